What follows belongs to an exercise in optimizing a design on an open flow for small area and a short achievable clock period; a production flow would make more cautious choices. The RTL was checked by simulation tests, not by an equivalence proof against the original design. The runs stand in the order in which they began. Some may have run side by side, so a run need not build on the results above it, and the first need not be the original design. The series may have gaps, and a smaller design here may also do less where the tests do not look. Power and IR drop assume default switching activity.

--- config.mk ---
export PLATFORM = sky130hd
export DESIGN_NAME = PPCPU
export DESIGN_NICKNAME = PPCPU
export VERILOG_FILES = /design/flow/design.v
export SDC_FILE = /design/flow/constraint.sdc
export NUM_CORES = 4
export LEC_CHECK = 0
export CAP_MARGIN = 20
export CORE_MARGIN = 2
export CORE_UTILIZATION = 40
export SETUP_SLACK_MARGIN = 0.3
export SLEW_MARGIN = 20
--- constraint.sdc ---
create_clock -name core_clock -period 7.0 [get_ports {Clock}]
set_input_delay 1.4000 -clock core_clock [delete_from_list [all_inputs] [get_ports {Clock}]]
set_output_delay 1.4000 -clock core_clock [all_outputs]
set_load 0.01 [all_outputs]
--- design.v ---
`timescale 1ns / 1ps
module PPCPU(Clock, Resetn, PC, IF_Inst, MEM_Alu,
             DM_Write, DM_WData, DM_RData);
input Clock, Resetn;
input [31:0] IF_Inst;
output [31:0] PC;
output [31:0] MEM_Alu;
output DM_Write;
output [31:0] DM_WData;
input [31:0] DM_RData;
integer i;
reg [31:2] pc;               
reg [31:0] ir;               
reg [31:28] id_pc4;          
reg [31:1] rs_oh, rt_oh;     
reg [31:0] ea, eb;           
reg [15:0] eimm;             
reg        eimm_s;           
reg        e_fa, e_fb, e_fimm;    
reg        e_add, e_sub, e_and, e_or, e_xor, e_srl, e_sll;
reg [4:0]  exe_rn;
reg        exe_wreg, exe_m2reg, exe_wmem, exe_is_jump, exe_is_beq, exe_is_bne;
reg [31:0] mem_alu, mem_b;
reg [16:0] mem_off;          
reg [4:0]  mem_rn;
reg        mem_wreg, mem_m2reg, mem_wmem, mem_branch;
reg        wb_branch;
reg [32*32-1:32] rf;         
reg [31:1] vld;              
assign PC = {pc, 2'b00};
assign MEM_Alu = mem_alu;
assign DM_Write = mem_wmem;
assign DM_WData = mem_b;
wire [31:0] mem_wd = mem_m2reg ? DM_RData : mem_alu;    
wire [31:1] rf_we;
genvar g;
generate for (g = 1; g < 32; g = g + 1) begin : wdec
    assign rf_we[g] = mem_wreg & (mem_rn == g);
end endgenerate
always @(posedge Clock)
    for (i = 1; i < 32; i = i + 1)
        if (rf_we[i]) rf[i*32 +: 32] <= mem_wd;
always @(posedge Clock or negedge Resetn)
    if (!Resetn) vld <= 0;
    else vld <= vld | rf_we;
wire [5:0] op = ir[31:26];
wire [5:0] func = ir[25:20];
wire [4:0] rs = ir[9:5];
wire [4:0] rt = ir[4:0];
wire [4:0] rd = ir[14:10];
wire op0 = op == 6'd0, op1 = op == 6'd1, op2 = op == 6'd2;
wire i_add  = op0 & (func[2:0] == 3'b001);
wire i_and  = op1 & (func[2:0] == 3'b001);
wire i_or   = op1 & (func[2:0] == 3'b010);
wire i_xor  = op1 & (func[2:0] == 3'b100);
wire i_srl  = op2 & (func[2:0] == 3'b010);
wire i_sll  = op2 & (func[2:0] == 3'b011);
wire i_addi = op == 6'd5;
wire i_andi = op == 6'd9;
wire i_ori  = op == 6'd10;
wire i_xori = op == 6'd12;
wire i_lw   = op == 6'd13;
wire i_sw   = op == 6'd14;
wire i_beq  = op == 6'd15;
wire i_bne  = op == 6'd16;
wire i_j    = op == 6'd18;
wire rs1_is_reg = i_add|i_and|i_or|i_xor|i_addi|i_andi|i_ori|i_xori|i_lw|i_sw|i_beq|i_bne;
wire rs2_is_reg = i_add|i_and|i_or|i_xor|i_srl|i_sll|i_sw|i_beq|i_bne;
wire shift  = i_sll|i_srl;
wire aluimm = i_addi|i_andi|i_ori|i_xori|i_lw|i_sw;
wire regrt  = i_addi|i_andi|i_ori|i_xori|i_lw;
wire sext   = i_addi|i_lw|i_sw|i_beq|i_bne;
wire a_exe = rs1_is_reg & exe_wreg & (exe_rn == rs);
wire b_exe = rs2_is_reg & exe_wreg & (exe_rn == rt);
wire a_mem = rs1_is_reg & mem_wreg & (mem_rn == rs);
wire b_mem = rs2_is_reg & mem_wreg & (mem_rn == rt);
wire stall = (exe_m2reg & (a_exe | b_exe)) | exe_is_bne | exe_is_beq;
wire discard = exe_is_jump | mem_branch | wb_branch | stall;
wire f1 = func == 6'd1, f2 = func == 6'd2, f3 = func == 6'd3, f4 = func == 6'd4;
wire d_add = op0 | i_addi | i_lw | i_sw;
wire d_and = (op1 & f1) | i_andi;
wire d_or  = (op1 & f2) | i_ori;
wire d_xor = (op1 & f4) | i_xori;
wire d_srl = op2 & f2;
wire d_sll = op2 & f3;
wire d_sub = i_beq | i_bne;
wire [31:1] rsv = rs_oh & vld;
wire [31:1] rtv = rt_oh & vld;
wire [31:1] rsi = rs_oh & ~vld;
wire [31:1] rti = rt_oh & ~vld;
reg [31:0] qa, qb;
always @* begin
    qa = 0;
    qb = 0;
    for (i = 1; i < 32; i = i + 1) begin
        qa = qa | ({32{rsv[i]}} & rf[i*32 +: 32]);
        qb = qb | ({32{rtv[i]}} & rf[i*32 +: 32]);
    end
    for (i = 1; i < 9; i = i + 1) begin
        qa[3:0] = qa[3:0] | ({4{rsi[i]}} & i[3:0]);
        qb[3:0] = qb[3:0] | ({4{rti[i]}} & i[3:0]);
    end
end
wire id_wreg = (i_add|i_and|i_or|i_xor|i_sll|i_srl|i_addi|i_andi|i_ori|i_xori|i_lw) & ~discard;
wire [4:0] id_rn = regrt ? rt : rd;
wire [31:2] pc4 = pc + 30'd1;
wire [31:2] bpc = pc + {{13{mem_off[16]}}, mem_off};
wire [31:2] jpc = {id_pc4, ir[25:0]};
wire [31:2] npc = mem_branch ? bpc : (i_j & ~wb_branch) ? jpc : pc4;
function [31:1] onehot(input [4:0] n);
    integer k;
    for (k = 1; k < 32; k = k + 1) onehot[k] = n == k;
endfunction
always @(posedge Clock or negedge Resetn)
    if (!Resetn) begin
        pc <= 0;
        ir <= 0;
        rs_oh <= 0;
        rt_oh <= 0;
    end else if (!stall) begin
        pc <= npc;
        ir <= IF_Inst;
        rs_oh <= onehot(IF_Inst[9:5]);
        rt_oh <= onehot(IF_Inst[4:0]);
    end
always @(posedge Clock)
    if (!stall) id_pc4 <= pc4[31:28];
always @(posedge Clock) begin
    ea <= shift ? {27'b0, ir[19:15]} : (a_mem & ~a_exe) ? mem_wd : qa;
    eb <= (b_mem & ~b_exe & ~aluimm) ? mem_wd : qb;
    eimm <= ir[25:10];
    eimm_s <= sext & ir[25];
    e_fa <= ~shift & a_exe;
    e_fb <= ~aluimm & b_exe;
    e_fimm <= aluimm;
end
always @(posedge Clock or negedge Resetn)
    if (!Resetn) begin
        {e_add, e_sub, e_and, e_or, e_xor, e_srl, e_sll} <= 0;
        exe_rn <= 0;
        {exe_wreg, exe_m2reg, exe_wmem, exe_is_jump, exe_is_beq, exe_is_bne} <= 0;
    end else begin
        {e_add, e_sub, e_and, e_or, e_xor, e_srl, e_sll} <= {d_add, d_sub, d_and, d_or, d_xor, d_srl, d_sll};
        exe_rn <= id_rn;
        exe_wreg <= id_wreg;
        exe_m2reg <= i_lw;
        exe_wmem <= i_sw & ~discard;
        exe_is_jump <= i_j;
        exe_is_beq <= i_beq & ~discard;
        exe_is_bne <= i_bne & ~discard;
    end
wire [31:0] eimm32 = {{16{eimm_s}}, eimm};
wire [31:0] alua = e_fa ? mem_alu : ea;
wire [31:0] alub = e_fb ? mem_alu : e_fimm ? eimm32 : eb;
wire [32:0] sum2 = {alua, 1'b1} + {alub ^ {32{e_sub}}, e_sub};
wire [31:0] sum = sum2[32:1];
wire [31:0] ealu = ({32{e_add | e_sub}} & sum)
                 | ({32{e_and}} & (alua & alub))
                 | ({32{e_or}}  & (alua | alub))
                 | ({32{e_xor}} & (alua ^ alub))
                 | ({32{e_srl}} & (alub >> ea[4:0]))
                 | ({32{e_sll}} & (alub << ea[4:0]));
wire eq = alua == alub;
wire branch = (exe_is_beq & eq) | (exe_is_bne & ~eq);
always @(posedge Clock or negedge Resetn)
    if (!Resetn) begin
        mem_alu <= 0;
        mem_rn <= 0;
        {mem_wreg, mem_m2reg, mem_wmem, mem_branch} <= 0;
        wb_branch <= 0;
    end else begin
        mem_alu <= ealu;
        mem_rn <= exe_rn;
        {mem_wreg, mem_m2reg, mem_wmem, mem_branch} <= {exe_wreg, exe_m2reg, exe_wmem, branch};
        wb_branch <= mem_branch;
    end
always @(posedge Clock) begin
    mem_b <= eb;
    mem_off <= {eimm_s, eimm} - 17'd1;
end
endmodule
--- run.sh ---
#!/bin/bash
# synth_recipe.tcl (not shown) runs the flow's synth.tcl, then flattens the netlist and writes it again
# the make line also repeats each setting of config.mk as NAME=value (left out here)
make -C /OpenROAD-flow-scripts/flow DESIGN_CONFIG=/design/flow/config.mk WORK_HOME=/design/flow/orfs CLKGATE_MAP_FILE= SYNTH_SCRIPT=/design/flow/synth_recipe.tcl finish
==> results of run 1 <==
[cells by family (layout without fill, tap and decap cells)]
| kind of cell | Yosys count | in the layout |
|---|---|---|
| AOI/OAI and AO/OA | 1614 | 1614 |
| DFF | 1344 | 1344 |
| and+or+nand+nor | 1166 | 1166 |
| buffers and inverters | 553 | 691 |
| muxes | 232 | 232 |
| adders and majority gates | 127 | 127 |
| xor gates and xnor gates | 125 | 125 |
| other | 1 | 11 |
[worst max-delay path, delay by kind of cell (launching register included)]
family,cells,cell delay [ps]
muxes,2,1150
buffers and inverters,1,380
and+or+nand+nor,6,1860
AOI/OAI and AO/OA,1,260
xor gates and xnor gates,1,150
DFF,1,710
adders and majority gates,1,430
[report_power, final]
part / switching (mW) / leakage (nW) / internal [mW]
clock network: 3.43 / 2.30 / 4.40
logic: 1.82 / 10.7 / 1.16
registers: 0.389 / 13.5 / 8.83
[registers in the layout (all words and copies together) (netlist names), 5 cells and up]
| name | cells |
|---|---|
| mem_b | 32 |
| mem_rn | 5 |
| rt_oh | 31 |
| rf | 992 |
| ir | 32 |
| vld | 31 |
| pc | 30 |
| ea | 32 |
| eb | 32 |
| exe_rn | 5 |
| rs_oh | 31 |
| mem_off | 17 |
| eimm | 16 |
| mem_alu | 32 |
[final cells by class]
cell class / instances / area (um2)
clock buffers: 169 / 3700
inverters: 127 / 478
flip-flops and latches: 1344 / 38000
clock inverters: 88 / 1060
fillers: 14200 / 85800
diodes: 9 / 22.5
well taps: 2072 / 2590
repair buffers: 307 / 2740
multi-input cells: 3266 / 24200
[worst min path at each step]
stage | endpoint | from | slack (ps) | cells past startpoint
2_1_floorplan | mem_b[10] | eb[10] | 320 | 0
5_1_grt | mem_wmem | exe_wmem | 360 | 0
6_report | mem_wmem | exe_wmem | 350 | 0
4_1_cts | mem_wmem | exe_wmem | 350 | 0
3_5_place_dp | mem_wmem | exe_wmem | 330 | 0
3_3_place_gp | mem_b[6] | eb[6] | 330 | 0
[through the flow]
stage	power [mW]	utilization [%]	area [um2]	std cells
after detailed placement	12.3	42.8	67900	7115
final	20.0	45.9	72700	7382
after global placement	12.3	42.8	67900	7115
after CTS	20.0	45.8	72700	7372
after floorplan	11.0	-	63900	5163
after global routing	20.6	45.9	72700	7375
[metal layers]
layer | global-route usage (%) | part of all wire (%) | vias up | wire length [um]
met5 | 0.208 | 0.033 | - | 99
met4 | 23.3 | 8.5 | 10 | 25300
met3 | 13.0 | 15 | 1594 | 45200
met2 | 51.7 | 42 | 5291 | 124000
met1 | 43.5 | 34 | 26000 | 102000
li1 | - | - | 20600 | -
[cell usage after synthesis, types with 101 or more instances]
cell type	number	area (um2)
a22oi_1	290	2180
a221oi_1	319	2790
nand2_1	375	1410
nand4_1	137	857
dfxtp_1	133	2660
ha_1	126	1580
a22o_1	311	2720
o21ai_0	134	671
inv_1	120	450
a21oi_1	178	891
edfxtp_1	996	29900
mux2i_1	102	1020
clkbuf_1	339	1270
dfrtp_1	215	5380
nand3_1	101	505
nor2_1	201	754
==> results.json, run 1 <==
{
  "status": "complete, no violations",
  "preCtsSetupSlack_ps": 2170,
  "netlist_instances": 5162,
  "setup_slack_ps": 2000,
  "synth_compound_area_share_pct": 19.3,
  "max-clock-path-buffers": 3,
  "slowest_stage": "mux2i_1",
  "die_w_um": 404,
  "antenna_found_initial": 10,
  "synth_seq_cells": 1344,
  "postSynthAreaPerCell_um2": 12.4,
  "crit_start": "e_fimm",
  "drive_above_1_share_pct": 12.2,
  "max_freq_ghz": 0.200,
  "post_cts_buffers": 0,
  "ctsHtreeMaxLevel": 4,
  "avgRoutedWirePerCell_um": 40.2,
  "crit_fanout": 21,
  "synth_xor_area_share_pct": 1.71,
  "initial_core_util_pct": 40.3,
  "dp_hpwl_mm": 170,
  "crit_type": "reg2reg",
  "rsz0062_at_grt": "no",
  "overflow": 0,
  "p_leak_nw": 26.5,
  "cts_resized": 0,
  "synth_fa_ha_area_share_pct": 2.50,
  "critical_path.most_common_cell": "nand2_1",
  "drt_wl_total_mm": 296,
  "synth_cell_types": 94,
  "drv_slew": 0,
  "cts_buffers": 140,
  "fin_worst_hold_slack_ps": 347,
  "hp-class": "reg2reg",
  "place_congestion": 0.952,
  "cts.sinks": 1344,
  "cp-end-kind": "flop",
  "cap_violations": 0,
  "layout.cells.most_common": "edfxtp_1",
  "clkTransAtPathRegs_ps": 60,
  "async_flop_share_pct": 16.0,
  "setup_violations": 0,
  "routed_via_density": 7.25,
  "syn-cell-area_mm2": 0.0639,
  "yosys_warnings": 1,
  "ios": 163,
  "arrival_ps": 5760,
  "die-area_mm2": 0.163,
  "num_vias": 53500,
  "syn_to_final_growth_pct": 13.9,
  "irDropWorstVdd_v": 0.000266,
  "track_usage_pct": 35.3,
  "port-buffer-count": 160,
  "insertion_delay_ps": 840,
  "synth_top_family_by_area": "compound AO/OA/AOI/OAI gates",
  "powerDensity_mw_per_mm2": 275,
  "route.detailed.drc": 0,
  "cts_tree": "built",
  "grt_start_max_net_pins": 109,
  "synthMuxAreaShare_pct": 4.77,
  "clock_skew_ps": 38.4,
  "die-height_um": 404,
  "ant_nets": 0,
  "rows": 146,
  "final.setup.tns_ps": 0,
  "finalHoldViolations": 0,
  "synth_edf_count": 996,
  "cts_hold_buf": 0,
  "crit_path_max_incr_delay_ps": 780,
  "synthFlopType": "edfxtp_1",
  "grt_first_pass_wirelength_mm": 402,
  "drt_pass1_iterations": 10,
  "synth_seq_area_share_pct": 59.4,
  "drt-initial-drc-count": 10800,
  "reg2reg_to": "mem_alu[30]",
  "crit_end": "mem_alu[30]",
  "cts-root-buf": "clkbuf_16",
  "required_ps": 7760,
  "r2r-start": "e_fimm",
  "rr_worst_depth": 12,
  "worst-slew-pin-transition_ps": 1220,
  "nets": 5379,
  "first_global_vias": 50200,
  "core_area_mm2": 0.159,
  "synth-simple-area-share_pct": 8.93,
  "min_period_over_period_pct": 71.5,
  "critPathLaunchType": "flop",
  "reg2reg_setup_slack_ps": 2000,
  "slew_headroom_pct": 17.7,
  "min_period_ps": 5000,
  "path_cells": "buf_4, mux2_2, mux2i_1, xnor2_1, ha_1, nand2_1, nor2_1, nand2_1, nor4_1, o31ai_1, or4_1, nand3_1",
  "final_cell_mix": "edfxtp_1 (996), nand2_1 (375), a221oi_1 (319), a22o_1 (311), a22oi_1 (290)"
}
==> run 2, diff against run 1 <==
--- a/design.v
+++ b/design.v
@@ -12,7 +12,6 @@
 reg [31:2] pc;               
 reg [31:0] ir;               
 reg [31:28] id_pc4;          
-reg [31:1] rs_oh, rt_oh;     
 reg [31:0] ea, eb;           
 reg [15:0] eimm;             
 reg        eimm_s;           
@@ -84,6 +83,11 @@
 wire d_srl = op2 & f2;
 wire d_sll = op2 & f3;
 wire d_sub = i_beq | i_bne;
+function [31:1] onehot(input [4:0] n);
+    integer k;
+    for (k = 1; k < 32; k = k + 1) onehot[k] = n == k;
+endfunction
+wire [31:1] rs_oh = onehot(rs), rt_oh = onehot(rt);
 wire [31:1] rsv = rs_oh & vld;
 wire [31:1] rtv = rt_oh & vld;
 wire [31:1] rsi = rs_oh & ~vld;
@@ -103,28 +107,19 @@
 end
 wire id_wreg = (i_add|i_and|i_or|i_xor|i_sll|i_srl|i_addi|i_andi|i_ori|i_xori|i_lw) & ~discard;
 wire [4:0] id_rn = regrt ? rt : rd;
-wire [31:2] pc4 = pc + 30'd1;
-wire [31:2] bpc = pc + {{13{mem_off[16]}}, mem_off};
+wire [31:2] pcadd = pc + (mem_branch ? {{13{mem_off[16]}}, mem_off} : 30'd1);
 wire [31:2] jpc = {id_pc4, ir[25:0]};
-wire [31:2] npc = mem_branch ? bpc : (i_j & ~wb_branch) ? jpc : pc4;
-function [31:1] onehot(input [4:0] n);
-    integer k;
-    for (k = 1; k < 32; k = k + 1) onehot[k] = n == k;
-endfunction
+wire [31:2] npc = (i_j & ~wb_branch & ~mem_branch) ? jpc : pcadd;
 always @(posedge Clock or negedge Resetn)
     if (!Resetn) begin
         pc <= 0;
         ir <= 0;
-        rs_oh <= 0;
-        rt_oh <= 0;
     end else if (!stall) begin
         pc <= npc;
         ir <= IF_Inst;
-        rs_oh <= onehot(IF_Inst[9:5]);
-        rt_oh <= onehot(IF_Inst[4:0]);
     end
 always @(posedge Clock)
-    if (!stall) id_pc4 <= pc4[31:28];
+    if (!stall) id_pc4 <= pcadd[31:28];    
 always @(posedge Clock) begin
     ea <= shift ? {27'b0, ir[19:15]} : (a_mem & ~a_exe) ? mem_wd : qa;
     eb <= (b_mem & ~b_exe & ~aluimm) ? mem_wd : qb;
@@ -152,14 +147,18 @@
 wire [31:0] eimm32 = {{16{eimm_s}}, eimm};
 wire [31:0] alua = e_fa ? mem_alu : ea;
 wire [31:0] alub = e_fb ? mem_alu : e_fimm ? eimm32 : eb;
+reg [31:0] sh_in, shl;
+always @* for (i = 0; i < 32; i = i + 1) sh_in[i] = e_sll ? alub[31-i] : alub[i];
+wire [31:0] shr = sh_in >> ea[4:0];
+always @* for (i = 0; i < 32; i = i + 1) shl[i] = shr[31-i];
 wire [32:0] sum2 = {alua, 1'b1} + {alub ^ {32{e_sub}}, e_sub};
 wire [31:0] sum = sum2[32:1];
 wire [31:0] ealu = ({32{e_add | e_sub}} & sum)
                  | ({32{e_and}} & (alua & alub))
                  | ({32{e_or}}  & (alua | alub))
                  | ({32{e_xor}} & (alua ^ alub))
-                 | ({32{e_srl}} & (alub >> ea[4:0]))
-                 | ({32{e_sll}} & (alub << ea[4:0]));
+                 | ({32{e_srl}} & shr)
+                 | ({32{e_sll}} & shl);
 wire eq = alua == alub;
 wire branch = (exe_is_beq & eq) | (exe_is_bne & ~eq);
 always @(posedge Clock or negedge Resetn)
--- a/config.mk
+++ b/config.mk
@@ -5,8 +5,9 @@
 export SDC_FILE = /design/flow/constraint.sdc
 export NUM_CORES = 4
 export LEC_CHECK = 0
+export ABC_CLOCK_PERIOD_IN_PS = 3000
 export CAP_MARGIN = 20
 export CORE_MARGIN = 2
 export CORE_UTILIZATION = 40
-export SETUP_SLACK_MARGIN = 0.3
+export SETUP_SLACK_MARGIN = 3.5
 export SLEW_MARGIN = 20
==> results.json, run 2 <==
{
  "postSynthAreaPerCell_um2": 12.8,
  "cts_tree": "built",
  "irDropWorstVdd_v": 0.000210,
  "core_area_mm2": 0.149,
  "cts_hold_buf": 0,
  "place_congestion": 0.993,
  "powerDensity_mw_per_mm2": 259,
  "track_usage_pct": 35.2,
  "synth_common_cells": "edfxtp_1 (996), a22oi_1 (405), clkbuf_1 (309)",
  "drt-initial-drc-count": 10700,
  "crit_fanout": 17,
  "max_freq_ghz": 0.259,
  "synth_top_cell_area_share_pct": 49.8,
  "arrival_ps": 4540,
  "cp_top_family": "simple AND/OR/NAND/NOR gates",
  "setup_violations": 0,
  "clkTransAtPathRegs_ps": 60,
  "netlist_instances": 4686,
  "rows": 142,
  "num_vias": 50200,
  "cts-root-buf": "clkbuf_16",
  "slowest_stage": "nor2b_2",
  "cts.sinks": 1282,
  "final_cell_mix": "edfxtp_1 (996), a22oi_1 (404), a221oi_1 (209), a22o_1 (201), buf_4 (194)",
  "finalHoldViolations": 0,
  "reg2reg_setup_slack_ps": 3140,
  "max-clock-path-buffers": 3,
  "drv_slew": 0,
  "synth_cell_types": 82,
  "first_global_vias": 47100,
  "drt_pass1_iterations": 11,
  "seq_area_mm2": 0.0364,
  "die-height_um": 391,
  "insertion_delay_ps": 830,
  "fillers": 13100,
  "synth_most_common_cell": "edfxtp_1",
  "die_w_um": 391,
  "antenna_found_initial": 9,
  "ctsHtreeMaxLevel": 4,
  "setup_slack_ps": 3140,
  "fin_util_pct": 47.4,
  "cap_violations": 0,
  "p_leak_nw": 25.6,
  "r2r-start": "ir[9]",
  "synthFlopType": "edfxtp_1",
  "fin_worst_hold_slack_ps": 349,
  "grt_first_pass_wirelength_mm": 376,
  "crit_type": "reg2reg",
  "clock_skew_ps": 33.6,
  "min_from": "exe_wmem",
  "top_register": "rf",
  "nets": 5038,
  "cp-end-kind": "flop",
  "status": "complete, no violations",
  "route.detailed.drc": 0,
  "routed_via_density": 7.19,
  "largest_register_ffs": 992,
  "synth_seq_area_share_pct": 60.6,
  "path_buf_inv": 1,
  "path_cells": "nor2b_2, and2_1, and3_4, buf_4, a22o_1, a221oi_1, and4_1, nand4_1, o22ai_1, o21ai_0",
  "async_flop_share_pct": 11.9,
  "preCtsSetupSlack_ps": 2260,
  "required_ps": 7690,
  "synth_largest_area_cell": "edfxtp_1",
  "drt_wl_total_mm": 281,
  "min_period_over_period_pct": 55.1,
  "worst-slew-pin-transition_ps": 1170,
  "crit_path_max_incr_delay_ps": 630,
  "rsz0062_at_grt": "yes",
  "die-area_mm2": 0.153,
  "yosys_warnings": 1,
  "layout.cells.most_common": "edfxtp_1",
  "ios": 163,
  "drive_above_1_share_pct": 17.7,
  "syn-cell-area_mm2": 0.0600,
  "multi_input_area_mm2": 0.0232,
  "cts_buffers": 136,
  "initial_core_util_pct": 40.2,
  "grt_start_max_net_pins": 84,
  "overflow": 0,
  "syn_to_final_growth_pct": 17.9,
  "dp_hpwl_mm": 157,
  "final.setup.tns_ps": 0,
  "yosys-top-cells-area": "edfxtp_1 (50%), dfrtp_1 (6.4%), a22oi_1 (5.1%), dfxtp_1 (4.4%), a221oi_1 (3.1%)",
  "synth_edf_count": 996,
  "min_period_ps": 3860,
  "hp-class": "reg2reg",
  "avgRoutedWirePerCell_um": 40.3,
  "crit_start": "ir[9]",
  "synth_seq_cells": 1282,
  "critPathLaunchType": "flop",
  "slew_headroom_pct": 21.7,
  "port-buffer-count": 160,
  "ant_nets": 0
}
[run 2: cell count changes after synthesis, sizes merged, moves of 60 or more]
| cell | before | now |
|---|---|---|
| a221oi | 319 | 211 |
| a22o | 311 | 201 |
| nand3 | 101 | 165 |
| nand2 | 376 | 176 |
| a22oi | 290 | 405 |
| dfrtp | 215 | 153 |
| o31ai | 66 | 6 |
[run 2: power breakdown]
group / switching [mW] / internal [mW] / leakage (nW) / total [mW]
Sequential: 0.253 / 8.39 / 11.9 / 8.65
Clock: 3.21 / 4.36 / 2.26 / 7.57
Combinational: 1.24 / 0.852 / 11.4 / 2.09
[run 2: kinds of logic after synthesis]
family / after synthesis / synth area share [%]
AOI/OAI and AO/OA: 1412 / 18.1
DFF: 1282 / 60.6
adders and majority gates: 126 / 2.64
xor gates and xnor gates: 114 / 1.66
buffers and inverters: 471 / 3.03
muxes: 294 / 5.75
other: 1 / 0.00625
and+or+nand+nor: 986 / 8.22
[run 2: cell type report]
cell class | instances | area share (%)
Tap cell | 2016 | 3.56
Multi-Input combinational cell | 2937 | 32.8
Antenna cell | 11 | 0.0389
Clock inverter | 71 | 1.21
Timing Repair Buffer | 389 | 5.09
Sequential cell | 1282 | 51.5
Inverter | 100 | 0.548
Clock buffer | 174 | 5.32
[run 2: path summary, 6_finish.rpt]
path / end / depth (start not counted)
worst max-delay path: ea[3] / 10
worst min-delay path: mem_wmem / 0
worst max register to register: ea[3] / 10
worst min register to register: mem_wmem / 0
max in group asynchronous: mem_alu[25] / 2
min in group asynchronous: ir[8] / 1
[run 2: through the flow]
step	total power, mW	std cells	area, um2
CTS	18.2	6903	69800
global placement	10.6	6609	64100
floorplan	9.75	4687	60100
global route	18.8	6970	70800
finish	18.3	6980	70800
detailed placement	10.6	6609	64100
[run 2: worst reg2reg max path, stage by stage (launching register included)]
cell	delay [ps]
dfrtp_2	540
nor2b_2	640
and2_1	290
and3_4	590
buf_4	530
a22o_1	250
a221oi_1	50
and4_1	280
nand4_1	110
o22ai_1	120
o21ai_0	330
[run 2: timing repair]
action | 4_1_cts | 5_1_grt
endpoints found under the setup margin | 135 | 123
setup buffers | 46 | 62
pin swaps | 37 | 57
cloned | 3 | 4
resized for setup | 149 | 115
[run 2: layer usage]
metal	wire [um]	up-vias	global-route usage, %
li1	-	19300	-
met1	94800	24500	42.3
met2	119000	4970	52.4
met3	41600	1435	12.8
met4	25100	14	24.8
met5	198	-	0
==> run 3, diff against run 2 <==
--- a/design.v
+++ b/design.v
@@ -11,16 +11,15 @@
 integer i;
 reg [31:2] pc;               
 reg [31:0] ir;               
+reg        id_j, id_r1, id_r2;    
 reg [31:28] id_pc4;          
 reg [31:0] ea, eb;           
-reg [15:0] eimm;             
-reg        eimm_s;           
-reg        e_fa, e_fb, e_fimm;    
+reg [31:0] es;               
+reg        e_fa, e_fb;       
 reg        e_add, e_sub, e_and, e_or, e_xor, e_srl, e_sll;
 reg [4:0]  exe_rn;
 reg        exe_wreg, exe_m2reg, exe_wmem, exe_is_jump, exe_is_beq, exe_is_bne;
 reg [31:0] mem_alu, mem_b;
-reg [16:0] mem_off;          
 reg [4:0]  mem_rn;
 reg        mem_wreg, mem_m2reg, mem_wmem, mem_branch;
 reg        wb_branch;
@@ -63,8 +62,8 @@
 wire i_beq  = op == 6'd15;
 wire i_bne  = op == 6'd16;
 wire i_j    = op == 6'd18;
-wire rs1_is_reg = i_add|i_and|i_or|i_xor|i_addi|i_andi|i_ori|i_xori|i_lw|i_sw|i_beq|i_bne;
-wire rs2_is_reg = i_add|i_and|i_or|i_xor|i_srl|i_sll|i_sw|i_beq|i_bne;
+wire rs1_is_reg = id_r1;
+wire rs2_is_reg = id_r2;
 wire shift  = i_sll|i_srl;
 wire aluimm = i_addi|i_andi|i_ori|i_xori|i_lw|i_sw;
 wire regrt  = i_addi|i_andi|i_ori|i_xori|i_lw;
@@ -107,27 +106,48 @@
 end
 wire id_wreg = (i_add|i_and|i_or|i_xor|i_sll|i_srl|i_addi|i_andi|i_ori|i_xori|i_lw) & ~discard;
 wire [4:0] id_rn = regrt ? rt : rd;
-wire [31:2] pcadd = pc + (mem_branch ? {{13{mem_off[16]}}, mem_off} : 30'd1);
+wire [31:0] imm = {{16{sext & ir[25]}}, ir[25:10]};
+function [2:0] if_flags(input [31:0] w);    
+    reg o0, o1, o2, add, a, o, x, rl, ll, addi, andi, ori, xori, lw, sw, beq, bne;
+    begin
+        o0 = w[31:26] == 6'd0; o1 = w[31:26] == 6'd1; o2 = w[31:26] == 6'd2;
+        add = o0 & (w[22:20] == 3'b001);
+        a   = o1 & (w[22:20] == 3'b001);
+        o   = o1 & (w[22:20] == 3'b010);
+        x   = o1 & (w[22:20] == 3'b100);
+        rl  = o2 & (w[22:20] == 3'b010);
+        ll  = o2 & (w[22:20] == 3'b011);
+        addi = w[31:26] == 6'd5;  andi = w[31:26] == 6'd9;  ori = w[31:26] == 6'd10;
+        xori = w[31:26] == 6'd12; lw = w[31:26] == 6'd13;   sw = w[31:26] == 6'd14;
+        beq = w[31:26] == 6'd15;  bne = w[31:26] == 6'd16;
+        if_flags = {w[31:26] == 6'd18,
+                    add|a|o|x|addi|andi|ori|xori|lw|sw|beq|bne,
+                    add|a|o|x|rl|ll|sw|beq|bne};
+    end
+endfunction
+wire [31:2] pc4 = pc + 30'd1;
+wire [31:2] bpc = pc + {{13{mem_b[16]}}, mem_b[16:0]};
+wire [31:2] pcadd = mem_branch ? bpc : pc4;
 wire [31:2] jpc = {id_pc4, ir[25:0]};
-wire [31:2] npc = (i_j & ~wb_branch & ~mem_branch) ? jpc : pcadd;
+wire [31:2] npc = (id_j & ~wb_branch & ~mem_branch) ? jpc : pcadd;
 always @(posedge Clock or negedge Resetn)
     if (!Resetn) begin
         pc <= 0;
         ir <= 0;
+        {id_j, id_r1, id_r2} <= 0;
     end else if (!stall) begin
         pc <= npc;
         ir <= IF_Inst;
+        {id_j, id_r1, id_r2} <= if_flags(IF_Inst);
     end
 always @(posedge Clock)
     if (!stall) id_pc4 <= pcadd[31:28];    
 always @(posedge Clock) begin
-    ea <= shift ? {27'b0, ir[19:15]} : (a_mem & ~a_exe) ? mem_wd : qa;
-    eb <= (b_mem & ~b_exe & ~aluimm) ? mem_wd : qb;
-    eimm <= ir[25:10];
-    eimm_s <= sext & ir[25];
+    ea <= shift ? {27'b0, ir[19:15]} : a_exe ? 32'b0 : a_mem ? mem_wd : qa;
+    eb <= aluimm ? imm : b_exe ? 32'b0 : b_mem ? mem_wd : qb;
+    es <= (i_beq | i_bne) ? {15'b0, {ir[25], ir[25:10]} - 17'd1} : qb;
     e_fa <= ~shift & a_exe;
     e_fb <= ~aluimm & b_exe;
-    e_fimm <= aluimm;
 end
 always @(posedge Clock or negedge Resetn)
     if (!Resetn) begin
@@ -144,9 +164,8 @@
         exe_is_beq <= i_beq & ~discard;
         exe_is_bne <= i_bne & ~discard;
     end
-wire [31:0] eimm32 = {{16{eimm_s}}, eimm};
-wire [31:0] alua = e_fa ? mem_alu : ea;
-wire [31:0] alub = e_fb ? mem_alu : e_fimm ? eimm32 : eb;
+wire [31:0] alua = ({32{e_fa}} & mem_alu) | ea;
+wire [31:0] alub = ({32{e_fb}} & mem_alu) | eb;
 reg [31:0] sh_in, shl;
 always @* for (i = 0; i < 32; i = i + 1) sh_in[i] = e_sll ? alub[31-i] : alub[i];
 wire [31:0] shr = sh_in >> ea[4:0];
@@ -174,7 +193,6 @@
         wb_branch <= mem_branch;
     end
 always @(posedge Clock) begin
-    mem_b <= eb;
-    mem_off <= {eimm_s, eimm} - 17'd1;
+    mem_b <= es;
 end
 endmodule
==> flow/run.sh (new file) <==
#!/bin/bash
# Layout: the standard flow (standard.sh, standard synthesis unchanged), with
# one change: the input and output ports are buffered with buf_2 cells instead of
# the buffer that buffer_ports picks by default (a slow delay cell).
set -e
PORT_BUF="-buffer_cell sky130_fd_sc_hd__buf_2"
export BUFFER_PORTS_ARGS="$PORT_BUF"
if [ -w config.mk ]; then
    echo "export BUFFER_PORTS_ARGS = $PORT_BUF" >> config.mk
fi
bash standard.sh > standard_sh.log 2>&1
==> standard.sh (new file) <==
#!/bin/bash
# synth_recipe.tcl (not shown) runs the flow's synth.tcl, then flattens the netlist and writes it again
# the make line also repeats each setting of config.mk as NAME=value (left out here)
make -C /OpenROAD-flow-scripts/flow DESIGN_CONFIG=/design/flow/config.mk WORK_HOME=/design/flow/orfs CLKGATE_MAP_FILE= SYNTH_SCRIPT=/design/flow/synth_recipe.tcl "${@:-finish}"
==> config.mk (replaced) <==
export PLATFORM = sky130hd
export DESIGN_NAME = PPCPU
export DESIGN_NICKNAME = PPCPU
export VERILOG_FILES = /design/flow/design.v
export SDC_FILE = /design/flow/constraint.sdc
export NUM_CORES = 4
export LEC_CHECK = 0
export CAP_MARGIN = 20
export CORE_MARGIN = 2
export CORE_UTILIZATION = 55
export SETUP_SLACK_MARGIN = 4.3
export SLEW_MARGIN = 20
export TNS_END_PERCENT = 0
export BUFFER_PORTS_ARGS = -buffer_cell sky130_fd_sc_hd__buf_2
removed: run.sh
==> results.json, run 3 <==
{
  "status": "complete, no violations",
  "synth_most_common_cell": "edfxtp_1",
  "cts-root-buf": "clkbuf_16",
  "nets": 5303,
  "cts.sinks": 1282,
  "max_freq_ghz": 0.295,
  "switchingPower_mw": 5.21,
  "synth_top_cell_area_share_pct": 49.4,
  "initial_core_util_pct": 55.5,
  "arrival_ps": 4000,
  "place_congestion": 1.01,
  "power.internal_mw": 13.7,
  "grt_start_max_net_pins": 85,
  "antenna_found_initial": 16,
  "ios": 163,
  "cts_hold_buf": 0,
  "p_leak_nw": 26.0,
  "async_flop_share_pct": 12.2,
  "drt-initial-drc-count": 12000,
  "synthFlopType": "edfxtp_1",
  "critPathLaunchType": "flop",
  "postSynthAreaPerCell_um2": 12.3,
  "grt_first_pass_wirelength_mm": 395,
  "drt_wl_total_mm": 293,
  "max-clock-path-buffers": 3,
  "sequentialPowerShare_pct": 46.9,
  "die-height_um": 336,
  "clock_skew_ps": 28.1,
  "synth_seq_cells": 1282,
  "pwr-share-comb_pct": 13.4,
  "insertion_delay_ps": 800,
  "die_w_um": 336,
  "clkTransAtPathRegs_ps": 60,
  "cap_violations": 0,
  "irDropWorstVdd_v": 0.000260,
  "crit_type": "reg2reg",
  "slew_headroom_pct": 19.8,
  "required_ps": 7600,
  "drv_slew": 0,
  "fin_cells": 6648,
  "track_usage_pct": 50.9,
  "crit_fanout": 20,
  "setup_violations": 0,
  "route.detailed.drc": 0,
  "preCtsSetupSlack_ps": 2970,
  "dp_hpwl_mm": 167,
  "first_global_vias": 49400,
  "yosys-top-cells-area": "edfxtp_1 (49%), dfrtp_1 (6.5%), a22oi_1 (6.3%), dfxtp_1 (4.3%), a221oi_1 (3.9%)",
  "finalHoldViolations": 0,
  "syn_to_final_growth_pct": 16.3,
  "cp-end-kind": "flop",
  "hp-class": "reg2reg",
  "synth_common_cells": "edfxtp_1 (996), a22oi_1 (505), nand2_1 (343)",
  "min_period_over_period_pct": 48.5,
  "die-area_mm2": 0.113,
  "rows": 121,
  "fillers": 8292,
  "routed_via_density": 8.08,
  "switching_share_pct": 27.6,
  "layout.cells.most_common": "edfxtp_1",
  "num_vias": 53700,
  "yosys_warnings": 1,
  "final.setup.tns_ps": 0,
  "rsz0062_at_grt": "yes",
  "setup_slack_ps": 3610,
  "synth_largest_area_cell": "edfxtp_1",
  "cts_buffers": 136,
  "top_register": "rf",
  "synth_cell_types": 81,
  "core_area_mm2": 0.109,
  "min_period_ps": 3390,
  "final_cell_mix": "edfxtp_1 (996), a22oi_1 (504), nand2_1 (341), a221oi_1 (258), buf_4 (220)",
  "worst-slew-pin-transition_ps": 1200,
  "ant_nets": 0,
  "powerDensity_mw_per_mm2": 269,
  "synth_edf_count": 996,
  "syn-cell-area_mm2": 0.0605,
  "largest_register_ffs": 992,
  "dpl.cell_count": 6270,
  "ctsHtreeMaxLevel": 4,
  "synth_seq_area_share_pct": 60.2,
  "netlist_instances": 4930,
  "overflow": 0,
  "cts_tree": "built",
  "pwr-share-clk_pct": 39.8,
  "avgRoutedWirePerCell_um": 44.1,
  "drt_pass1_iterations": 13,
  "port-buffer-count": 160,
  "drive_above_1_share_pct": 20.4
}
==> run 3: cell types whose count changed after synthesis, moves of 40 or more <==
cell      previous run  this run
nand2_1            176       343
mux2_2             112        52
buf_2                6        77
nor2_1             205       141
a22oi_1            405       505
a21oi_1            129       193
clkbuf_1           309       261
a222oi_1           124        37
mux2i_1            119        79
a221oi_1           211       268
==> run 3: logic make-up after synthesis <==
| kind of cell | synth area share, % |
|---|---|
| flip-flops | 60.2 |
| buffers and inverters | 3.46 |
| adder cells (fa/ha/maj) | 2.62 |
| other | 0.00620 |
| multiplexers | 3.02 |
| AND/OR/NAND/NOR | 8.98 |
| AO/OA/AOI/OAI | 20.1 |
| XOR/XNOR | 1.62 |
==> run 3: power by group through the flow <==
stage / registers (mW) / clock network [mW] / logic (mW)
CTS: 8.83 / 7.49 / 2.39
finish: 8.86 / 7.52 / 2.52
floorplan: 8.82 / 0 / 1.39
global placement: 8.97 / 0 / 2.20
global route: 8.86 / 7.78 / 2.67
detailed placement: 8.97 / 0 / 2.20
==> run 3: worst paths after layout <==
path	from	end	slack, ps	cells after the start
min	es[11]	mem_b[11]	320	0
min reg2reg	es[11]	mem_b[11]	320	0
max	ir[7]	ea[18]	3610	8
max reg2reg	ir[7]	ea[18]	3610	8
max in group asynchronous	Resetn	ir[0]	5110	2
min in group asynchronous	Resetn	pc[21]	560	1
==> run 3: worst max-delay path, stage by stage (launching register included) <==
cell      delay [ps]
dfrtp_2          530
inv_1            140
nor2_4           460
and3_4           620
buf_6            430
a22oi_1          180
nand4_1          130
nor3_1            80
a221oi_1         570
==> run 3: per-layer routing <==
metal  track usage (%)  wire (um)  vias up
met5              3.83        764        -
met4              36.3      28200       36
met3              24.4      50500     1839
met2              71.5     119000     5910
met1              61.0      94800    25900
li1                  -          -    20100
==> run 3: stage by stage <==
stage	total power, mW	cell area, um2	hold slack, ps	utilization [%]
6_report	18.9	70400	324	64.6
5_1_grt	19.3	70400	324	64.5
4_1_cts	18.7	70000	321	64.2
3_5_place_dp	11.2	63200	312	58.0
3_3_place_gp	11.2	63200	311	57.9
2_1_floorplan	10.2	60700	310	-
==> run 3: layout make-up <==
cell class	count	area (um2)	area share (%)
inverters	120	474	0.674
diodes	12	30.0	0.0427
repair buffers	429	3300	4.70
clock inverters	75	860	1.22
multi-input cells	3141	23700	33.7
well taps	1414	1770	2.51
clock buffers	174	3730	5.30
repair inverters	1	5.00	0.00711
flip-flops and latches	1282	36500	51.8
==> run 3: repair_timing <==
action	in CTS	in global routing
pin swaps	62	33
setup buffers	97	14
endpoints found under the setup margin	412	428
endpoints found under the hold margin	0	0
resized for setup	295	51
gates cloned	6	0
==> run 4, diff against run 3 <==
--- a/design.v
+++ b/design.v
@@ -13,6 +13,7 @@
 reg [31:0] ir;               
 reg        id_j, id_r1, id_r2;    
 reg [31:28] id_pc4;          
+reg [31:1] rs_oh, rt_oh;     
 reg [31:0] ea, eb;           
 reg [31:0] es;               
 reg        e_fa, e_fb;       
@@ -82,28 +83,18 @@
 wire d_srl = op2 & f2;
 wire d_sll = op2 & f3;
 wire d_sub = i_beq | i_bne;
-function [31:1] onehot(input [4:0] n);
-    integer k;
-    for (k = 1; k < 32; k = k + 1) onehot[k] = n == k;
-endfunction
-wire [31:1] rs_oh = onehot(rs), rt_oh = onehot(rt);
-wire [31:1] rsv = rs_oh & vld;
-wire [31:1] rtv = rt_oh & vld;
-wire [31:1] rsi = rs_oh & ~vld;
-wire [31:1] rti = rt_oh & ~vld;
-reg [31:0] qa, qb;
+wire va = |(rs_oh & vld), vb = |(rt_oh & vld);
+reg [31:0] ra, rb;
 always @* begin
-    qa = 0;
-    qb = 0;
+    ra = 0;
+    rb = 0;
     for (i = 1; i < 32; i = i + 1) begin
-        qa = qa | ({32{rsv[i]}} & rf[i*32 +: 32]);
-        qb = qb | ({32{rtv[i]}} & rf[i*32 +: 32]);
-    end
-    for (i = 1; i < 9; i = i + 1) begin
-        qa[3:0] = qa[3:0] | ({4{rsi[i]}} & i[3:0]);
-        qb[3:0] = qb[3:0] | ({4{rti[i]}} & i[3:0]);
+        ra = ra | ({32{rs_oh[i]}} & rf[i*32 +: 32]);
+        rb = rb | ({32{rt_oh[i]}} & rf[i*32 +: 32]);
     end
 end
+wire [31:0] qa = va ? ra : {28'b0, (rs <= 5'd8) ? rs[3:0] : 4'd0};
+wire [31:0] qb = vb ? rb : {28'b0, (rt <= 5'd8) ? rt[3:0] : 4'd0};
 wire id_wreg = (i_add|i_and|i_or|i_xor|i_sll|i_srl|i_addi|i_andi|i_ori|i_xori|i_lw) & ~discard;
 wire [4:0] id_rn = regrt ? rt : rd;
 wire [31:0] imm = {{16{sext & ir[25]}}, ir[25:10]};
@@ -140,8 +131,16 @@
         ir <= IF_Inst;
         {id_j, id_r1, id_r2} <= if_flags(IF_Inst);
     end
+function [31:1] onehot(input [4:0] n);
+    integer k;
+    for (k = 1; k < 32; k = k + 1) onehot[k] = n == k;
+endfunction
 always @(posedge Clock)
-    if (!stall) id_pc4 <= pcadd[31:28];    
+    if (!stall) begin
+        id_pc4 <= pcadd[31:28];    
+        rs_oh <= onehot(IF_Inst[9:5]);
+        rt_oh <= onehot(IF_Inst[4:0]);
+    end
 always @(posedge Clock) begin
     ea <= shift ? {27'b0, ir[19:15]} : a_exe ? 32'b0 : a_mem ? mem_wd : qa;
     eb <= aluimm ? imm : b_exe ? 32'b0 : b_mem ? mem_wd : qb;
==> results.json, run 4 <==
{
  "status": "complete, no violations",
  "synth_common_cells": "edfxtp_1 (1,058), a221oi_1 (391), a22o_1 (363)",
  "postSynthAreaPerCell_um2": 12.7,
  "min_period_over_period_pct": 48.0,
  "die-area_mm2": 0.116,
  "pwr-share-clk_pct": 33.8,
  "route.detailed.drc": 0,
  "irDropWorstVdd_v": 0.000321,
  "worst-slew-pin-transition_ps": 1370,
  "nets": 5257,
  "netlist_instances": 4892,
  "critPathLaunchType": "flop",
  "path_depth": 8,
  "port-buffer-count": 160,
  "ctsHtreeMaxLevel": 4,
  "overflow": 0,
  "async_flop_share_pct": 11.6,
  "layout.cells.most_common": "edfxtp_1",
  "switching_share_pct": 32.1,
  "slew_headroom_pct": 7.98,
  "power.internal_mw": 15.2,
  "whs_path_depth": 0,
  "drv_slew": 0,
  "syn_to_final_growth_pct": 15.2,
  "syn-cell-area_mm2": 0.0623,
  "p_leak_nw": 26.6,
  "fin_worst_hold_slack_ps": 316,
  "grt_first_pass_wirelength_mm": 396,
  "clkTransAtPathRegs_ps": 60,
  "crit_fanout": 25,
  "synth_seq_area_share_pct": 61.4,
  "largest_register_ffs": 992,
  "grt_start_max_net_pins": 85,
  "path_buf_inv": 1,
  "pwr-share-comb_pct": 22.8,
  "routed_via_density": 8.02,
  "first_global_vias": 49700,
  "synth_cell_types": 80,
  "cts_buffers": 142,
  "finalHoldViolations": 0,
  "drive_above_1_share_pct": 18.3,
  "cp_top_family": "compound AO/OA/AOI/OAI gates",
  "drt_pass1_iterations": 10,
  "core_area_mm2": 0.112,
  "synthFlopType": "edfxtp_1",
  "cts_tree": "built",
  "max_freq_ghz": 0.297,
  "synth_largest_area_cell": "edfxtp_1",
  "ios": 163,
  "initial_core_util_pct": 55.4,
  "sequentialPowerShare_pct": 43.4,
  "synth_seq_cells": 1344,
  "final_cell_mix": "edfxtp_1 (1,058), a221oi_1 (370), a22o_1 (363), nand2_1 (243), nor2_1 (208)",
  "synth_edf_count": 1058,
  "die_w_um": 341,
  "cp-end-kind": "flop",
  "path_cells": "buf_4, a22o_1, a221oi_1, nand4_1, o21ai_1, nor2_1, a21oi_1, o21ai_0",
  "top_register": "rf",
  "synth_most_common_cell": "edfxtp_1",
  "drt_wl_total_mm": 293,
  "final.setup.tns_ps": 0,
  "num_vias": 53600,
  "rows": 123,
  "cap_violations": 0,
  "die-height_um": 341,
  "fin_util_pct": 63.8,
  "cts.sinks": 1344,
  "arrival_ps": 3990,
  "avgRoutedWirePerCell_um": 43.8,
  "cts-root-buf": "clkbuf_16",
  "slowest_stage": "edfxtp_1",
  "powerDensity_mw_per_mm2": 311,
  "ant_nets": 0,
  "required_ps": 7620,
  "switchingPower_mw": 7.18,
  "setup_violations": 0,
  "insertion_delay_ps": 780,
  "synth_top_cell_area_share_pct": 51.0,
  "yosys_warnings": 1,
  "hp-class": "reg2reg",
  "finalPower_mw": 22.4,
  "crit_type": "reg2reg",
  "yosys-top-cells-area": "edfxtp_1 (51%), dfrtp_1 (6.3%), a221oi_1 (5.5%), a22o_1 (5.1%), dfxtp_1 (4.2%)",
  "crit_path_max_incr_delay_ps": 810,
  "cts_hold_buf": 0,
  "rsz0062_at_grt": "yes",
  "place_congestion": 1.00,
  "rr_worst_depth": 8,
  "clock_skew_ps": 50.0,
  "dp_hpwl_mm": 160,
  "track_usage_pct": 49.3,
  "min_period_ps": 3360,
  "max-clock-path-buffers": 3,
  "antenna_found_initial": 20,
  "drt-initial-drc-count": 12100
}
==> run 4: cell count changes after synthesis, moves of 46 or more <==
cell	change
a221oi_1	+123
a222oi_1	+60
nand3_1	-74
and3_1	-70
edfxtp_1	+62
clkbuf_1	+46
buf_2	-62
nor2_1	+105
a22o_1	+180
nand2_1	-100
a22oi_1	-306
==> run 4: worst reg2reg max path: stages (launching register included) <==
cell and delay [ps]:
edfxtp_1 810, buf_4 560, a22o_1 350, a221oi_1 290, nand4_1 120, o21ai_1 780
nor2_1 90, a21oi_1 140, o21ai_0 80
==> run 4: worst paths after layout <==
| check | from | to | slack, ps |
|---|---|---|---|
| min in group asynchronous | Resetn | mem_alu[29] | 630 |
| max in group asynchronous | Resetn | vld[6] | 5000 |
| hold reg to reg | es[15] | mem_b[15] | 320 |
| setup reg to reg | rt_oh[19] | eb[25] | 3640 |
| hold / removal | es[15] | mem_b[15] | 320 |
| setup / recovery | rt_oh[19] | eb[25] | 3640 |
==> run 4: area by class of cell <==
cell class	instances	area (um2)
clock inverter	73	758
inverter	134	532
clock buffer	183	3840
antenna	8	20.0
timing repair inverter	1	8.76
multi-input combinational	3046	23400
tap	1500	1880
fill	8662	40700
timing repair buffer	396	3030
sequential	1344	38300
==> run 4: power by group through the flow <==
stage | combinational [mW] | sequential (mW) | clock [mW]
final | 5.10 | 9.72 | 7.55
after global routing | 5.32 | 9.73 | 7.86
after CTS | 4.74 | 9.68 | 7.53
after detailed placement | 4.43 | 9.83 | 0
after global placement | 4.41 | 9.83 | 0
after floorplan | 2.74 | 9.60 | 0
==> run 4: kinds of logic (layout without fill, tap and decap cells) <==
logic type	count (synthesis)	in the layout	synth area share (%)
xor gates and xnor gates	114	114	1.60
AOI/OAI and AO/OA	1646	1646	20.4
other	1	10	0.00602
DFF	1344	1344	61.4
buffers and inverters	503	787	3.11
adders and majority gates	126	126	2.54
muxes	152	152	3.13
and+or+nand+nor	1006	1006	7.82
==> run 4: routing by layer <==
metal	share of wire, %	up-vias	GRT usage [%]
met4	9.1	20	33.5
met2	40	5841	68.9
met1	33	25800	60.8
met3	18	1752	22.6
met5	0.14	-	1.84
li1	-	20200	-
==> run 4: repair_timing <==
item                                    4_1_cts  5_1_grt
pin swaps                                    33       25
endpoints found under the setup margin      395      376
buffers inserted                             69        9
gates cloned                                  6        1
gates resized for setup                     192       63
==> run 4: per-stage QoR <==
| stage | setup slack (ps) | cell area (um2) | std cells |
|---|---|---|---|
| floorplan | 3850 | 62600 | 4893 |
| global placement | 2680 | 65100 | 6332 |
| detailed placement | 2570 | 65200 | 6334 |
| CTS | 3890 | 71400 | 6665 |
| global route | 3750 | 71800 | 6679 |
| finish | 3640 | 71800 | 6685 |
==> run 5, diff against run 4 <==
--- a/design.v
+++ b/design.v
@@ -16,11 +16,13 @@
 reg [31:1] rs_oh, rt_oh;     
 reg [31:0] ea, eb;           
 reg [31:0] es;               
-reg        e_fa, e_fb;       
+reg        e_fa;             
+reg        e_fbp, e_fbn, e_fbr, e_fbs;    
 reg        e_add, e_sub, e_and, e_or, e_xor, e_srl, e_sll;
 reg [4:0]  exe_rn;
 reg        exe_wreg, exe_m2reg, exe_wmem, exe_is_jump, exe_is_beq, exe_is_bne;
 reg [31:0] mem_alu, mem_b;
+reg [31:0] mem_alu_n;        
 reg [4:0]  mem_rn;
 reg        mem_wreg, mem_m2reg, mem_wmem, mem_branch;
 reg        wb_branch;
@@ -30,12 +32,12 @@
 assign MEM_Alu = mem_alu;
 assign DM_Write = mem_wmem;
 assign DM_WData = mem_b;
+function [31:1] onehot(input [4:0] n);
+    integer k;
+    for (k = 1; k < 32; k = k + 1) onehot[k] = n == k;
+endfunction
 wire [31:0] mem_wd = mem_m2reg ? DM_RData : mem_alu;    
-wire [31:1] rf_we;
-genvar g;
-generate for (g = 1; g < 32; g = g + 1) begin : wdec
-    assign rf_we[g] = mem_wreg & (mem_rn == g);
-end endgenerate
+reg [31:1] rf_we;
 always @(posedge Clock)
     for (i = 1; i < 32; i = i + 1)
         if (rf_we[i]) rf[i*32 +: 32] <= mem_wd;
@@ -98,6 +100,11 @@
 wire id_wreg = (i_add|i_and|i_or|i_xor|i_sll|i_srl|i_addi|i_andi|i_ori|i_xori|i_lw) & ~discard;
 wire [4:0] id_rn = regrt ? rt : rd;
 wire [31:0] imm = {{16{sext & ir[25]}}, ir[25:10]};
+wire [31:0] opb_id = aluimm ? imm : b_mem ? mem_wd : qb;
+function [31:0] rev32(input [31:0] x);
+    integer k;
+    for (k = 0; k < 32; k = k + 1) rev32[k] = x[31-k];
+endfunction
 function [2:0] if_flags(input [31:0] w);    
     reg o0, o1, o2, add, a, o, x, rl, ll, addi, andi, ori, xori, lw, sw, beq, bne;
     begin
@@ -131,10 +138,6 @@
         ir <= IF_Inst;
         {id_j, id_r1, id_r2} <= if_flags(IF_Inst);
     end
-function [31:1] onehot(input [4:0] n);
-    integer k;
-    for (k = 1; k < 32; k = k + 1) onehot[k] = n == k;
-endfunction
 always @(posedge Clock)
     if (!stall) begin
         id_pc4 <= pcadd[31:28];    
@@ -143,10 +146,13 @@
     end
 always @(posedge Clock) begin
     ea <= shift ? {27'b0, ir[19:15]} : a_exe ? 32'b0 : a_mem ? mem_wd : qa;
-    eb <= aluimm ? imm : b_exe ? 32'b0 : b_mem ? mem_wd : qb;
+    eb <= (~aluimm & b_exe) ? 32'b0 : d_sub ? ~opb_id : d_sll ? rev32(opb_id) : opb_id;
     es <= (i_beq | i_bne) ? {15'b0, {ir[25], ir[25:10]} - 17'd1} : qb;
     e_fa <= ~shift & a_exe;
-    e_fb <= ~aluimm & b_exe;
+    e_fbp <= ~aluimm & b_exe & ~d_sub;
+    e_fbn <= ~aluimm & b_exe & d_sub;
+    e_fbr <= ~aluimm & b_exe & d_sll;
+    e_fbs <= ~aluimm & b_exe & ~d_sll;
 end
 always @(posedge Clock or negedge Resetn)
     if (!Resetn) begin
@@ -164,12 +170,12 @@
         exe_is_bne <= i_bne & ~discard;
     end
 wire [31:0] alua = ({32{e_fa}} & mem_alu) | ea;
-wire [31:0] alub = ({32{e_fb}} & mem_alu) | eb;
-reg [31:0] sh_in, shl;
-always @* for (i = 0; i < 32; i = i + 1) sh_in[i] = e_sll ? alub[31-i] : alub[i];
+wire [31:0] alub = ({32{e_fbp}} & mem_alu) | ({32{e_fbn}} & mem_alu_n) | eb;
+wire [31:0] sh_in = ({32{e_fbs}} & mem_alu) | ({32{e_fbr}} & rev32(mem_alu)) | eb;
+reg [31:0] shl;
 wire [31:0] shr = sh_in >> ea[4:0];
 always @* for (i = 0; i < 32; i = i + 1) shl[i] = shr[31-i];
-wire [32:0] sum2 = {alua, 1'b1} + {alub ^ {32{e_sub}}, e_sub};
+wire [32:0] sum2 = {alua, 1'b1} + {alub, e_sub};
 wire [31:0] sum = sum2[32:1];
 wire [31:0] ealu = ({32{e_add | e_sub}} & sum)
                  | ({32{e_and}} & (alua & alub))
@@ -177,21 +183,24 @@
                  | ({32{e_xor}} & (alua ^ alub))
                  | ({32{e_srl}} & shr)
                  | ({32{e_sll}} & shl);
-wire eq = alua == alub;
+wire eq = &(alua ^ alub);    
 wire branch = (exe_is_beq & eq) | (exe_is_bne & ~eq);
 always @(posedge Clock or negedge Resetn)
     if (!Resetn) begin
         mem_alu <= 0;
         mem_rn <= 0;
+        rf_we <= 0;
         {mem_wreg, mem_m2reg, mem_wmem, mem_branch} <= 0;
         wb_branch <= 0;
     end else begin
         mem_alu <= ealu;
         mem_rn <= exe_rn;
+        rf_we <= exe_wreg ? onehot(exe_rn) : 31'b0;
         {mem_wreg, mem_m2reg, mem_wmem, mem_branch} <= {exe_wreg, exe_m2reg, exe_wmem, branch};
         wb_branch <= mem_branch;
     end
 always @(posedge Clock) begin
+    mem_alu_n <= ~ealu;
     mem_b <= es;
 end
 endmodule
==> results.json, run 5 <==
{
  "largest_register_ffs": 992,
  "synth-simple-area-share_pct": 9.74,
  "setup_slack_ps": 3360,
  "ant_nets": 0,
  "path_buf_inv": 1,
  "slew_headroom_pct": 9.37,
  "syn-cell-area_mm2": 0.0640,
  "rsz0062_at_grt": "yes",
  "antenna_found_initial": 28,
  "netlist_instances": 5139,
  "place_congestion": 0.980,
  "critPathLaunchType": "flop",
  "die-height_um": 345,
  "crit_path_max_incr_delay_ps": 1000,
  "synth_seq_area_share_pct": 62.1,
  "cts_tree": "built",
  "clkTransAtPathRegs_ps": 60,
  "placed_cell_area_mm2": 0.0665,
  "cp-end-kind": "flop",
  "yosys_warnings": 1,
  "hp-class": "reg2reg",
  "worst-slew-pin-transition_ps": 1360,
  "synth_seq_cells": 1410,
  "nets": 5410,
  "cap_violations": 0,
  "fillers": 8980,
  "drive_above_1_share_pct": 15.0,
  "final.setup.tns_ps": 0,
  "critical_path.most_common_cell": "nor3_1",
  "insertion_delay_ps": 810,
  "min_period_over_period_pct": 52.0,
  "max_freq_ghz": 0.275,
  "reg2reg_setup_slack_ps": 3360,
  "layout.cells.most_common": "edfxtp_1",
  "yosys-top-cells-area": "edfxtp_1 (50%), dfrtp_1 (7.3%), dfxtp_1 (5.2%), a22oi_1 (4.3%), a221oi_1 (4.2%)",
  "first_global_vias": 50200,
  "clock_skew_ps": 33.4,
  "port-buffer-count": 160,
  "drt-initial-drc-count": 11400,
  "synth_edf_count": 1058,
  "fin_util_pct": 62.4,
  "core_area_mm2": 0.116,
  "cp_top_family": "simple AND/OR/NAND/NOR gates",
  "required_ps": 7680,
  "cts-root-buf": "clkbuf_16",
  "path_cells": "buf_4, a22o_1, a221oi_1, nand4_1, nor3_1, nor3_1, a21oi_1, nor2_1",
  "grt_start_max_net_pins": 160,
  "synth_most_common_cell": "edfxtp_1",
  "synth_fa_ha_area_share_pct": 1.90,
  "slowest_stage": "nor3_1",
  "max-clock-path-buffers": 3,
  "arrival_ps": 4320,
  "finalHoldViolations": 0,
  "die_w_um": 345,
  "preCtsSetupSlack_ps": 2830,
  "crit_type": "reg2reg",
  "ctsHtreeMaxLevel": 4,
  "cts.sinks": 1410,
  "synth_common_cells": "edfxtp_1 (1,058), a22oi_1 (367), nor2_1 (327)",
  "drt_pass1_iterations": 11,
  "cts_buffers": 145,
  "setup_violations": 0,
  "p_leak_nw": 26.4,
  "num_vias": 54700,
  "ios": 163,
  "grt_first_pass_wirelength_mm": 397,
  "top_register": "rf",
  "synthFlopType": "edfxtp_1",
  "irDropWorstVdd_v": 0.000336,
  "synth_cell_types": 84,
  "crit_start": "rs_oh[27]",
  "final_area_mm2": 0.0722,
  "routed_via_density": 7.92,
  "powerDensity_mw_per_mm2": 317,
  "cts_hold_buf": 0,
  "drt_wl_total_mm": 293,
  "min_from": "es[2]",
  "multi_input_area_mm2": 0.0227,
  "async_flop_share_pct": 13.3,
  "synth_largest_area_cell": "edfxtp_1",
  "synth_compound_area_share_pct": 20.0,
  "die-area_mm2": 0.119,
  "postSynthAreaPerCell_um2": 12.5,
  "r2r-start": "rs_oh[27]",
  "synth_xor_area_share_pct": 0.917,
  "fin_cells": 6904,
  "track_usage_pct": 47.8,
  "rows": 125,
  "avgRoutedWirePerCell_um": 42.4,
  "dp_hpwl_mm": 163,
  "status": "complete, no violations",
  "initial_core_util_pct": 55.3,
  "final_cell_mix": "edfxtp_1 (1,058), a22oi_1 (367), nor2_1 (325), a221oi_1 (304), nand2_1 (297)",
  "drv_slew": 0,
  "synthMuxAreaShare_pct": 2.27,
  "route.detailed.drc": 0,
  "dpl.cell_count": 6581,
  "syn_to_final_growth_pct": 12.8,
  "min_period_ps": 3640,
  "synth_top_cell_area_share_pct": 49.7,
  "crit_fanout": 22,
  "overflow": 0,
  "seq_area_mm2": 0.0398,
  "synth_top_family_by_area": "compound AO/OA/AOI/OAI gates"
}
[run 5: cell count changes after synthesis, moves of 55 or more]
cell	previous run	this run
a22oi_1	199	367
a221oi_1	391	305
a22o_1	363	280
nor2_1	246	327
nand3_1	81	152
nand2_1	243	298
[run 5: worst paths after layout]
check	endpoint	cells after the start
setup reg to reg	ea[15]	8
setup / recovery	ea[15]	8
min in group asynchronous	mem_alu[14]	1
max in group asynchronous	rf_we[7]	2
hold reg to reg	mem_b[2]	0
hold / removal	mem_b[2]	0
[run 5: final cells by class]
cell class / instances / area share (%)
antenna: 11 / 0.0381
tap: 1524 / 2.64
clock buffer: 188 / 5.45
clock inverter: 80 / 1.44
multi-input combinational: 3229 / 31.4
inverter: 112 / 0.600
sequential: 1410 / 55.2
timing repair buffer: 350 / 3.28
[run 5: per-stage QoR]
stage          hold WS, ps  total power, mW
5_1_grt                329             23.4
2_1_floorplan          310             12.8
3_5_place_dp           312             14.6
4_1_cts                321             22.6
6_report               313             22.9
3_3_place_gp           312             14.5
[run 5: cell families after synthesis]
logic type,count (synthesis)
AO/OA/AOI/OAI,1654
flip-flops,1410
AND/OR/NAND/NOR,1291
buffers and inverters,501
multiplexers,119
adder cells (fa/ha/maj),96
XOR/XNOR,67
other,1
[run 5: metal layers]
metal	track usage (%)	up-vias	part of all wire [%]
met5	0.280	-	0.090
met4	29.7	24	8.2
met3	20.6	1673	17
met2	69.2	5885	42
met1	58.9	26300	33
li1	-	20800	-
[run 5: power breakdown]
group          internal (mW)  leakage, nW  total, mW  switching (mW)
logic                   1.56         10.1       4.63            3.07
registers               9.60         13.8       10.1           0.532
clock network           4.57         2.40       8.11            3.54
total                   15.7         26.4       22.9            7.14
[run 5: repair_timing]
action / CTS / global route
endpoints found under the setup margin: 381 / 381
gates cloned: 0 / 0
gates resized for setup: 38 / 49
pin swaps: 12 / 15
buffers inserted: 27 / 16
endpoints found under the hold margin: 0 / 0
==> run 6, diff against run 5 <==
--- a/design.v
+++ b/design.v
@@ -16,13 +16,11 @@
 reg [31:1] rs_oh, rt_oh;     
 reg [31:0] ea, eb;           
 reg [31:0] es;               
-reg        e_fa;             
-reg        e_fbp, e_fbn, e_fbr, e_fbs;    
+reg        e_fa, e_fb;       
 reg        e_add, e_sub, e_and, e_or, e_xor, e_srl, e_sll;
 reg [4:0]  exe_rn;
 reg        exe_wreg, exe_m2reg, exe_wmem, exe_is_jump, exe_is_beq, exe_is_bne;
 reg [31:0] mem_alu, mem_b;
-reg [31:0] mem_alu_n;        
 reg [4:0]  mem_rn;
 reg        mem_wreg, mem_m2reg, mem_wmem, mem_branch;
 reg        wb_branch;
@@ -32,12 +30,12 @@
 assign MEM_Alu = mem_alu;
 assign DM_Write = mem_wmem;
 assign DM_WData = mem_b;
-function [31:1] onehot(input [4:0] n);
-    integer k;
-    for (k = 1; k < 32; k = k + 1) onehot[k] = n == k;
-endfunction
 wire [31:0] mem_wd = mem_m2reg ? DM_RData : mem_alu;    
-reg [31:1] rf_we;
+wire [31:1] rf_we;
+genvar g;
+generate for (g = 1; g < 32; g = g + 1) begin : wdec
+    assign rf_we[g] = mem_wreg & (mem_rn == g);
+end endgenerate
 always @(posedge Clock)
     for (i = 1; i < 32; i = i + 1)
         if (rf_we[i]) rf[i*32 +: 32] <= mem_wd;
@@ -100,11 +98,6 @@
 wire id_wreg = (i_add|i_and|i_or|i_xor|i_sll|i_srl|i_addi|i_andi|i_ori|i_xori|i_lw) & ~discard;
 wire [4:0] id_rn = regrt ? rt : rd;
 wire [31:0] imm = {{16{sext & ir[25]}}, ir[25:10]};
-wire [31:0] opb_id = aluimm ? imm : b_mem ? mem_wd : qb;
-function [31:0] rev32(input [31:0] x);
-    integer k;
-    for (k = 0; k < 32; k = k + 1) rev32[k] = x[31-k];
-endfunction
 function [2:0] if_flags(input [31:0] w);    
     reg o0, o1, o2, add, a, o, x, rl, ll, addi, andi, ori, xori, lw, sw, beq, bne;
     begin
@@ -138,21 +131,22 @@
         ir <= IF_Inst;
         {id_j, id_r1, id_r2} <= if_flags(IF_Inst);
     end
+function [31:1] onehot(input [4:0] n);
+    integer k;
+    for (k = 1; k < 32; k = k + 1) onehot[k] = n == k;
+endfunction
 always @(posedge Clock)
-    if (!stall) begin
-        id_pc4 <= pcadd[31:28];    
-        rs_oh <= onehot(IF_Inst[9:5]);
-        rt_oh <= onehot(IF_Inst[4:0]);
-    end
+    if (!stall) id_pc4 <= pcadd[31:28];    
+always @(posedge Clock) begin
+    rs_oh <= onehot(stall ? ir[9:5] : IF_Inst[9:5]);
+    rt_oh <= onehot(stall ? ir[4:0] : IF_Inst[4:0]);
+end
 always @(posedge Clock) begin
     ea <= shift ? {27'b0, ir[19:15]} : a_exe ? 32'b0 : a_mem ? mem_wd : qa;
-    eb <= (~aluimm & b_exe) ? 32'b0 : d_sub ? ~opb_id : d_sll ? rev32(opb_id) : opb_id;
+    eb <= aluimm ? imm : b_exe ? 32'b0 : b_mem ? mem_wd : qb;
     es <= (i_beq | i_bne) ? {15'b0, {ir[25], ir[25:10]} - 17'd1} : qb;
     e_fa <= ~shift & a_exe;
-    e_fbp <= ~aluimm & b_exe & ~d_sub;
-    e_fbn <= ~aluimm & b_exe & d_sub;
-    e_fbr <= ~aluimm & b_exe & d_sll;
-    e_fbs <= ~aluimm & b_exe & ~d_sll;
+    e_fb <= ~aluimm & b_exe;
 end
 always @(posedge Clock or negedge Resetn)
     if (!Resetn) begin
@@ -170,12 +164,12 @@
         exe_is_bne <= i_bne & ~discard;
     end
 wire [31:0] alua = ({32{e_fa}} & mem_alu) | ea;
-wire [31:0] alub = ({32{e_fbp}} & mem_alu) | ({32{e_fbn}} & mem_alu_n) | eb;
-wire [31:0] sh_in = ({32{e_fbs}} & mem_alu) | ({32{e_fbr}} & rev32(mem_alu)) | eb;
-reg [31:0] shl;
+wire [31:0] alub = ({32{e_fb}} & mem_alu) | eb;
+reg [31:0] sh_in, shl;
+always @* for (i = 0; i < 32; i = i + 1) sh_in[i] = e_sll ? alub[31-i] : alub[i];
 wire [31:0] shr = sh_in >> ea[4:0];
 always @* for (i = 0; i < 32; i = i + 1) shl[i] = shr[31-i];
-wire [32:0] sum2 = {alua, 1'b1} + {alub, e_sub};
+wire [32:0] sum2 = {alua, 1'b1} + {alub ^ {32{e_sub}}, e_sub};
 wire [31:0] sum = sum2[32:1];
 wire [31:0] ealu = ({32{e_add | e_sub}} & sum)
                  | ({32{e_and}} & (alua & alub))
@@ -183,24 +177,21 @@
                  | ({32{e_xor}} & (alua ^ alub))
                  | ({32{e_srl}} & shr)
                  | ({32{e_sll}} & shl);
-wire eq = &(alua ^ alub);    
+wire eq = alua == alub;
 wire branch = (exe_is_beq & eq) | (exe_is_bne & ~eq);
 always @(posedge Clock or negedge Resetn)
     if (!Resetn) begin
         mem_alu <= 0;
         mem_rn <= 0;
-        rf_we <= 0;
         {mem_wreg, mem_m2reg, mem_wmem, mem_branch} <= 0;
         wb_branch <= 0;
     end else begin
         mem_alu <= ealu;
         mem_rn <= exe_rn;
-        rf_we <= exe_wreg ? onehot(exe_rn) : 31'b0;
         {mem_wreg, mem_m2reg, mem_wmem, mem_branch} <= {exe_wreg, exe_m2reg, exe_wmem, branch};
         wb_branch <= mem_branch;
     end
 always @(posedge Clock) begin
-    mem_alu_n <= ~ealu;
     mem_b <= es;
 end
 endmodule
==> results.json, run 6 <==
{
  "path_buf_inv": 1,
  "largest_register_ffs": 992,
  "track_usage_pct": 49.0,
  "cts-root-buf": "clkbuf_16",
  "cts_hold_buf": 0,
  "clock_skew_ps": 31.9,
  "routed_via_density": 7.99,
  "setup_violations": 0,
  "finalPower_mw": 19.3,
  "switching_share_pct": 28.0,
  "max_freq_ghz": 0.290,
  "p_leak_nw": 25.6,
  "top_register": "rf",
  "critPathLaunchType": "flop",
  "max-clock-path-buffers": 3,
  "yosys-top-cells-area": "edfxtp_1 (49%), dfrtp_1 (6.3%), dfxtp_1 (6.2%), a221oi_1 (5.5%), a22o_1 (5.1%)",
  "cp-end-kind": "flop",
  "finalHoldViolations": 0,
  "cts_buffers": 138,
  "clkTransAtPathRegs_ps": 60,
  "nets": 5215,
  "synthFlopType": "edfxtp_1",
  "rsz0062_at_grt": "yes",
  "synth_largest_area_cell": "edfxtp_1",
  "die-height_um": 339,
  "slew_headroom_pct": 7.08,
  "antenna_found_initial": 19,
  "dp_hpwl_mm": 169,
  "cts_tree": "built",
  "ant_nets": 0,
  "path_cells": "buf_4, a22o_1, a221oi_1, nand4_1, nor3_1, nand2_1, o21ai_1, nor2_1, a21oi_1, o21ai_0",
  "powerDensity_mw_per_mm2": 276,
  "pwr-share-comb_pct": 14.1,
  "drv_slew": 0,
  "min_period_ps": 3450,
  "layout.cells.most_common": "edfxtp_1",
  "syn-cell-area_mm2": 0.0616,
  "final.setup.tns_ps": 0,
  "synth_top_cell_area_share_pct": 48.6,
  "power.internal_mw": 13.9,
  "setup_slack_ps": 3550,
  "core_area_mm2": 0.111,
  "crit_path_max_incr_delay_ps": 840,
  "hp-class": "reg2reg",
  "preCtsSetupSlack_ps": 2460,
  "crit_type": "reg2reg",
  "async_flop_share_pct": 11.6,
  "drive_above_1_share_pct": 18.0,
  "cp_top_family": "simple AND/OR/NAND/NOR gates",
  "pwr-share-clk_pct": 37.9,
  "overflow": 0,
  "irDropWorstVdd_v": 0.000277,
  "avgRoutedWirePerCell_um": 43.6,
  "yosys_warnings": 1,
  "status": "complete, no violations",
  "sequentialPowerShare_pct": 47.9,
  "synth_seq_cells": 1344,
  "postSynthAreaPerCell_um2": 12.6,
  "min_period_over_period_pct": 49.3,
  "initial_core_util_pct": 55.6,
  "synth_common_cells": "edfxtp_1 (996), a221oi_1 (390), a22o_1 (361)",
  "drt_wl_total_mm": 289,
  "syn_to_final_growth_pct": 13.7,
  "synth_edf_count": 996,
  "drt-initial-drc-count": 11300,
  "synth_most_common_cell": "edfxtp_1",
  "num_vias": 53000,
  "route.detailed.drc": 0,
  "worst-slew-pin-transition_ps": 1390,
  "rows": 122,
  "cap_violations": 0,
  "required_ps": 7610,
  "fin_cells": 6630,
  "drt_pass1_iterations": 10,
  "insertion_delay_ps": 790,
  "crit_fanout": 20,
  "port-buffer-count": 160,
  "switchingPower_mw": 5.40,
  "arrival_ps": 4060,
  "grt_first_pass_wirelength_mm": 391,
  "die_w_um": 339,
  "die-area_mm2": 0.115,
  "synth_seq_area_share_pct": 61.2,
  "ios": 163,
  "place_congestion": 0.995,
  "synth_cell_types": 84,
  "final_cell_mix": "edfxtp_1 (996), a221oi_1 (381), a22o_1 (361), nand2_1 (234), nor2_1 (233)",
  "netlist_instances": 4903,
  "ctsHtreeMaxLevel": 4,
  "slowest_stage": "nor3_1",
  "first_global_vias": 48800,
  "cts.sinks": 1344,
  "grt_start_max_net_pins": 65,
  "dpl.cell_count": 6327
}
==> run 6: area by class of cell <==
type	instances	area, um2
Antenna cell	14	35.0
Clock buffer	190	3880
Clock inverter	55	518
Fill cell	8677	40800
Inverter	105	414
Multi-Input combinational cell	3079	23100
Sequential cell	1344	37800
Tap cell	1488	1860
Timing Repair Buffer	355	2430
==> run 6: cells by family (layout without fill, tap and decap cells) <==
kind of cell | Yosys count | count (layout) | synth area share, %
AO/OA/AOI/OAI | 1673 | 1673 | 20.8
flip-flops | 1344 | 1344 | 61.2
AND/OR/NAND/NOR | 1006 | 1006 | 7.87
buffers and inverters | 481 | 705 | 3.06
multiplexers | 157 | 157 | 2.93
adder cells (fa/ha/maj) | 126 | 126 | 2.57
XOR/XNOR | 115 | 115 | 1.64
other | 1 | 16 | 0.00609
==> run 6: power by group through the flow <==
| stage | logic (mW) | clock network [mW] | registers, mW |
|---|---|---|---|
| floorplan | 1.56 | 0 | 9.19 |
| global placement | 2.44 | 0 | 9.37 |
| detailed placement | 2.45 | 0 | 9.37 |
| CTS | 2.56 | 7.29 | 9.22 |
| global route | 2.87 | 7.62 | 9.25 |
| finish | 2.73 | 7.32 | 9.25 |
==> run 6: worst paths after layout <==
kind                       startpoint         end  slack, ps  cells past startpoint
hold reg to reg                es[21]   mem_b[21]        320                      0
setup reg to reg            rt_oh[28]       eb[3]       3550                     10
max in group asynchronous      Resetn  mem_alu[1]       5120                      2
min in group asynchronous      Resetn      pc[29]        540                      1
hold / removal                 es[21]   mem_b[21]        320                      0
setup / recovery            rt_oh[28]       eb[3]       3550                     10
==> run 6: stage by stage <==
step	area (um2)	utilization (%)	hold WS [ps]
floorplan	61700	-	310
global placement	64300	58.0	310
detailed placement	64300	58.0	312
CTS	69600	62.8	318
global route	70000	63.1	318
finish	70000	63.2	321
==> run 6: worst register-to-register path, cell delays in order, from the launching register on <==
cell	delay, ps
dfxtp_2	640
buf_4	480
a22o_1	310
a221oi_1	240
nand4_1	150
nor3_1	840
nand2_1	120
o21ai_1	170
nor2_1	80
a21oi_1	130
o21ai_0	120
==> run 6: routing by layer <==
| layer | wire [um] | global-route usage, % | part of all wire (%) | up-vias |
|---|---|---|---|---|
| li1 | - | - | - | 20000 |
| met1 | 95700 | 60.8 | 33 | 25500 |
| met2 | 117000 | 68.9 | 41 | 5757 |
| met3 | 49900 | 21.9 | 17 | 1727 |
| met4 | 26300 | 32.5 | 9.1 | 20 |
| met5 | 163 | 0 | 0.056 | - |
==> run 6: timing repair <==
action / 4_1_cts / 5_1_grt
gates resized for setup: 148 / 51
setup buffers: 27 / 15
pin swaps: 18 / 24
endpoints found under the setup margin: 727 / 916
==> run 7, diff against run 6 <==
--- a/design.v
+++ b/design.v
@@ -138,8 +138,8 @@
 always @(posedge Clock)
     if (!stall) id_pc4 <= pcadd[31:28];    
 always @(posedge Clock) begin
-    rs_oh <= onehot(stall ? ir[9:5] : IF_Inst[9:5]);
-    rt_oh <= onehot(stall ? ir[4:0] : IF_Inst[4:0]);
+    rs_oh <= stall ? onehot(ir[9:5]) : onehot(IF_Inst[9:5]);
+    rt_oh <= stall ? onehot(ir[4:0]) : onehot(IF_Inst[4:0]);
 end
 always @(posedge Clock) begin
     ea <= shift ? {27'b0, ir[19:15]} : a_exe ? 32'b0 : a_mem ? mem_wd : qa;
==> results.json, run 7 <==
{
  "track_usage_pct": 49.1,
  "synthFlopType": "edfxtp_1",
  "min_period_over_period_pct": 50.6,
  "syn-cell-area_mm2": 0.0617,
  "routed_via_density": 7.96,
  "cts.sinks": 1344,
  "ant_nets": 0,
  "setup_violations": 0,
  "rows": 122,
  "clkTransAtPathRegs_ps": 60,
  "switching_share_pct": 28.1,
  "synth_edf_count": 996,
  "drive_above_1_share_pct": 17.8,
  "drt_pass1_iterations": 11,
  "grt_first_pass_wirelength_mm": 394,
  "ctsHtreeMaxLevel": 4,
  "layout.cells.most_common": "edfxtp_1",
  "r2r-start": "rt_oh[3]",
  "port-buffer-count": 160,
  "dpl.cell_count": 6345,
  "max_freq_ghz": 0.282,
  "nets": 5249,
  "synth_top_cell_area_share_pct": 48.4,
  "max-clock-path-buffers": 3,
  "pwr-share-comb_pct": 13.9,
  "synth_most_common_cell": "edfxtp_1",
  "synth_common_cells": "edfxtp_1 (996), a221oi_1 (394), a22o_1 (368)",
  "synth_seq_area_share_pct": 61.0,
  "fin_worst_hold_slack_ps": 304,
  "status": "complete, no violations",
  "syn_to_final_growth_pct": 14.5,
  "required_ps": 7650,
  "ios": 163,
  "cap_violations": 0,
  "sequentialPowerShare_pct": 46.9,
  "num_vias": 53100,
  "drt-initial-drc-count": 11100,
  "powerDensity_mw_per_mm2": 279,
  "crit_fanout": 20,
  "pwr-share-clk_pct": 39.2,
  "antenna_found_initial": 15,
  "arrival_ps": 4200,
  "overflow": 0,
  "place_congestion": 0.986,
  "die-area_mm2": 0.115,
  "switchingPower_mw": 5.55,
  "core_area_mm2": 0.111,
  "largest_register_ffs": 992,
  "initial_core_util_pct": 55.6,
  "crit_type": "reg2reg",
  "dp_hpwl_mm": 167,
  "cts-root-buf": "clkbuf_16",
  "cts_buffers": 141,
  "avgRoutedWirePerCell_um": 43.5,
  "worst-slew-pin-transition_ps": 1340,
  "irDropWorstVdd_v": 0.000269,
  "insertion_delay_ps": 810,
  "postSynthAreaPerCell_um2": 12.6,
  "die-height_um": 339,
  "clock_skew_ps": 47.8,
  "rsz0062_at_grt": "yes",
  "power.internal_mw": 14.2,
  "synth_largest_area_cell": "edfxtp_1",
  "yosys_warnings": 1,
  "cts_tree": "built",
  "cts_hold_buf": 0,
  "synth_seq_cells": 1344,
  "drt_wl_total_mm": 290,
  "slew_headroom_pct": 9.99,
  "cp-end-kind": "flop",
  "final.setup.tns_ps": 0,
  "p_leak_nw": 26.5,
  "final_cell_mix": "edfxtp_1 (996), a221oi_1 (379), a22o_1 (368), nand2_1 (268), nor2_1 (201)",
  "first_global_vias": 49600,
  "netlist_instances": 4916,
  "fin_cells": 6669,
  "synth_cell_types": 76,
  "grt_start_max_net_pins": 69,
  "finalHoldViolations": 0,
  "yosys-top-cells-area": "edfxtp_1 (48%), dfrtp_1 (6.3%), dfxtp_1 (6.2%), a221oi_1 (5.6%), a22o_1 (5.2%)",
  "min_period_ps": 3540,
  "route.detailed.drc": 0,
  "drv_slew": 0,
  "top_register": "rf",
  "async_flop_share_pct": 11.6,
  "min_from": "es[2]",
  "critPathLaunchType": "flop",
  "die_w_um": 339,
  "hp-class": "reg2reg",
  "crit_start": "rt_oh[3]"
}
## run 7: timing repair
action                                 CTS  global route
setup endpoints to repair              516           543
pin swaps                               27            20
gates cloned                             9             2
setup buffers                           34            10
resized for setup                      122            44
endpoints found under the hold margin    0             0
## run 7: worst max-delay path: stages (launching register included)
cell and delay (ps):
dfxtp_2 900, a22oi_1 270, nand4_1 170, or4_4 520, buf_4 410, o21ai_0 490
nand2_1 160, o21ai_0 80, o21ai_0 370
## run 7: per-stage QoR
stage | utilization [%] | setup WS [ps] | area (um2) | total power, mW
final | 63.7 | 3460 | 70700 | 19.7
after global routing | 63.7 | 3560 | 70700 | 20.2
after CTS | 63.3 | 3740 | 70200 | 19.5
after detailed placement | 58.1 | 2800 | 64500 | 11.9
after global placement | 58.1 | 2830 | 64500 | 11.9
after floorplan | - | 3540 | 61900 | 10.8
## run 7: area by class of cell
| cell class | instances | area (um2) |
|---|---|---|
| clock buffer | 177 | 3810 |
| inverter | 123 | 500 |
| timing repair inverter | 2 | 13.8 |
| sequential | 1344 | 37800 |
| antenna | 8 | 20.0 |
| timing repair buffer | 361 | 2700 |
| tap | 1488 | 1860 |
| multi-input combinational | 3084 | 23100 |
| fill | 8585 | 40300 |
| clock inverter | 82 | 923 |
## run 7: final timing paths
path | end | slack [ps] | cells after the start
setup / recovery | eb[10] | 3460 | 8
hold / removal | mem_b[2] | 300 | 0
hold reg to reg | mem_b[2] | 300 | 0
min in group asynchronous | pc[22] | 550 | 1
setup reg to reg | eb[10] | 3460 | 8
max in group asynchronous | mem_alu[9] | 5150 | 2
## run 7: cell families after synthesis
group,after synthesis,synth area share [%]
AO/OA/AOI/OAI,1652,20.5
XOR/XNOR,112,1.59
adder cells (fa/ha/maj),126,2.57
buffers and inverters,489,3.09
flip-flops,1344,61.0
multiplexers,168,3.25
other,1,0.00607
AND/OR/NAND/NOR,1024,7.99
## run 7: power groups by stage
stage	Combinational (mW)	Clock, mW	Sequential, mW
floorplan	1.55	0	9.21
detailed placement	2.49	0	9.38
CTS	2.60	7.70	9.23
global placement	2.47	0	9.38
global route	2.90	8.04	9.26
finish	2.75	7.73	9.25
## run 7: per-layer routing
metal / up-vias / track usage (%) / part of all wire (%) / routed length [um]
met3: 1708 / 21.0 / 17 / 49100
li1: 20100 / - / - / -
met1: 25600 / 60.4 / 33 / 95400
met4: 12 / 34.7 / 9.5 / 27700
met2: 5671 / 69.4 / 41 / 118000
met5: - / 0 / 0.10 / 293
==> run 8, diff against run 7 <==
--- a/design.v
+++ b/design.v
@@ -30,12 +30,12 @@
 assign MEM_Alu = mem_alu;
 assign DM_Write = mem_wmem;
 assign DM_WData = mem_b;
+function [31:1] onehot(input [4:0] n);
+    integer k;
+    for (k = 1; k < 32; k = k + 1) onehot[k] = n == k;
+endfunction
 wire [31:0] mem_wd = mem_m2reg ? DM_RData : mem_alu;    
-wire [31:1] rf_we;
-genvar g;
-generate for (g = 1; g < 32; g = g + 1) begin : wdec
-    assign rf_we[g] = mem_wreg & (mem_rn == g);
-end endgenerate
+reg [31:1] rf_we;
 always @(posedge Clock)
     for (i = 1; i < 32; i = i + 1)
         if (rf_we[i]) rf[i*32 +: 32] <= mem_wd;
@@ -131,10 +131,6 @@
         ir <= IF_Inst;
         {id_j, id_r1, id_r2} <= if_flags(IF_Inst);
     end
-function [31:1] onehot(input [4:0] n);
-    integer k;
-    for (k = 1; k < 32; k = k + 1) onehot[k] = n == k;
-endfunction
 always @(posedge Clock)
     if (!stall) id_pc4 <= pcadd[31:28];    
 always @(posedge Clock) begin
@@ -183,11 +179,13 @@
     if (!Resetn) begin
         mem_alu <= 0;
         mem_rn <= 0;
+        rf_we <= 0;
         {mem_wreg, mem_m2reg, mem_wmem, mem_branch} <= 0;
         wb_branch <= 0;
     end else begin
         mem_alu <= ealu;
         mem_rn <= exe_rn;
+        rf_we <= exe_wreg ? onehot(exe_rn) : 31'b0;
         {mem_wreg, mem_m2reg, mem_wmem, mem_branch} <= {exe_wreg, exe_m2reg, exe_wmem, branch};
         wb_branch <= mem_branch;
     end
==> results.json, run 8 <==
{
  "status": "complete, no violations",
  "min_period_ps": 3420,
  "clock_skew_ps": 30.0,
  "port-buffer-count": 160,
  "grt_start_max_net_pins": 86,
  "fin_worst_hold_slack_ps": 323,
  "powerDensity_mw_per_mm2": 284,
  "max-clock-path-buffers": 3,
  "route.detailed.drc": 0,
  "critPathLaunchType": "flop",
  "r2r-start": "rt_oh[23]",
  "first_global_vias": 49700,
  "placed_cell_area_mm2": 0.0648,
  "layout.cells.most_common": "edfxtp_1",
  "path_cells": "a22o_1, a221oi_1, nand3_1, or4_2, buf_6, o21ai_0, nor2_1, a21oi_1, o21ai_0",
  "netlist_instances": 4892,
  "synthFlopType": "edfxtp_1",
  "synth_edf_count": 996,
  "avgRoutedWirePerCell_um": 43.8,
  "whs_endpoint": "mem_b[14]",
  "insertion_delay_ps": 790,
  "synth_common_cells": "edfxtp_1 (996), a221oi_1 (385), a22o_1 (360)",
  "top_register": "rf",
  "num_vias": 54000,
  "nets": 5240,
  "dp_hpwl_mm": 164,
  "cts_buffers": 142,
  "drv_slew": 0,
  "cts.sinks": 1375,
  "antenna_found_initial": 16,
  "synth_largest_area_cell": "edfxtp_1",
  "die-height_um": 340,
  "initial_core_util_pct": 55.4,
  "dpl.cell_count": 6338,
  "postSynthAreaPerCell_um2": 12.7,
  "rr_worst_depth": 9,
  "grt_first_pass_wirelength_mm": 395,
  "hp-class": "reg2reg",
  "required_ps": 7630,
  "crit_path_max_incr_delay_ps": 710,
  "fin_cells": 6688,
  "cap_violations": 0,
  "p_leak_nw": 27.1,
  "crit_type": "reg2reg",
  "slowest_stage": "or4_2",
  "drive_above_1_share_pct": 19.5,
  "rsz0062_at_grt": "yes",
  "irDropWorstVdd_v": 0.000319,
  "final.setup.tns_ps": 0,
  "syn-cell-area_mm2": 0.0622,
  "fillers": 8659,
  "synth_seq_cells": 1375,
  "die_w_um": 340,
  "path_buf_inv": 1,
  "min_from": "es[14]",
  "ant_nets": 0,
  "whs_path_depth": 0,
  "min_period_over_period_pct": 48.9,
  "syn_to_final_growth_pct": 15.0,
  "synth_top_cell_area_share_pct": 48.1,
  "rows": 123,
  "setup_violations": 0,
  "yosys-top-cells-area": "edfxtp_1 (48%), dfrtp_1 (7.5%), dfxtp_1 (6.2%), a221oi_1 (5.4%), a22o_1 (5.1%)",
  "finalPower_mw": 20.4,
  "cts-root-buf": "clkbuf_16",
  "max_freq_ghz": 0.292,
  "path_depth": 9,
  "reg2reg_to": "eb[30]",
  "drt_wl_total_mm": 293,
  "final_area_mm2": 0.0716,
  "clkTransAtPathRegs_ps": 70,
  "cts_hold_buf": 0,
  "synth_seq_area_share_pct": 61.8,
  "reg2reg_setup_slack_ps": 3580,
  "die-area_mm2": 0.116,
  "cp-end-kind": "flop",
  "slew_headroom_pct": 18.1,
  "critical_path.most_common_cell": "o21ai_0",
  "place_congestion": 1.02,
  "synth_most_common_cell": "edfxtp_1",
  "arrival_ps": 4050,
  "cts_tree": "built",
  "core_area_mm2": 0.112,
  "largest_register_ffs": 992,
  "overflow": 0,
  "drt-initial-drc-count": 11700,
  "ctsHtreeMaxLevel": 4,
  "synth_cell_types": 81,
  "finalHoldViolations": 0,
  "ios": 163,
  "drt_pass1_iterations": 14,
  "worst-slew-pin-transition_ps": 1220,
  "yosys_warnings": 1,
  "track_usage_pct": 49.1,
  "cp_top_family": "compound AO/OA/AOI/OAI gates",
  "routed_via_density": 8.07,
  "async_flop_share_pct": 13.6,
  "crit_fanout": 32,
  "final_cell_mix": "edfxtp_1 (996), a221oi_1 (377), a22o_1 (360), nor2_1 (264), nand2_1 (231)"
}
-- run 8: cell type report --
cell class              instances  area, um2  area share, %
inverters                     132        533          0.745
repair inverters                1       7.51         0.0105
clock inverters                88       1100           1.54
repair buffers                358       2570           3.59
clock buffers                 176       3910           5.46
well taps                    1500       1880           2.62
diodes                         20       50.0         0.0699
flip-flops and latches       1375      38600           53.9
multi-input cells            3038      22900           32.0
-- run 8: worst max path at each step --
stage                     from           to  slack (ps)
finish               rt_oh[23]       eb[30]        3580
global route        mem_branch       pc[28]        3600
CTS                       e_fb  mem_alu[28]        3670
detailed placement       ea[3]  mem_alu[29]        2560
global placement         ea[3]  mem_alu[29]        2490
floorplan                 e_fb  mem_alu[29]        3780
-- run 8: where the power goes --
group | internal, mW | total (mW) | switching [mW]
logic | 0.977 | 2.73 | 1.75
registers | 9.02 | 9.42 | 0.401
clock network | 4.81 | 8.20 | 3.39
-- run 8: worst register-to-register path: cells and delay by family (launching register included) --
family                 cells  cell delay, ps
AND/OR/NAND/NOR            3             910
flip-flops                 1             600
AO/OA/AOI/OAI              5            1430
buffers and inverters      1             330
-- run 8: cell families after synthesis --
family | count (synthesis) | synth area share [%]
AOI/OAI and AO/OA | 1631 | 20.3
other | 1 | 0.00603
xor gates and xnor gates | 113 | 1.59
DFF | 1375 | 61.8
muxes | 159 | 2.97
adders and majority gates | 126 | 2.55
and+or+nand+nor | 1007 | 7.79
buffers and inverters | 480 | 3.00
-- run 8: timing repair --
item                       CTS  global route
setup buffers               36            24
hold endpoints to repair     0             0
pin swaps                   28            48
resized for setup           91           151
setup endpoints to repair  323           384
cloned                       4             2
-- run 8: metal layers --
metal / vias to the layer above / GRT usage [%] / share of wire (%)
met5: - / 0.817 / 0.089
met4: 16 / 33.2 / 9.1
met3: 1781 / 21.4 / 17
met2: 5933 / 69.0 / 41
met1: 26100 / 61.1 / 33
li1: 20100 / - / -
-- run 8: stage by stage --
| stage | util, % | setup WS [ps] |
|---|---|---|
| floorplan | - | 3780 |
| global placement | 57.7 | 2490 |
| detailed placement | 57.7 | 2560 |
| CTS | 62.8 | 3670 |
| global route | 63.7 | 3600 |
| finish | 63.7 | 3580 |
==> run 9, diff against run 8 <==
--- a/design.v
+++ b/design.v
@@ -30,12 +30,12 @@
 assign MEM_Alu = mem_alu;
 assign DM_Write = mem_wmem;
 assign DM_WData = mem_b;
-function [31:1] onehot(input [4:0] n);
-    integer k;
-    for (k = 1; k < 32; k = k + 1) onehot[k] = n == k;
-endfunction
 wire [31:0] mem_wd = mem_m2reg ? DM_RData : mem_alu;    
-reg [31:1] rf_we;
+wire [31:1] rf_we;
+genvar g;
+generate for (g = 1; g < 32; g = g + 1) begin : wdec
+    assign rf_we[g] = mem_wreg & (mem_rn == g);
+end endgenerate
 always @(posedge Clock)
     for (i = 1; i < 32; i = i + 1)
         if (rf_we[i]) rf[i*32 +: 32] <= mem_wd;
@@ -131,11 +131,15 @@
         ir <= IF_Inst;
         {id_j, id_r1, id_r2} <= if_flags(IF_Inst);
     end
+function [31:1] onehot(input [4:0] n);
+    integer k;
+    for (k = 1; k < 32; k = k + 1) onehot[k] = n == k;
+endfunction
 always @(posedge Clock)
     if (!stall) id_pc4 <= pcadd[31:28];    
 always @(posedge Clock) begin
-    rs_oh <= stall ? onehot(ir[9:5]) : onehot(IF_Inst[9:5]);
-    rt_oh <= stall ? onehot(ir[4:0]) : onehot(IF_Inst[4:0]);
+    rs_oh <= onehot(stall ? ir[9:5] : IF_Inst[9:5]);
+    rt_oh <= onehot(stall ? ir[4:0] : IF_Inst[4:0]);
 end
 always @(posedge Clock) begin
     ea <= shift ? {27'b0, ir[19:15]} : a_exe ? 32'b0 : a_mem ? mem_wd : qa;
@@ -179,13 +183,11 @@
     if (!Resetn) begin
         mem_alu <= 0;
         mem_rn <= 0;
-        rf_we <= 0;
         {mem_wreg, mem_m2reg, mem_wmem, mem_branch} <= 0;
         wb_branch <= 0;
     end else begin
         mem_alu <= ealu;
         mem_rn <= exe_rn;
-        rf_we <= exe_wreg ? onehot(exe_rn) : 31'b0;
         {mem_wreg, mem_m2reg, mem_wmem, mem_branch} <= {exe_wreg, exe_m2reg, exe_wmem, branch};
         wb_branch <= mem_branch;
     end
--- a/config.mk
+++ b/config.mk
@@ -10,5 +10,5 @@
 export CORE_UTILIZATION = 55
 export SETUP_SLACK_MARGIN = 4.3
 export SLEW_MARGIN = 20
-export TNS_END_PERCENT = 0
+export TNS_END_PERCENT = 100
 export BUFFER_PORTS_ARGS = -buffer_cell sky130_fd_sc_hd__buf_2
==> results.json, run 9 <==
{
  "sequentialPowerShare_pct": 44.6,
  "powerDensity_mw_per_mm2": 275,
  "finalPower_mw": 20.8,
  "pwr-share-comb_pct": 17.4,
  "ios": 163,
  "port-buffer-count": 160,
  "avgRoutedWirePerCell_um": 43.3,
  "initial_core_util_pct": 55.6,
  "place_congestion": 1.00,
  "cts.sinks": 1344,
  "critPathLaunchType": "flop",
  "num_vias": 54700,
  "switchingPower_mw": 5.93,
  "slowest_stage": "dfrtp_4",
  "arrival_ps": 3910,
  "synth_xor_area_share_pct": 1.64,
  "dpl.cell_count": 6318,
  "synth-simple-area-share_pct": 7.87,
  "grt_first_pass_wirelength_mm": 400,
  "synth_seq_area_share_pct": 61.2,
  "min_period_ps": 3260,
  "preCtsSetupSlack_ps": 2560,
  "synth_fa_ha_area_share_pct": 2.57,
  "async_flop_share_pct": 11.6,
  "synthFlopType": "edfxtp_1",
  "cts_hold_buf": 0,
  "track_usage_pct": 50.0,
  "dp_hpwl_mm": 169,
  "top_register": "rf",
  "routed_via_density": 7.98,
  "largest_register_ffs": 992,
  "path_cells": "buf_12, buf_16, xnor2_4, ha_4, a211oi_4, nor2_2, o31a_1, a31oi_4, nor2_4, a2111oi_4, o21bai_2, a211oi_2, xor2_1, o21ai_1",
  "setup_violations": 0,
  "overflow": 0,
  "drt_pass1_iterations": 10,
  "setup_slack_ps": 3740,
  "fin_worst_hold_slack_ps": 319,
  "min_period_over_period_pct": 46.5,
  "netlist_instances": 4903,
  "antenna_found_initial": 19,
  "cts_tree": "built",
  "cts_buffers": 142,
  "reg2reg_to": "mem_alu[25]",
  "synth_compound_area_share_pct": 20.8,
  "drv_slew": 0,
  "rr_worst_depth": 14,
  "synth_most_common_cell": "edfxtp_1",
  "final_cell_mix": "edfxtp_1 (996), a22o_1 (361), a221oi_1 (358), buf_4 (297), nor2_1 (219)",
  "drt-initial-drc-count": 11900,
  "clock_skew_ps": 38.2,
  "synth_top_cell_area_share_pct": 48.6,
  "required_ps": 7650,
  "syn-cell-area_mm2": 0.0616,
  "fin_cells": 6860,
  "cts-root-buf": "clkbuf_16",
  "rows": 122,
  "synth_common_cells": "edfxtp_1 (996), a221oi_1 (390), a22o_1 (361)",
  "p_leak_nw": 27.6,
  "crit_fanout": 6,
  "hp-class": "reg2reg",
  "worst-slew-pin-transition_ps": 1150,
  "route.detailed.drc": 0,
  "pwr-share-clk_pct": 38.0,
  "final_area_mm2": 0.0755,
  "die_w_um": 339,
  "synthMuxAreaShare_pct": 2.93,
  "drive_above_1_share_pct": 27.8,
  "status": "complete, no violations",
  "synth_cell_types": 84,
  "final.setup.tns_ps": 0,
  "path_buf_inv": 2,
  "irDropWorstVdd_v": 0.000257,
  "synth_seq_cells": 1344,
  "ctsHtreeMaxLevel": 4,
  "switching_share_pct": 28.5,
  "finalHoldViolations": 0,
  "insertion_delay_ps": 810,
  "yosys-top-cells-area": "edfxtp_1 (49%), dfrtp_1 (6.3%), dfxtp_1 (6.2%), a221oi_1 (5.5%), a22o_1 (5.1%)",
  "core_area_mm2": 0.111,
  "fin_util_pct": 68.2,
  "min_from": "es[28]",
  "rsz0062_at_grt": "yes",
  "grt_start_max_net_pins": 73,
  "r2r-start": "e_sub",
  "crit_path_max_incr_delay_ps": 510,
  "reg2reg_setup_slack_ps": 3740,
  "syn_to_final_growth_pct": 22.7,
  "crit_type": "reg2reg",
  "first_global_vias": 50700,
  "placed_cell_area_mm2": 0.0645,
  "cp_top_family": "compound AO/OA/AOI/OAI gates",
  "whs_endpoint": "mem_b[28]",
  "cap_violations": 0,
  "slew_headroom_pct": 23.2,
  "nets": 5433,
  "ant_nets": 0,
  "synth_edf_count": 996,
  "synth_top_family_by_area": "compound AO/OA/AOI/OAI gates",
  "cp-end-kind": "flop",
  "max_freq_ghz": 0.307,
  "clkTransAtPathRegs_ps": 70,
  "yosys_warnings": 1,
  "synth_largest_area_cell": "edfxtp_1",
  "die-area_mm2": 0.115,
  "max-clock-path-buffers": 3,
  "postSynthAreaPerCell_um2": 12.6,
  "layout.cells.most_common": "edfxtp_1",
  "fillers": 8038,
  "die-height_um": 339,
  "power.internal_mw": 14.9,
  "whs_path_depth": 0,
  "drt_wl_total_mm": 297
}
## run 9: changes by cell type in the layout (fill, tap and decap cells not counted), sizes merged, moves of 9 or more
cell / previous run / this run
dfrtp: 187 / 156
a211oi: 19 / 28
clkbuf: 179 / 170
inv: 138 / 110
buf: 354 / 561
a31oi: 31 / 12
a221oi: 387 / 401
and2: 38 / 21
a21oi: 187 / 228
a221o: 22 / 8
a222oi: 99 / 66
o21ai: 172 / 210
nor2b: 27 / 43
## run 9: repair_timing
action                     in CTS  in global routing
gates resized for setup       545                290
setup buffers                 165                 88
pin swaps                     140                124
setup endpoints to repair     599                411
cloned                         10                  4
## run 9: worst reg2reg max path: stages, from the launching register on
cell and delay, ps:
dfrtp_4 510, buf_12 160, buf_16 160, xnor2_4 140
ha_4 190, a211oi_4 250, nor2_2 80, o31a_1 320
a31oi_4 190, nor2_4 70, a2111oi_4 360, o21bai_2 110
a211oi_2 330, xor2_1 190, o21ai_1 70
## run 9: how the worst max path moves through the flow
| stage | startpoint | endpoint | slack, ps | cells after the start |
|---|---|---|---|---|
| final | e_sub | mem_alu[25] | 3740 | 14 |
| after global routing | e_sub | mem_alu[29] | 3640 | 14 |
| after CTS | mem_branch | id_pc4[30] | 3750 | 14 |
| after detailed placement | ea[2] | mem_alu[27] | 2560 | 13 |
| after global placement | ea[2] | mem_alu[31] | 2550 | 13 |
| after floorplan | e_fb | mem_alu[25] | 3630 | 17 |
## run 9: area by class of cell
type / instances / area (um2) / share of cell area, %
Antenna cell: 14 / 35.0 / 0.0464
Sequential cell: 1344 / 37900 / 50.2
Timing Repair inverter: 1 / 5.00 / 0.00663
Clock inverter: 94 / 1160 / 1.54
Tap cell: 1488 / 1860 / 2.47
Clock buffer: 167 / 3700 / 4.90
Timing Repair Buffer: 566 / 4930 / 6.53
Inverter: 105 / 422 / 0.558
Multi-Input combinational cell: 3081 / 25500 / 33.8
## run 9: metal layers
metal | track usage [%] | share of wire (%)
met1 | 60.3 | 32
met2 | 70.7 | 40
met3 | 22.1 | 17
met4 | 36.5 | 10
met5 | 1.17 | 0.12
## run 9: power groups by stage
| stage | logic [mW] | registers, mW | clock network, mW |
|---|---|---|---|
| floorplan | 1.60 | 9.20 | 0 |
| global placement | 2.49 | 9.39 | 0 |
| detailed placement | 2.50 | 9.39 | 0 |
| CTS | 3.09 | 9.24 | 7.89 |
| global route | 3.76 | 9.27 | 8.22 |
| finish | 3.61 | 9.27 | 7.91 |
## run 9: logic make-up after synthesis
logic type / count (synthesis)
compound gates: 1673
flops: 1344
simple gates: 1006
buf+inv: 481
mux: 157
fa+ha+maj: 126
xor+xnor: 115
other cells: 1

## static timing again, ports no longer ideal
Ports are ideal in the flow. The routed layouts listed here were re-timed in OpenROAD. Step 1 (the two cells are an assumption about what drives the block):
set clk [get_ports {Clock}]
set_driving_cell -lib_cell sky130_fd_sc_hd__clkbuf_16 $clk
set_driving_cell -lib_cell sky130_fd_sc_hd__buf_2 [delete_from_list [all_inputs] $clk]
Step 2, shift: input delay + t, output delay - t, t = (earliest + latest rising clock arrival at the registers) / 2. This alone moves slack from input paths to output paths. Three values: no drivers, after step 1, after step 2; two values: the first two.
| run | t (ns) | setup slack, ns | hold slack, ns | worst data-port slew with drivers (ns) | cell pins on the clock port's net |
|---|---|---|---|---|---|
| run 1 | 0.893 | 1.997 / 1.997 / 1.997 | 0.347 / 0.347 / 0.347 | 0.06 | 1 |
| run 2 | 0.893 | 3.144 / 3.144 / 3.144 | 0.349 / 0.349 / 0.349 | 0.06 | 1 |
| run 3 | 0.861 | 3.606 / 3.606 / 3.348 | 0.324 / 0.324 / 0.324 | 0.04 | 1 |
| run 4 | 0.830 | 3.637 / 3.637 / 3.609 | 0.316 / 0.316 / 0.316 | 0.06 | 1 |
| run 5 | 0.874 | 3.359 / 3.359 / 3.359 | 0.313 / 0.313 / 0.313 | 0.08 | 1 |
| run 6 | 0.853 | 3.549 / 3.549 / 3.248 | 0.321 / 0.321 / 0.321 | 0.05 | 1 |
| run 7 | 0.864 | 3.455 / 3.455 / 3.331 | 0.304 / 0.304 / 0.304 | 0.04 | 1 |
| run 8 | 0.852 | 3.579 / 3.579 / 3.249 | 0.323 / 0.323 / 0.323 | 0.05 | 1 |
| run 9 | 0.863 | 3.742 / 3.742 / 3.731 | 0.319 / 0.319 / 0.319 | 0.05 | 1 |
After both steps every run listed still meets setup and hold. The setup slack of run 8, which loses most, moves by 0.000 ns with the drivers and by -0.330 ns with both steps.
